This design comes from an exercise in tuning for small area and a short achievable clock period on the open sky130 flow, not from production work.
At most, simulation tests tie the RTL to the original design; equivalence was not proved.
The runs stand in the order in which they began. Some may have run side by side, so a run need not build on the results above it, and the first need not be the original design.
Not every run is shown, and edits may drop behaviour that the tests do not exercise.
The RTL of run 2 was laid out without a check of its function.
No activity file was given, so power comes from the tool's default toggle rates. The flow treats the clock pin as an ideal source, which a real chip does not have.

==> design.v <==
module PC (
    input rst,
    input clk,
    input En,
    input [31:0] PCNext,
    output reg [31:0] PC
);
  always @(posedge clk) begin
    if (rst) begin
      PC <= 32'b0;
    end else if (En == 1'b1) begin
      PC <= PCNext;
    end else begin
      PC <= PC;
    end
  end
endmodule
module cla_4_bit (
    input [3:0] A,
    input [3:0] B,
    input Cin,
    output [3:0] S,
    output Cout
);
  wire G[3:0], P[3:0];
  wire C[3:0];
  assign G[0] = A[0] & B[0];
  assign G[1] = A[1] & B[1];
  assign G[2] = A[2] & B[2];
  assign G[3] = A[3] & B[3];
  assign P[0] = A[0] | B[0];
  assign P[1] = A[1] | B[1];
  assign P[2] = A[2] | B[2];
  assign P[3] = A[3] | B[3];
  assign C[0] = Cin;
  assign C[1] = G[0] | (P[0] & Cin);
  assign C[2] = G[1] | (P[1] & (G[0] | (P[0] & Cin)));
  assign C[3] = G[2] | (P[2] & (G[1] | (P[1] & (G[0] | (P[0] & Cin)))));
  assign Cout = G[3] | (P[3] & (G[2] | (P[2] & (G[1] | (P[1] & (G[0] | (P[0] & Cin)))))));
  assign S[0] = A[0] ^ B[0] ^ C[0];
  assign S[1] = A[1] ^ B[1] ^ C[1];
  assign S[2] = A[2] ^ B[2] ^ C[2];
  assign S[3] = A[3] ^ B[3] ^ C[3];
endmodule
module cla_32_bit (
    input [31:0] A,
    input [31:0] B,
    input Cin,
    output [31:0] S,
    output Cout
);
  wire [3:0] S_in[0:7];
  wire [3:0] Co  [0:7];
  cla_4_bit F0 (
      .A(A[3:0]),
      .B(B[3:0]),
      .Cin(Cin),
      .S(S_in[0]),
      .Cout(Co[0])
  );
  cla_4_bit F1 (
      .A(A[7:4]),
      .B(B[7:4]),
      .Cin(Co[0]),
      .S(S_in[1]),
      .Cout(Co[1])
  );
  cla_4_bit F2 (
      .A(A[11:8]),
      .B(B[11:8]),
      .Cin(Co[1]),
      .S(S_in[2]),
      .Cout(Co[2])
  );
  cla_4_bit F3 (
      .A(A[15:12]),
      .B(B[15:12]),
      .Cin(Co[2]),
      .S(S_in[3]),
      .Cout(Co[3])
  );
  cla_4_bit F4 (
      .A(A[19:16]),
      .B(B[19:16]),
      .Cin(Co[3]),
      .S(S_in[4]),
      .Cout(Co[4])
  );
  cla_4_bit F5 (
      .A(A[23:20]),
      .B(B[23:20]),
      .Cin(Co[4]),
      .S(S_in[5]),
      .Cout(Co[5])
  );
  cla_4_bit F6 (
      .A(A[27:24]),
      .B(B[27:24]),
      .Cin(Co[5]),
      .S(S_in[6]),
      .Cout(Co[6])
  );
  cla_4_bit F7 (
      .A(A[31:28]),
      .B(B[31:28]),
      .Cin(Co[6]),
      .S(S_in[7]),
      .Cout(Co[7])
  );
  assign Cout = Co[7];
  assign S = {S_in[7], S_in[6], S_in[5], S_in[4], S_in[3], S_in[2], S_in[1], S_in[0]};
endmodule
module alu (
    input [31:0] A,
    input [31:0] B,
    input [2:0] ALUControl,
    output [31:0] Result,
    output Zero
);
  wire [31:0] a_and_b;
  wire [31:0] a_or_b;
  wire [31:0] not_b;
  wire [31:0] sum;
  reg [31:0] mux_1, mux_2;
  wire Cout;
  assign a_and_b = A & B;
  assign a_or_b  = A | B;
  assign not_b   = ~B;
  assign mux_1   = (ALUControl[2] == 0) ? B : not_b;
  cla_32_bit ADDER (
      .A(A),
      .B(mux_1),
      .Cin(ALUControl[2]),
      .Cout(Cout),
      .S(sum)
  );
  assign mux_2 = (ALUControl[1:0] == 2'b00) ? a_and_b : 
             (ALUControl[1:0] == 2'b01) ? a_or_b : 
             (ALUControl[1:0] == 2'b10) ? sum : 
             (ALUControl[1:0] == 2'b11) ? {31'b0, sum[31]} : {32'b0};
  assign Result = mux_2;
  assign Zero = &(~Result);
endmodule
module alu_decoder (
    input  [5:0] Funct,
    input  [1:0] ALUOp,
    output [2:0] ALUControl
);
  assign ALUControl = (ALUOp == 2'b00) ? 3'b010: 
                    (ALUOp[0] == 1'b1) ? 3'b110:
                    ((ALUOp[1] == 1'b1) & (Funct == 6'b100000)) ? 3'b010:
                    ((ALUOp[1] == 1'b1) & (Funct == 6'b100010)) ? 3'b110:
                    ((ALUOp[1] == 1'b1) & (Funct == 6'b100100)) ? 3'b000:
                    ((ALUOp[1] == 1'b1) & (Funct == 6'b100101)) ? 3'b001:
                    ((ALUOp[1] == 1'b1) & (Funct == 6'b101010)) ? 3'b111: 3'b000;
endmodule
module main_decoder (
    input [5:0] Opcode,
    output MemtoReg,
    output MemWrite,
    output Branch,
    ALUSrc,
    RegDst,
    RegWrite,
    output [1:0] ALUOp
);
  assign RegWrite = ((Opcode == 6'b000000) || (Opcode == 6'b100011)) ? 1'b1 : 1'b0;
  assign MemWrite = (Opcode == 6'b101011) ? 1'b1 : 1'b0;
  assign ALUSrc = ((Opcode == 6'b101011) || (Opcode == 6'b100011)) ? 1'b1 : 1'b0;
  assign Branch = (Opcode == 6'b000100) ? 1'b1 : 1'b0;
  assign RegDst = (Opcode == 6'b000000) ? 1'b1 : 1'b0;
  assign MemtoReg = (Opcode == 6'b100011) ? 1'b1 : 1'b0;
  assign ALUOp = (Opcode == 6'b000000) ? 2'b10 : (Opcode == 6'b000100) ? 2'b01 : 2'b00;
endmodule
module control_unit (
    input [5:0] Opcode,
    input [5:0] Funct,
    output MemtoReg,
    MemWrite,
    Branch,
    ALUSrc,
    RegDst,
    RegWrite,
    output [2:0] ALUControl
);
  wire [1:0] ALUOp;
  main_decoder MAIN_DECODER (
      .Opcode(Opcode),
      .MemtoReg(MemtoReg),
      .MemWrite(MemWrite),
      .Branch(Branch),
      .ALUSrc(ALUSrc),
      .RegDst(RegDst),
      .RegWrite(RegWrite),
      .ALUOp(ALUOp)
  );
  alu_decoder ALU_DECODER (
      .Funct(Funct),
      .ALUOp(ALUOp),
      .ALUControl(ALUControl)
  );
endmodule
module sign_extend (
    input  [15:0] sign_in,
    output [31:0] SignImm
);
  assign SignImm = {{16{sign_in[15]}}, sign_in};
endmodule
module register_file (
    input clk,
    input rst,
    input [4:0] A1,
    A2,
    A3,
    input [31:0] WD3,
    output [31:0] RD1,
    RD2,
    input WE3
);
  reg [31:0] Registers[31:0];
  assign RD1 = (rst == 1'b1) ? 32'b0 : Registers[A1];
  assign RD2 = (rst == 1'b1) ? 32'b0 : Registers[A2];
  integer i;
  always @(posedge clk) begin
    if (rst) begin
      for (i = 0; i < 32; i = i + 1) begin
        Registers[i] = 32'd0;
      end
    end else if (WE3) begin
      Registers[A3] <= WD3;
    end
  end
endmodule
module fetch_cycle (
    input clk,
    input rst,
    input PCSrcM,
    input StallD,
    input StallF,
    input [31:0] PCBranchM,
    input [31:0] InstrF,
    output [31:0] PCF,
    output reg [31:0] InstructionD,
    output reg [31:0] PCPlus4D
);
  wire [31:0] PCF_Next;
  wire [31:0] PCPlus4F;
  PC PCIns (
      .En(~StallF),
      .rst(rst),
      .clk(clk),
      .PCNext(PCF_Next),
      .PC(PCF)
  );
  assign PCF_Next = (PCSrcM == 1) ? PCBranchM : PCPlus4F;
  assign PCPlus4F = (PCF + 32'd4);
  always @(posedge clk) begin
    if (rst) begin
      InstructionD <= 0;
      PCPlus4D <= 0;
    end else begin
      if (StallD == 1'b1) begin
        PCPlus4D <= PCPlus4D;
        InstructionD <= InstructionD;
      end else begin
        PCPlus4D <= PCPlus4F;
        InstructionD <= InstrF;
      end
    end
  end
endmodule
module decode_cycle (
    input clk,
    input rst,
    input RegWriteW,
    input [31:0] ResultW,
    input [31:0] PCPlus4D,
    input [4:0] WriteRegW,
    input [31:0] InstructionD,
    input FlushE,
    output reg [31:0] PCPlus4E,
    output reg [31:0] SignImmE,
    output reg [31:0] RD1E,
    output reg [31:0] RD2E,
    output reg [4:0] RtE,
    RdE,
    RsE,
    output reg RegWriteE,
    MemtoRegE,
    MemWriteE,
    BranchE,
    ALUSrcE,
    RegDstE,
    output reg [2:0] ALUControlE,
    output [4:0] RsD,
    RtD
);
  wire [31:0] RD1D, RD2D;
  wire [31:0] SignImmD;
  wire RegWriteD, MemtoRegD, MemWriteD, BranchD, ALUSrcD, RegDstD;
  wire [2:0] ALUControlD;
  register_file RF (
      .clk(clk),
      .rst(rst),
      .A1 (InstructionD[25:21]),
      .A2 (InstructionD[20:16]),
      .A3 (WriteRegW),
      .WD3(ResultW),
      .RD1(RD1D),
      .RD2(RD2D),
      .WE3(RegWriteW)
  );
  sign_extend SignExtend (
      .sign_in(InstructionD[15:0]),
      .SignImm(SignImmD)
  );
  control_unit CU (
      .Opcode(InstructionD[31:26]),
      .Funct(InstructionD[5:0]),
      .MemtoReg(MemtoRegD),
      .MemWrite(MemWriteD),
      .Branch(BranchD),
      .ALUSrc(ALUSrcD),
      .RegDst(RegDstD),
      .RegWrite(RegWriteD),
      .ALUControl(ALUControlD)
  );
  assign RsD = InstructionD[25:21];
  assign RtD = InstructionD[20:16];
  always @(posedge clk) begin
    if (rst) begin
      RtE <= 0;
      RdE <= 0;
      RsE <= 0;
      SignImmE <= 0;
      RD1E <= 0;
      RD2E <= 0;
      PCPlus4E <= 0;
      RegWriteE <= 0;
      MemtoRegE <= 0;
      MemWriteE <= 0;
      BranchE <= 0;
      ALUSrcE <= 0;
      RegDstE <= 0;
      ALUControlE <= 0;
    end else begin
      if (FlushE == 1'b1) begin
        RtE <= 0;
        RdE <= 0;
        RsE <= 0;
        SignImmE <= 0;
        RD1E <= 0;
        RD2E <= 0;
        PCPlus4E <= 0;
        RegWriteE <= 0;
        MemtoRegE <= 0;
        MemWriteE <= 0;
        BranchE <= 0;
        ALUSrcE <= 0;
        RegDstE <= 0;
        ALUControlE <= 0;
      end else begin
        RtE <= InstructionD[20:16];
        RdE <= InstructionD[15:11];
        RsE <= InstructionD[25:21];
        SignImmE <= SignImmD;
        PCPlus4E <= PCPlus4D;
        RD1E <= RD1D;
        RD2E <= RD2D;
        RegWriteE <= RegWriteD;
        MemtoRegE <= MemtoRegD;
        MemWriteE <= MemWriteD;
        BranchE <= BranchD;
        ALUSrcE <= ALUSrcD;
        RegDstE <= RegDstD;
        ALUControlE <= ALUControlD;
      end
    end
  end
endmodule
module hazard_unit (
    input [4:0] WriteRegM,
    WriteRegW,
    input RegWriteM,
    RegWriteW,
    input MemtoRegE,
    input [4:0] RsD,
    RtD,
    RsE,
    RtE,
    output [1:0] ForwardAE,
    ForwardBE,
    output StallF,
    StallD,
    FlushE
);
  assign ForwardAE = ((RsE) != 0 && (RsE == WriteRegM) && RegWriteM)  ? 2'b10  : 
                        ((RsE) !=0 && (RsE == WriteRegW) && RegWriteW) ? 2'b01 :  2'b00;
  assign ForwardBE = ((RtE) != 0 && (RtE == WriteRegM) && RegWriteM)  ? 2'b10  : 
                        ((RtE) !=0 && (RtE == WriteRegW) && RegWriteW) ? 2'b01 :  2'b00;
  wire lwstall;
  assign lwstall = (((RsD == RtE) || (RtD == RtE)) && MemtoRegE) ? 1'b1 : 1'b0;
  assign StallF  = lwstall;
  assign StallD  = lwstall;
  assign FlushE  = lwstall;
endmodule
module execute_cycle (
    input clk,
    input rst,
    input RegWriteE,
    MemtoRegE,
    MemWriteE,
    BranchE,
    ALUSrcE,
    RegDstE,
    input [31:0] ALUInFromM,
    input [31:0] ResultW,
    input [2:0] ALUControlE,
    input [31:0] RD1E,
    RD2E,
    input [1:0] ForwardAE,
    ForwardBE,
    input [4:0] RtE,
    RdE,
    input [31:0] SignImmE,
    input [31:0] PCPlus4E,
    output reg ZeroM,
    output reg [31:0] ALUOutM,
    output reg [31:0] WriteDataM,
    output reg [4:0] WriteRegM,
    output reg [31:0] PCBranchM,
    output reg RegWriteM,
    output reg MemtoRegM,
    output reg MemWriteM,
    output reg BranchM
);
  wire [31:0] _SrcBE, SrcBE, SrcAE;
  wire [31:0] WriteDataE;
  wire [4:0] WriteRegE;
  wire [31:0] PCBranchE;
  wire [31:0] ALUResultE;
  wire ZeroE;
  assign SrcAE = (ForwardAE == 2'b00) ? RD1E : (ForwardAE == 2'b01) ? ResultW : ALUInFromM;
  assign _SrcBE = (ForwardBE == 2'b00) ? RD2E : (ForwardBE == 2'b01) ? ResultW : ALUInFromM;
  assign SrcBE = (ALUSrcE == 1) ? SignImmE : _SrcBE;
  assign WriteDataE = RD2E;
  assign WriteRegE = (RegDstE == 1) ? RdE : RtE;
  assign PCBranchE = (PCPlus4E + (SignImmE << 2));
  alu ALU (
      .A(SrcAE),
      .B(SrcBE),
      .ALUControl(ALUControlE),
      .Result(ALUResultE),
      .Zero(ZeroE)
  );
  always @(posedge clk) begin
    if (rst) begin
      ZeroM <= 0;
      ALUOutM <= 0;
      WriteDataM <= 0;
      WriteRegM <= 0;
      PCBranchM <= 0;
      RegWriteM <= 0;
      MemtoRegM <= 0;
      MemWriteM <= 0;
      BranchM <= 0;
    end else begin
      ZeroM <= ZeroE;
      ALUOutM <= ALUResultE;
      WriteDataM <= WriteDataE;
      WriteRegM <= WriteRegE;
      PCBranchM <= PCBranchE;
      RegWriteM <= RegWriteE;
      MemtoRegM <= MemtoRegE;
      MemWriteM <= MemWriteE;
      BranchM <= BranchE;
    end
  end
endmodule
module memory_cycle (
    input clk,
    input rst,
    input RegWriteM,
    input MemtoRegM,
    input MemWriteM,
    input BranchM,
    input ZeroM,
    input [31:0] ALUOutM,
    input [31:0] WriteDataM,
    input [4:0] WriteRegM,
    input [31:0] ReadDataM,
    output reg RegWriteW,
    output reg MemtoRegW,
    output reg [31:0] ALUOutW,
    output reg [31:0] ReadDataW,
    output reg [4:0] WriteRegW,
    output PCSrcM,
    output [31:0] _ALUOutM
);
  assign PCSrcM = BranchM & ZeroM;
  assign _ALUOutM = ALUOutM;
  always @(posedge clk) begin
    if (rst) begin
      RegWriteW <= 0;
      MemtoRegW <= 0;
      ALUOutW   <= 0;
      ReadDataW <= 0;
      WriteRegW <= 0;
    end else begin
      RegWriteW <= RegWriteM;
      MemtoRegW <= MemtoRegM;
      ALUOutW   <= ALUOutM;
      ReadDataW <= ReadDataM;
      WriteRegW <= WriteRegM;
    end
  end
endmodule
module writeback_cycle (
    input clk,
    rst,
    input MemtoRegW,
    input [31:0] ALUOutW,
    input [31:0] ReadDataW,
    output [31:0] ResultW
);
  assign ResultW = (MemtoRegW == 1) ? ReadDataW : ALUOutW;
endmodule
module pipelined_mips (
    input clk,
    input rst,
    output [31:0] imem_addr,
    input [31:0] imem_rdata,
    output [31:0] dmem_addr,
    output [31:0] dmem_wdata,
    output dmem_we,
    output dmem_re,
    input [31:0] dmem_rdata
);
  wire [31:0] PCBranchM, InstructionD, PCPlus4D;
  wire RegWriteW;
  wire [31:0] ResultW, PCPlus4E, SignImmE, RD2E, RD1E;
  wire [4:0] RtE, RdE, RsE, RsD, RtD;
  wire RegWriteE, MemtoRegE, BranchE, ALUSrcE, RegDstE, MemWriteE;
  wire [2:0] ALUControlE;
  wire ZeroM, RegWriteM, MemtoRegM, MemWriteM, BranchM;
  wire [31:0] ALUOutM, WriteDataM;
  wire [4:0] WriteRegM;
  wire [1:0] ForwardAE, ForwardBE;
  wire [31:0] ALUInFromM;
  wire MemtoRegW, PCSrcM;
  wire [31:0] ALUOutW, ReadDataW;
  wire [4:0] WriteRegW;
  wire StallF, StallD, FlushE;
  wire [31:0] PCF;
  assign imem_addr  = PCF;
  assign dmem_addr  = ALUOutM;
  assign dmem_wdata = WriteDataM;
  assign dmem_we    = MemWriteM;
  assign dmem_re    = MemtoRegM;
  fetch_cycle FetchCycle (
      .clk(clk),
      .rst(rst),
      .StallD(StallD),
      .StallF(StallF),
      .PCSrcM(PCSrcM),
      .PCBranchM(PCBranchM),
      .InstrF(imem_rdata),
      .PCF(PCF),
      .InstructionD(InstructionD),
      .PCPlus4D(PCPlus4D)
  );
  decode_cycle DecodeCycle (
      .clk(clk),
      .rst(rst),
      .RegWriteW(RegWriteW),
      .FlushE(FlushE),
      .ResultW(ResultW),
      .PCPlus4D(PCPlus4D),
      .WriteRegW(WriteRegW),
      .InstructionD(InstructionD),
      .PCPlus4E(PCPlus4E),
      .SignImmE(SignImmE),
      .RD1E(RD1E),
      .RD2E(RD2E),
      .RtE(RtE),
      .RdE(RdE),
      .RsE(RsE),
      .RegWriteE(RegWriteE),
      .MemtoRegE(MemtoRegE),
      .MemWriteE(MemWriteE),
      .BranchE(BranchE),
      .ALUSrcE(ALUSrcE),
      .RegDstE(RegDstE),
      .ALUControlE(ALUControlE),
      .RsD(RsD),
      .RtD(RtD)
  );
  hazard_unit HazardUnit (
      .WriteRegM(WriteRegM),
      .WriteRegW(WriteRegW),
      .RegWriteM(RegWriteM),
      .RegWriteW(RegWriteW),
      .MemtoRegE(MemtoRegE),
      .RsE(RsE),
      .RtE(RtE),
      .RsD(RsD),
      .RtD(RtD),
      .ForwardAE(ForwardAE),
      .ForwardBE(ForwardBE),
      .StallF(StallF),
      .StallD(StallD),
      .FlushE(FlushE)
  );
  execute_cycle ExecuteCycle (
      .clk(clk),
      .rst(rst),
      .PCPlus4E(PCPlus4E),
      .SignImmE(SignImmE),
      .ALUInFromM(ALUInFromM),
      .ResultW(ResultW),
      .ForwardAE(ForwardAE),
      .ForwardBE(ForwardBE),
      .RD1E(RD1E),
      .RD2E(RD2E),
      .RtE(RtE),
      .RdE(RdE),
      .RegWriteE(RegWriteE),
      .MemtoRegE(MemtoRegE),
      .MemWriteE(MemWriteE),
      .BranchE(BranchE),
      .ALUSrcE(ALUSrcE),
      .RegDstE(RegDstE),
      .ALUControlE(ALUControlE),
      .ZeroM(ZeroM),
      .ALUOutM(ALUOutM),
      .WriteDataM(WriteDataM),
      .WriteRegM(WriteRegM),
      .PCBranchM(PCBranchM),
      .RegWriteM(RegWriteM),
      .MemtoRegM(MemtoRegM),
      .MemWriteM(MemWriteM),
      .BranchM(BranchM)
  );
  memory_cycle MemoryCycle (
      .clk(clk),
      .rst(rst),
      .RegWriteM(RegWriteM),
      .MemtoRegM(MemtoRegM),
      .MemWriteM(MemWriteM),
      .BranchM(BranchM),
      .ZeroM(ZeroM),
      .ALUOutM(ALUOutM),
      .WriteDataM(WriteDataM),
      .WriteRegM(WriteRegM),
      .ReadDataM(dmem_rdata),
      .RegWriteW(RegWriteW),
      .MemtoRegW(MemtoRegW),
      .ALUOutW(ALUOutW),
      .ReadDataW(ReadDataW),
      .WriteRegW(WriteRegW),
      .PCSrcM(PCSrcM),
      ._ALUOutM(ALUInFromM)
  );
  writeback_cycle WriteBackCycle (
      .clk(clk),
      .rst(rst),
      .MemtoRegW(MemtoRegW),
      .ALUOutW(ALUOutW),
      .ReadDataW(ReadDataW),
      .ResultW(ResultW)
  );
endmodule
==> run.sh <==
#!/bin/bash
# synth_recipe.tcl (not shown) runs the flow's synth.tcl, then flattens the netlist and writes it again
# the make line also repeats each setting of config.mk as NAME=value (left out here)
make -C /OpenROAD-flow-scripts/flow DESIGN_CONFIG=/design/flow/config.mk WORK_HOME=/design/flow/orfs CLKGATE_MAP_FILE= SYNTH_SCRIPT=/design/flow/synth_recipe.tcl finish
==> config.mk <==
export PLATFORM = sky130hd
export DESIGN_NAME = pipelined_mips
export DESIGN_NICKNAME = pipelined_mips
export VERILOG_FILES = /design/flow/design.v
export SDC_FILE = /design/flow/constraint.sdc
export NUM_CORES = 4
export LEC_CHECK = 0
export CAP_MARGIN = 20
export CORE_MARGIN = 2
export CORE_UTILIZATION = 40
export PLACE_DENSITY = 0.6
export SLEW_MARGIN = 20
==> constraint.sdc <==
create_clock -name core_clock -period 17.0 [get_ports {clk}]
set_input_delay 3.4000 -clock core_clock [delete_from_list [all_inputs] [get_ports {clk}]]
set_output_delay 3.4000 -clock core_clock [all_outputs]
set_load 0.01 [all_outputs]
==> results.sh, run 1 <==
export IMPL_cp_required_ns=17.71
export IMPL_placement_io_buffers=163
export IMPL_period_minus_slack_ns=16.52
export IMPL_ys_warn_count=10
export IMPL_fin_cells=7649
export IMPL_die_width_um=421
export IMPL_ir_drop_v=0.0000917
export IMPL_outcome="complete, no violations"
export IMPL_worst_hold_path_type="reg2reg"
export IMPL_clk_path_buf_depth=3
export IMPL_maxSlewViolCount=0
export IMPL_first_pass_iters=8
export IMPL_grt_total_usage_pct=26.7
export IMPL_switching_share_pct=24.4
export IMPL_worst_setup_path_type="reg2reg"
export IMPL_mostFrequentLayoutCells="1305 x nor2_1, 1024 x edfxtp_1, 640 x mux4_2"
export IMPL_switching_power_uw=2030
export IMPL_wirelength_um=236000
export IMPL_antenna_found_initial=4
export IMPL_largest_reg_flops=1024
export IMPL_pin_count=164
export IMPL_final_common_cell="nor2_1"
export IMPL_postCtsHoldBufs=0
export IMPL_max_clock_freq_mhz=60.5
export IMPL_synth_main_ff_cell="edfxtp_1"
export IMPL_drv_cap=0
export IMPL_finalClockSkew_ns=0.0377
export IMPL_drc=0
export IMPL_core_area_mm2=0.172
export IMPL_cp_end_kind="register"
export IMPL_grt_max_degree=183
export IMPL_cts_root_buf="clkbuf_16"
export IMPL_crit_arrival_ns=17.23
export IMPL_setup_tns_ns=0
export IMPL_cp_top_family="adder cells"
export IMPL_finalCritPeriodShare_pct=97.2
export IMPL_drive_gt1_share_pct=22.5
export IMPL_internal_power_uw=6270
export IMPL_grt_pass1_wl_um=337000
export IMPL_hold_viol=0
export IMPL_path_clk_slew_ns=0.06
export IMPL_areaGrowthSynthToFinish_pct=14.1
export IMPL_start_util_pct=40.4
export IMPL_htreeDepth=4
export IMPL_netlist_area_mm2=0.0695
export IMPL_grt_overflow_total=0
export IMPL_slowest_stage="or4_4"
export IMPL_clkPwrFrac_pct=42.3
export IMPL_p_leak_uw=0.0265
export IMPL_post_place_cells=7365
export IMPL_ys_ff_latch=1428
export IMPL_rsz0062_at_grt="no"
export IMPL_p_comb_share_pct=10.1
export IMPL_via_per_inst=6.08
export IMPL_drtIter0Drc=5895
export IMPL_setup_viol=0
export IMPL_clk_latency_ns=0.81
export IMPL_start_kind="register"
export IMPL_syn_inst=5230
export IMPL_final_util_pct=46.1
export IMPL_routedWlPerCell_um=30.8
export IMPL_grt_pass1_vias=46600
export IMPL_cts_tree="done"
export IMPL_cts_inserted_buffers=155
export IMPL_crit_buf_inv=4
export IMPL_synth_edff_count=1024
export IMPL_power_frac_seq_pct=47.6
export IMPL_synthArstFlopShare_pct=0
export IMPL_syn_avg_cell_area_um2=13.3
export IMPL_relSlewSlack_pct=21.4
export IMPL_p_per_area_mw_per_mm2=105
export IMPL_antenna_left=0
export IMPL_slowest_delay_ns=0.58
export IMPL_nets=5341
export IMPL_dpl_hpwl_um=140000
export IMPL_largest_register="DecodeCycle.RF.Registers"
export IMPL_holdWs_ns=0.435
export IMPL_crit_top_cell="fa_1"
export IMPL_tightestPinTransition_ns=1.18
export IMPL_yosysUniqueCellTypes=77
export IMPL_dieArea_mm2=0.177
export IMPL_cts_sink_count=1428
export IMPL_gp_congestion=0.881
export IMPL_die_h_um=421
export IMPL_critical_path_max_fanout=3
export IMPL_vias=46500
export IMPL_seq_area_frac_synth_pct=55.9
export IMPL_rows=152
[worst paths after layout]
path / slack, ns / end / cells past startpoint / start
hold / removal: 0.44 / ExecuteCycle.PCBranchM[0] / 1 / DecodeCycle.PCPlus4E[0]
setup reg to reg: 0.48 / ExecuteCycle.ZeroM / 46 / DecodeCycle.RtE[2]
setup / recovery: 0.48 / ExecuteCycle.ZeroM / 46 / DecodeCycle.RtE[2]
hold reg to reg: 0.44 / ExecuteCycle.PCBranchM[0] / 1 / DecodeCycle.PCPlus4E[0]
[Yosys cell counts (all sizes together) (16+ instances only)]
cell type	n	share of area, %
nor3b	22	0.24
nand3	47	0.34
edfxtp	1024	44
o21ai	108	0.81
buf	101	0.75
nand2	207	1.1
mux2i	104	1.5
clkbuf	411	2.2
fa	31	0.89
o31ai	45	0.50
xnor2	58	0.73
ha	30	0.54
mux4	640	21
a21oi	134	0.97
dfxtp	404	12
nor2b	114	1.0
xor2	53	0.67
nor2	1306	7.1
a211oi	45	0.49
a31oi	16	0.14
and3	91	0.82
inv	44	0.24
nor3	25	0.18
maj3	21	0.31
[area by class of cell]
cell class / count / area, um2
multi-input cells: 3246 / 29100
inverters: 44 / 166
well taps: 2310 / 2890
fillers: 15100 / 92800
diodes: 1 / 2.50
clock buffers: 211 / 4520
flip-flops and latches: 1428 / 38900
clock inverters: 70 / 753
repair buffers: 339 / 3000
[stage by stage]
| stage | total power, uW | setup slack [ns] | instance area [um2] |
|---|---|---|---|
| 2_1_floorplan | 4490 | 0.562 | 69500 |
| 3_3_place_gp | 4840 | 0.128 | 73900 |
| 3_5_place_dp | 4850 | 0.0317 | 73900 |
| 4_1_cts | 8330 | 0.0197 | 79200 |
| 5_1_grt | 8520 | 0.00458 | 79300 |
| 6_report | 8310 | 0.479 | 79300 |
[layer usage]
metal / routed length (um) / GRT usage (%) / vias to the layer above / part of all wire [%]
met2: 112000 / 43.1 / 2839 / 48
met3: 25000 / 6.31 / 602 / 11
met5: 41 / 0 / - / 0.017
li1: - / - / 19400 / -
met1: 85600 / 33.7 / 23700 / 36
met4: 12800 / 13.4 / 6 / 5.4
[repair_timing]
item,in CTS,in global routing
setup endpoints to repair,0,3
setup buffers,0,1
resized for setup,0,9
[logic make-up after synthesis]
| logic type | share of synthesized area [%] |
|---|---|
| AND/OR/NAND/NOR | 11.5 |
| flip-flops | 55.9 |
| multiplexers | 22.2 |
| buffers and inverters | 3.20 |
| AO/OA/AOI/OAI | 3.96 |
| XOR/XNOR | 1.43 |
| adder cells (fa/ha/maj) | 1.75 |
[power groups by stage]
stage	clock [uW]	combinational [uW]	sequential, uW
floorplan	0	524	3970
global placement	0	821	4020
detailed placement	0	823	4030
CTS	3550	825	3950
global route	3680	874	3970
finish	3510	837	3950
==> run 2: changes to the inputs <==
==> design.v (replaced) <==
module register_file (
    input clk,
    input clr,
    input [4:0] A1,
    input [4:0] A2,
    input [4:0] A3,
    input [31:0] WD3,
    input WE3,
    output [31:0] RD1,
    output [31:0] RD2
);
  wire [31:0] wdata = clr ? 32'd0 : WD3;
  reg [31:0] R[0:31];
  genvar i;
  generate
    for (i = 0; i < 32; i = i + 1) begin : g_reg
      wire wen = clr | (WE3 & (A3 == i));
      always @(posedge clk) if (wen) R[i] <= wdata;
    end
  endgenerate
  reg [31:0] rd1, rd2;
  integer k;
  always @(*) begin
    rd1 = 32'd0;
    rd2 = 32'd0;
    for (k = 0; k < 32; k = k + 1) begin
      rd1 = rd1 | (R[k] & {32{A1 == k}});
      rd2 = rd2 | (R[k] & {32{A2 == k}});
    end
  end
  assign RD1 = rd1;
  assign RD2 = rd2;
endmodule
module pipelined_mips (
    input clk,
    input rst,
    output [31:0] imem_addr,
    input [31:0] imem_rdata,
    output [31:0] dmem_addr,
    output [31:0] dmem_wdata,
    output dmem_we,
    output dmem_re,
    input [31:0] dmem_rdata
);
  reg  [31:2] pcF;
  wire [31:2] pcPlus4F = pcF + 30'd1;
  wire        stall;
  reg         pcSrcM;
  reg  [31:0] wdataM;   
  always @(posedge clk) begin
    if (rst) pcF <= 30'd0;
    else if (!stall) pcF <= pcSrcM ? wdataM[31:2] : pcPlus4F;
  end
  assign imem_addr = {pcF, 2'b00};
  wire [5:0] opF = imem_rdata[31:26];
  wire isRF = (opF == 6'b000000);
  wire isLwF = (opF == 6'b100011);
  wire isSwF = (opF == 6'b101011);
  wire isBeqF = (opF == 6'b000100);
  reg isRD, isLwD, isSwD, isBeqD;
  reg [4:0] rsD, rtD;
  reg [15:0] immD;
  reg [31:2] pcPlus4D;
  always @(posedge clk) begin
    if (rst) begin
      isRD   <= 1'b0;
      isLwD  <= 1'b0;
      isSwD  <= 1'b0;
      isBeqD <= 1'b0;
    end else if (!stall) begin
      isRD   <= isRF;
      isLwD  <= isLwF;
      isSwD  <= isSwF;
      isBeqD <= isBeqF;
    end
    if (!stall) begin
      rsD      <= imem_rdata[25:21];
      rtD      <= imem_rdata[20:16];
      immD     <= imem_rdata[15:0];
      pcPlus4D <= pcPlus4F;
    end
  end
  wire [4:0] rdD = immD[15:11];
  wire [5:0] functD = immD[5:0];
  wire [31:0] rd1D, rd2D;
  reg  [31:0] resultW;
  reg  [ 4:0] writeRegW;
  reg         regWriteW;
  reg rstQ;
  always @(posedge clk) rstQ <= rst;
  register_file RF (
      .clk(clk),
      .clr(rstQ),
      .A1 (rsD),
      .A2 (rtD),
      .A3 (writeRegW),
      .WD3(resultW),
      .WE3(regWriteW),
      .RD1(rd1D),
      .RD2(rd2D)
  );
  reg [2:0] aluCtlD;
  always @(*) begin
    if (!isRD) aluCtlD = 3'b010;
    else
      case (functD)
        6'b100000: aluCtlD = 3'b010;
        6'b100010: aluCtlD = 3'b110;
        6'b100101: aluCtlD = 3'b001;
        6'b101010: aluCtlD = 3'b111;
        default:   aluCtlD = 3'b000;
      endcase
  end
  wire [4:0] writeRegD = isRD ? rdD : rtD;
  reg regWriteE, memToRegE, memWriteE, branchE;
  reg [4:0] writeRegE;
  reg regWriteM;
  reg [4:0] writeRegM;
  wire rsHitE = (rsD == writeRegE);
  wire rtHitE = (rtD == writeRegE);
  assign stall = memToRegE & (rsHitE | rtHitE);
  wire rsNZ = |rsD;
  wire rtNZ = |rtD;
  wire fwdAMD = rsNZ & rsHitE & regWriteE;
  wire fwdBMD = rtNZ & rtHitE & regWriteE;
  wire fwdAWD = rsNZ & (rsD == writeRegM) & regWriteM;
  wire fwdBWD = rtNZ & (rtD == writeRegM) & regWriteM;
  reg [31:0] rd1E, rd2E;
  reg [15:0] immE;
  reg [31:2] pcPlus4E;
  reg aluSrcE;
  reg [2:0] aluCtlE;
  reg fwdAME, fwdAWE, fwdBME, fwdBWE;
  always @(posedge clk) begin
    if (rst | stall) begin
      regWriteE <= 1'b0;
      memToRegE <= 1'b0;
      memWriteE <= 1'b0;
      branchE   <= 1'b0;
    end else begin
      regWriteE <= isRD | isLwD;
      memToRegE <= isLwD;
      memWriteE <= isSwD;
      branchE   <= isBeqD;
    end
    writeRegE <= writeRegD;
    rd1E      <= rd1D;
    rd2E      <= rd2D;
    immE      <= immD;
    pcPlus4E  <= pcPlus4D;
    aluSrcE   <= isLwD | isSwD;
    aluCtlE   <= aluCtlD;
    fwdAME    <= fwdAMD;
    fwdAWE    <= fwdAWD;
    fwdBME    <= fwdBMD;
    fwdBWE    <= fwdBWD;
  end
  reg [31:0] aluOutM;
  wire [31:0] srcA = fwdAME ? aluOutM : fwdAWE ? resultW : rd1E;
  wire [31:0] regB = fwdBME ? aluOutM : fwdBWE ? resultW : rd2E;
  wire [31:0] immExtE = {{16{immE[15]}}, immE};
  wire [31:0] srcB = aluSrcE ? immExtE : regB;
  wire [31:0] bIn = aluCtlE[2] ? ~srcB : srcB;
  wire [31:0] sum = srcA + bIn + {31'd0, aluCtlE[2]};
  reg  [31:0] aluRes;
  always @(*) begin
    case (aluCtlE[1:0])
      2'b00: aluRes = srcA & srcB;
      2'b01: aluRes = srcA | srcB;
      2'b10: aluRes = sum;
      default: aluRes = {31'd0, sum[31]};
    endcase
  end
  wire eqE = (srcA == regB);
  wire [31:2] targetE = pcPlus4E + {{14{immE[15]}}, immE};
  reg memToRegM, memWriteM;
  always @(posedge clk) begin
    if (rst) begin
      regWriteM <= 1'b0;
      memToRegM <= 1'b0;
      memWriteM <= 1'b0;
      pcSrcM    <= 1'b0;
    end else begin
      regWriteM <= regWriteE;
      memToRegM <= memToRegE;
      memWriteM <= memWriteE;
      pcSrcM    <= branchE & eqE;
    end
    writeRegM <= writeRegE;
    aluOutM   <= aluRes;
    wdataM    <= branchE ? {targetE, 2'b00} : rd2E;
  end
  assign dmem_addr  = aluOutM;
  assign dmem_wdata = wdataM;
  assign dmem_we    = memWriteM;
  assign dmem_re    = memToRegM;
  always @(posedge clk) begin
    if (rst) regWriteW <= 1'b0;
    else regWriteW <= regWriteM;
    writeRegW <= writeRegM;
    resultW   <= memToRegM ? dmem_rdata : aluOutM;
  end
endmodule
==> run 2 against run 1 <==
Synthesized area fell by 16%. Still clean on timing, DRC and antenna. Register-to-register slack improved by 12 ns. Final cell count fell by 15%. Power grew 14%. Highest routed layer unchanged.
==> results.sh, run 2 <==
export IMPL_outcome="complete, no violations"
export IMPL_placement_io_buffers=161
export IMPL_nets=4624
export IMPL_crit_arrival_ns=2.48
export IMPL_yosys_area_top_type="edfxtp_1"
export IMPL_worst_hold_path_type="reg2reg"
export IMPL_period_minus_slack_ns=5.88
export IMPL_wirelength_um=268000
export IMPL_place_area_mm2=0.0628
export IMPL_drive_gt1_share_pct=11.9
export IMPL_mostFrequentLayoutCells="1080 x edfxtp_1, 648 x a22oi_1, 264 x dfxtp_1"
export IMPL_first_pass_iters=11
export IMPL_antenna_found_initial=14
export IMPL_ys_warn_count=3
export IMPL_hold_viol=0
export IMPL_setup_viol=0
export IMPL_synth_most_common_cell="edfxtp_1"
export IMPL_cts_sink_count=1353
export IMPL_start_util_pct=40.4
export IMPL_worst_setup_path_type="reg2out"
export IMPL_cp_top_family="flip-flops"
export IMPL_postCtsHoldBufs=0
export IMPL_grt_pass1_wl_um=357000
export IMPL_grt_max_degree=69
export IMPL_die_width_um=386
export IMPL_largest_reg_flops=1024
export IMPL_via_per_inst=7.26
export IMPL_pin_count=164
export IMPL_tightestPinTransition_ns=1.28
export IMPL_antenna_left=0
export IMPL_drtIter0Drc=9951
export IMPL_syn_avg_cell_area_um2=13.3
export IMPL_final_area_mm2=0.0675
export IMPL_drv_cap=0
export IMPL_critical_path_max_fanout=34
export IMPL_grt_total_usage_pct=34.8
export IMPL_p_per_area_mw_per_mm2=140
export IMPL_finalCritPeriodShare_pct=34.6
export IMPL_synth_top_cell_area_share_pct=55.7
export IMPL_seq_area_frac_synth_pct=65.1
export IMPL_final_common_cell="edfxtp_1"
export IMPL_postCtsSetupRepairBufs=0
export IMPL_setup_tns_ns=0
export IMPL_cts_tree="done"
export IMPL_yosysUniqueCellTypes=80
export IMPL_synth_edff_count=1080
export IMPL_die_h_um=386
export IMPL_synth_area_top_cells="edfxtp_1 56%, dfxtp_1 9.4%, a22oi_1 8.4%, a221oi_1 2.9%, a22o_1 2.9%"
export IMPL_maxSlewViolCount=0
export IMPL_areaGrowthSynthToFinish_pct=16.0
export IMPL_synthArstFlopShare_pct=0
export IMPL_path_clk_slew_ns=0.06
export IMPL_gp_congestion=0.939
export IMPL_grt_overflow_total=0
export IMPL_clk_latency_ns=0.82
export IMPL_netlist_area_mm2=0.0582
export IMPL_relSlewSlack_pct=14.7
export IMPL_ys_ff_latch=1353
export IMPL_dieArea_mm2=0.149
export IMPL_syn_inst=4365
export IMPL_crit_chain="clkdlybuf4s50_1"
export IMPL_start_kind="register"
export IMPL_vias=47500
export IMPL_reg2reg_slack_ns=12.22
export IMPL_ctsResizeCount=0
export IMPL_ys_top_cells_by_count="1080 x edfxtp_1, 648 x a22oi_1, 273 x dfxtp_1"
export IMPL_finalClockSkew_ns=0.0422
export IMPL_ir_drop_v=0.000118
export IMPL_slowest_delay_ns=0.99
export IMPL_cts_root_buf="clkbuf_16"
export IMPL_cp_end_kind="output pin"
export IMPL_largest_register="RF.R"
export IMPL_dpl_hpwl_um=140000
export IMPL_routedWlPerCell_um=40.9
export IMPL_fillers=12600
export IMPL_cp_required_ns=13.60
export IMPL_rsz0062_at_grt="no"
export IMPL_rows=139
export IMPL_core_area_mm2=0.144
export IMPL_cts_inserted_buffers=141
export IMPL_slowest_stage="dfxtp_2"
export IMPL_grt_pass1_vias=44100
export IMPL_crit_buf_inv=1
export IMPL_p_leak_uw=0.0234
export IMPL_drc=0
export IMPL_synth_main_ff_cell="edfxtp_1"
export IMPL_htreeDepth=4
export IMPL_max_clock_freq_mhz=170
export IMPL_clk_path_buf_depth=3
run 2: cell types whose count changed after synthesis, sizes merged, moves of 107 or more:
| cell | change |
|---|---|
| a22o | +191 |
| clkbuf | -180 |
| nand2 | -112 |
| nand4 | +107 |
| nand3 | +127 |
| a221oi | +188 |
| mux4 | -640 |
| nor2 | -1069 |
| dfxtp | -131 |
| a22oi | +636 |
run 2: path summary, 6_finish.rpt:
path | from | to | depth (start not counted)
hold / removal | pcPlus4D[12] | pcPlus4E[12] | 0
setup reg to reg | fwdBWE | aluOutM[28] | 17
setup / recovery | memToRegM | dmem_re | 1
hold reg to reg | pcPlus4D[12] | pcPlus4E[12] | 0
run 2: cell families (layout without fill, tap and decap cells):
kind of cell    after synthesis  count (layout)  share of synthesized area, %
other cells                   1              28                       0.00644
simple gates                850             850                          7.50
mux                         134             134                          2.42
xor+xnor                    161             161                          2.42
flops                      1353            1353                          65.1
fa+ha+maj                    92              92                          1.87
compound gates             1420            1420                          18.3
buf+inv                     354             598                          2.35
run 2: area by class of cell:
class / instances / area [um2] / share of cell area [%]
flip-flops and latches: 1353 / 37900 / 56.1
clock buffers: 182 / 3740 / 5.54
inverters: 56 / 210 / 0.311
clock inverters: 75 / 838 / 1.24
diodes: 26 / 65.1 / 0.0963
multi-input cells: 2659 / 19800 / 29.4
repair buffers: 285 / 2560 / 3.79
well taps: 1903 / 2380 / 3.53
run 2: per-stage QoR:
stage	setup slack (ns)	instances	utilization (%)	hold slack (ns)	total power, uW
6_report	11.12	6539	46.9	0.334	9470
3_3_place_gp	11.92	6253	43.6	0.324	6270
4_1_cts	11.06	6510	46.8	0.331	9350
3_5_place_dp	11.90	6253	43.6	0.328	6290
5_1_grt	11.01	6528	46.9	0.345	9680
2_1_floorplan	12.44	4366	-	0.323	5450
run 2: routing by layer:
| layer | up-vias | GRT usage [%] | wire length, um |
|---|---|---|---|
| li1 | 18000 | - | - |
| met5 | - | 1.98 | 301 |
| met3 | 1621 | 16.2 | 46200 |
| met1 | 22900 | 41.6 | 88300 |
| met4 | 12 | 24.4 | 25600 |
| met2 | 4988 | 49.3 | 107000 |
run 2: where the power goes:
part	switching [uW]	total (uW)	internal (uW)	leakage [uW]
logic	881	1380	502	0.00779
registers	571	4960	4390	0.0134
clock network	1390	3120	1730	0.00223
total	2840	9470	6630	0.0234
==> run 3: changes to the inputs <==
--- a/design.v
+++ b/design.v
@@ -11,24 +11,83 @@
 );
   wire [31:0] wdata = clr ? 32'd0 : WD3;
-  reg [31:0] R[0:31];
-  genvar i;
+  wire [31:0] q[0:31];
+  genvar i, j;
   generate
     for (i = 0; i < 32; i = i + 1) begin : g_reg
+      reg [31:0] r;
       wire wen = clr | (WE3 & (A3 == i));
-      always @(posedge clk) if (wen) R[i] <= wdata;
+      always @(posedge clk) if (wen) r <= wdata;
+      assign q[i] = r;
     end
   endgenerate
-  reg [31:0] rd1, rd2;
-  integer k;
-  always @(*) begin
-    rd1 = 32'd0;
-    rd2 = 32'd0;
-    for (k = 0; k < 32; k = k + 1) begin
-      rd1 = rd1 | (R[k] & {32{A1 == k}});
-      rd2 = rd2 | (R[k] & {32{A2 == k}});
-    end
-  end
-  assign RD1 = rd1;
-  assign RD2 = rd2;
+  wire [31:0] sel1, sel2;
+  generate
+    for (i = 0; i < 32; i = i + 1) begin : g_dec
+      assign sel1[i] = (A1 == i);
+      assign sel2[i] = (A2 == i);
+    end
+    for (j = 0; j < 32; j = j + 1) begin : g_bit
+      wire [31:0] col;
+      for (i = 0; i < 32; i = i + 1) begin : g_col
+        assign col[i] = q[i][j];
+      end
+      rf_read_bit P1 (.sel(sel1), .d(col), .y(RD1[j]));
+      rf_read_bit P2 (.sel(sel2), .d(col), .y(RD2[j]));
+    end
+  endgenerate
+endmodule
+module rf_read_bit (
+    input [31:0] sel,
+    input [31:0] d,
+    output y
+);
+  wire [10:0] n;
+  genvar k;
+  generate
+    for (k = 0; k < 10; k = k + 1) begin : g_aoi
+      rf_aoi222 G (
+          .a1(sel[3*k]), .a2(d[3*k]),
+          .b1(sel[3*k+1]), .b2(d[3*k+1]),
+          .c1(sel[3*k+2]), .c2(d[3*k+2]),
+          .y(n[k])
+      );
+    end
+  endgenerate
+  rf_aoi22 G10 (.a1(sel[30]), .a2(d[30]), .b1(sel[31]), .b2(d[31]), .y(n[10]));
+  wire [2:0] m;
+  rf_nand4 N0 (.a(n[0]), .b(n[1]), .c(n[2]), .d(n[3]), .y(m[0]));
+  rf_nand4 N1 (.a(n[4]), .b(n[5]), .c(n[6]), .d(n[7]), .y(m[1]));
+  rf_nand3 N2 (.a(n[8]), .b(n[9]), .c(n[10]), .y(m[2]));
+  rf_or3 O (.a(m[0]), .b(m[1]), .c(m[2]), .y(y));
+endmodule
+module rf_aoi222 (
+    input a1, a2, b1, b2, c1, c2,
+    output y
+);
+  assign y = ~((a1 & a2) | (b1 & b2) | (c1 & c2));
+endmodule
+module rf_aoi22 (
+    input a1, a2, b1, b2,
+    output y
+);
+  assign y = ~((a1 & a2) | (b1 & b2));
+endmodule
+module rf_nand4 (
+    input a, b, c, d,
+    output y
+);
+  assign y = ~(a & b & c & d);
+endmodule
+module rf_nand3 (
+    input a, b, c,
+    output y
+);
+  assign y = ~(a & b & c);
+endmodule
+module rf_or3 (
+    input a, b, c,
+    output y
+);
+  assign y = a | b | c;
 endmodule
 module pipelined_mips (
@@ -122,14 +181,27 @@
   wire rsNZ = |rsD;
   wire rtNZ = |rtD;
+  wire aluSrcD = isLwD | isSwD;
   wire fwdAMD = rsNZ & rsHitE & regWriteE;
   wire fwdBMD = rtNZ & rtHitE & regWriteE;
   wire fwdAWD = rsNZ & (rsD == writeRegM) & regWriteM;
   wire fwdBWD = rtNZ & (rtD == writeRegM) & regWriteM;
+  wire [2:0] selAD = fwdAMD ? 3'b001 : fwdAWD ? 3'b010 : 3'b100;
+  wire [3:0] selBD = aluSrcD ? 4'b1000 : fwdBMD ? 4'b0001 : fwdBWD ? 4'b0010 : 4'b0100;
+  reg [3:0] resSelD;
+  always @(*) begin
+    case (aluCtlD[1:0])
+      2'b00: resSelD = 4'b0001;
+      2'b01: resSelD = 4'b0010;
+      2'b10: resSelD = 4'b0100;
+      default: resSelD = 4'b1000;
+    endcase
+  end
   reg [31:0] rd1E, rd2E;
   reg [15:0] immE;
   reg [31:2] pcPlus4E;
-  reg aluSrcE;
-  reg [2:0] aluCtlE;
-  reg fwdAME, fwdAWE, fwdBME, fwdBWE;
+  reg subE;
+  reg [3:0] resSelE;
+  reg [2:0] selAE;
+  reg [3:0] selBE;
   always @(posedge clk) begin
     if (rst | stall) begin
@@ -149,30 +221,25 @@
     immE      <= immD;
     pcPlus4E  <= pcPlus4D;
-    aluSrcE   <= isLwD | isSwD;
-    aluCtlE   <= aluCtlD;
-    fwdAME    <= fwdAMD;
-    fwdAWE    <= fwdAWD;
-    fwdBME    <= fwdBMD;
-    fwdBWE    <= fwdBWD;
+    subE      <= aluCtlD[2];
+    resSelE   <= resSelD;
+    selAE     <= selAD;
+    selBE     <= selBD;
   end
   reg [31:0] aluOutM;
-  wire [31:0] srcA = fwdAME ? aluOutM : fwdAWE ? resultW : rd1E;
-  wire [31:0] regB = fwdBME ? aluOutM : fwdBWE ? resultW : rd2E;
   wire [31:0] immExtE = {{16{immE[15]}}, immE};
-  wire [31:0] srcB = aluSrcE ? immExtE : regB;
-  wire [31:0] bIn = aluCtlE[2] ? ~srcB : srcB;
-  wire [31:0] sum = srcA + bIn + {31'd0, aluCtlE[2]};
-  reg  [31:0] aluRes;
-  always @(*) begin
-    case (aluCtlE[1:0])
-      2'b00: aluRes = srcA & srcB;
-      2'b01: aluRes = srcA | srcB;
-      2'b10: aluRes = sum;
-      default: aluRes = {31'd0, sum[31]};
-    endcase
-  end
-  wire eqE = (srcA == regB);
+  wire [31:0] srcA = ({32{selAE[0]}} & aluOutM) | ({32{selAE[1]}} & resultW) |
+                     ({32{selAE[2]}} & rd1E);
+  wire [31:0] srcB = ({32{selBE[0]}} & aluOutM) | ({32{selBE[1]}} & resultW) |
+                     ({32{selBE[2]}} & rd2E) | ({32{selBE[3]}} & immExtE);
+  wire [31:0] bIn = subE ? ~srcB : srcB;
+  wire [31:0] sum = srcA + bIn + {31'd0, subE};
+  wire [31:0] aluRes = ({32{resSelE[0]}} & (srcA & srcB)) |
+                       ({32{resSelE[1]}} & (srcA | srcB)) |
+                       ({32{resSelE[2]}} & sum) |
+                       {31'd0, resSelE[3] & sum[31]};
+  wire eqE = (srcA == srcB);
   wire [31:2] targetE = pcPlus4E + {{14{immE[15]}}, immE};
   reg memToRegM, memWriteM;
+  reg ldM;   
   always @(posedge clk) begin
     if (rst) begin
@@ -187,4 +254,5 @@
       pcSrcM    <= branchE & eqE;
     end
+    ldM       <= memToRegE;
     writeRegM <= writeRegE;
     aluOutM   <= aluRes;
@@ -199,5 +267,5 @@
     else regWriteW <= regWriteM;
     writeRegW <= writeRegM;
-    resultW   <= memToRegM ? dmem_rdata : aluOutM;
-  end
-endmodule
+    resultW   <= ldM ? dmem_rdata : aluOutM;
+  end
+endmodule
==> flow/run.sh (new file) <==
#!/bin/bash
# Layout flow: the standard flow (standard.sh, unchanged synthesis), with
# two changes to how the layout is made:
#  - every input and output port still gets a buffer, but a buf_2 instead of
#    the delay-cell buffer that buffer_ports picks by default;
#  - timing repair over-fixes setup: it works on every path whose slack is
#    under SETUP_SLACK_MARGIN, so the achieved period shrinks. The clock
#    period and the constraints are the design's, unchanged.
# The make output goes to flow_make.log here; ORFS keeps each step's own log
# under orfs/logs/.
set -euo pipefail
bash standard.sh \
  "BUFFER_PORTS_ARGS=-buffer_cell sky130_fd_sc_hd__buf_2" \
  SETUP_SLACK_MARGIN=12.8 \
  finish > flow_make.log 2>&1
==> standard.sh (new file) <==
#!/bin/bash
# synth_recipe.tcl (not shown) runs the flow's synth.tcl, then flattens the netlist and writes it again
# the make line also repeats each setting of config.mk as NAME=value (left out here)
make -C /OpenROAD-flow-scripts/flow DESIGN_CONFIG=/design/flow/config.mk WORK_HOME=/design/flow/orfs CLKGATE_MAP_FILE= SYNTH_SCRIPT=/design/flow/synth_recipe.tcl "${@:-finish}"
--- a/config.mk
+++ b/config.mk
@@ -8,5 +8,8 @@
 export CAP_MARGIN = 20
 export CORE_MARGIN = 2
-export CORE_UTILIZATION = 40
-export PLACE_DENSITY = 0.6
+export CORE_UTILIZATION = 60
+export CTS_CLUSTER_DIAMETER = 100
+export CTS_CLUSTER_SIZE = 30
+export PLACE_DENSITY = 0.75
 export SLEW_MARGIN = 20
+export SYNTH_HIERARCHICAL = 1
removed: run.sh
==> run 3 against run 2 <==
Hold slack better by 0.011 ns. Sequential share of layout area is 4.5 points higher. Non-clock buffer count is 90 higher. Largest cell class unchanged. Flip-flop and latch count is 5 higher. Critical path type unchanged. Still clean. Clock skew hardly changed. Clock power is 48% lower. Via count is 11% lower. Synthesized cell count is 14% lower. Die area is 35% lower. Design area is 6.7% lower. First-iteration DRC count is 3.3% higher. Count of clock-buffer cells in the layout is 100 lower.
==> results.sh, run 3 <==
export IMPL_largest_register="RF.g.r"
export IMPL_finalCritPeriodShare_pct=27.2
export IMPL_seq_area_mm2=0.0382
export IMPL_gp_congestion=1.01
export IMPL_seq_area_frac_synth_pct=67.4
export IMPL_rr_worst_depth=6
export IMPL_cts_tree="done"
export IMPL_crit_arrival_ns=1.23
export IMPL_grt_overflow_total=0
export IMPL_slowest_delay_ns=0.38
export IMPL_p_leak_uw=0.0226
export IMPL_via_per_inst=7.81
export IMPL_syn_avg_cell_area_um2=15.0
export IMPL_synth_main_ff_cell="edfxtp_1"
export IMPL_period_minus_slack_ns=4.63
export IMPL_setup_viol=0
export IMPL_dieArea_mm2=0.0965
export IMPL_mostFrequentLayoutCells="1080 x edfxtp_1, 672 x a222oi_1, 209 x buf_4"
export IMPL_post_place_cells=5224
export IMPL_placement_io_buffers=161
export IMPL_nets=4294
export IMPL_crit_chain="buf_6"
export IMPL_areaGrowthSynthToFinish_pct=11.7
export IMPL_ys_top_cells_by_count="1080 x edfxtp_1, 672 x a222oi_1, 278 x dfxtp_1"
export IMPL_synth_most_common_cell="edfxtp_1"
export IMPL_relSlewSlack_pct=17.5
export IMPL_critical_path_max_fanout=2
export IMPL_synth_edff_count=1080
export IMPL_worst_hold_path_type="reg2reg"
export IMPL_die_width_um=311
export IMPL_min_path_cells=0
export IMPL_fillers=6317
export IMPL_multi_input_area_mm2=0.0182
export IMPL_htreeDepth=2
export IMPL_vias=42200
export IMPL_drive_gt1_share_pct=19.3
export IMPL_ys_ff_latch=1358
export IMPL_synthArstFlopShare_pct=0
export IMPL_cp_required_ns=13.60
export IMPL_clk_path_buf_depth=3
export IMPL_final_util_pct=67.6
export IMPL_clk_latency_ns=0.73
export IMPL_wirelength_um=196000
export IMPL_cp_top_family="flip-flops"
export IMPL_grt_pass1_wl_um=275000
export IMPL_grt_total_usage_pct=39.3
export IMPL_p_comb_share_pct=19.4
export IMPL_synth_top_cell_area_share_pct=57.5
export IMPL_drv_cap=0
export IMPL_switching_share_pct=30.4
export IMPL_finalClockSkew_ns=0.0418
export IMPL_power_frac_seq_pct=60.6
export IMPL_grt_max_degree=65
export IMPL_fin_cells=5400
export IMPL_outcome="complete, no violations"
export IMPL_switching_power_uw=2440
export IMPL_die_h_um=311
export IMPL_start_util_pct=60.5
export IMPL_drtIter0Drc=10300
export IMPL_first_pass_iters=12
export IMPL_syn_inst=3763
export IMPL_rows=112
export IMPL_path_depth=1
export IMPL_netlist_area_mm2=0.0564
export IMPL_clkPwrFrac_pct=20.1
export IMPL_antenna_found_initial=34
export IMPL_drc=0
export IMPL_postCtsHoldBufs=0
export IMPL_routedWlPerCell_um=36.2
export IMPL_core_area_mm2=0.0932
export IMPL_ys_warn_count=8
export IMPL_cts_sink_count=1358
export IMPL_slowest_stage="dfxtp_4"
export IMPL_p_per_area_mw_per_mm2=128
export IMPL_ir_drop_v=0.0000844
export IMPL_cts_root_buf="clkbuf_16"
export IMPL_start_kind="register"
export IMPL_max_clock_freq_mhz=216
export IMPL_setup_tns_ns=0
export IMPL_largest_reg_flops=1024
export IMPL_final_common_cell="edfxtp_1"
export IMPL_hold_viol=0
export IMPL_yosysUniqueCellTypes=78
export IMPL_p_total_uw=8030
export IMPL_maxSlewViolCount=0
export IMPL_crit_buf_inv=1
export IMPL_yosys_area_top_type="edfxtp_1"
export IMPL_cp_end_kind="output pin"
export IMPL_internal_power_uw=5590
export IMPL_worst_setup_path_type="reg2out"
export IMPL_path_clk_slew_ns=0.12
export IMPL_antenna_left=0
export IMPL_pin_count=164
export IMPL_dp_slack_ns=12.27
export IMPL_synth_area_top_cells="edfxtp_1 58%, a222oi_1 12%, dfxtp_1 9.9%, ha_1 2.8%, nand4_1 1.5%"
export IMPL_fin_ws_ns=12.37
export IMPL_rsz0062_at_grt="yes"
export IMPL_grt_pass1_vias=39500
export IMPL_cts_inserted_buffers=52
export IMPL_dpl_hpwl_um=120000
export IMPL_tightestPinTransition_ns=1.24
==> run 3: layout make-up <==
cell class / count / share of cell area (%)
Inverter: 88 / 0.526
Antenna cell: 10 / 0.0397
Tap cell: 1254 / 2.49
Sequential cell: 1358 / 60.7
Multi-Input combinational cell: 2227 / 29.0
Timing Repair Buffer: 375 / 4.89
Clock inverter: 6 / 0.127
Clock buffer: 82 / 2.31
==> run 3: per-layer routing <==
layer,GRT usage [%],vias to the layer above,wire length (um)
met1,50.8,20500,64400
met4,24.5,24,14800
met5,0,-,180
met3,12.3,622,31800
li1,-,17200,-
met2,57.9,3912,84400
==> run 3: kinds of logic after synthesis <==
| family | count (synthesis) | share of synthesized area, % |
|---|---|---|
| adder cells (fa/ha/maj) | 126 | 2.82 |
| XOR/XNOR | 124 | 1.93 |
| flip-flops | 1358 | 67.4 |
| buffers and inverters | 179 | 1.21 |
| other | 1 | 0.00665 |
| multiplexers | 68 | 1.33 |
| AND/OR/NAND/NOR | 800 | 7.50 |
| AO/OA/AOI/OAI | 1107 | 17.8 |
==> run 3: worst paths after layout <==
kind                from       endpoint  slack, ns
max reg2reg       rtD[1]       rd2E[25]      13.02
max          aluOutM[29]  dmem_addr[29]      12.37
min              immD[9]        immE[9]       0.34
min reg2reg      immD[9]        immE[9]       0.34
==> run 3: modules after synthesis, one instance, submodules excluded, a selection <==
| module | cells | flops+latches | times used |
|---|---|---|---|
| rf_nand3 | 1 | 0 | 64 |
| rf_or3 | 1 | 0 | 64 |
| pipelined_mips | 1597 | 334 | 1 |
| rf_aoi22 | 1 | 0 | 64 |
| rf_aoi222 | 1 | 0 | 640 |
| rf_nand4 | 1 | 0 | 128 |
| register_file | 1206 | 1024 | 1 |
==> run 3: repair_timing <==
action | in CTS | in global routing
pin swaps | 0 | 1
hold endpoints to repair | 0 | 0
setup buffers | 63 | 12
resized for setup | 226 | 10
endpoints found under the setup margin | 100 | 147
==> run 3: power by group through the flow <==
stage	Combinational, uW	Sequential [uW]	Clock, uW
floorplan	729	4730	0
global placement	1300	4850	0
detailed placement	1320	4890	0
CTS	1480	4830	1610
global route	1620	4900	1710
finish	1560	4860	1610
==> run 3: through the flow <==
step                      hold WS [ns]  area (um2)
after global routing             0.357       63000
after global placement           0.323       59900
after CTS                        0.351       62800
final                            0.344       63000
after detailed placement         0.329       60000
after floorplan                  0.323       56400
==> run 4: changes to the inputs <==
--- a/design.v
+++ b/design.v
@@ -1,2 +1,33 @@
+module bk_add #(
+    parameter N = 32
+) (
+    input [N-1:0] A,
+    input [N-1:0] B,
+    input CI,
+    output [N-1:0] S
+);
+  wire [N-1:0] p = A ^ B;
+  wire [N-1:0] g0 = A & B;
+  reg [N-1:0] G, P;
+  integer l, i;
+  always @(*) begin
+    G = g0;
+    P = p;
+    G[0] = g0[0] | (p[0] & CI);
+    for (l = 0; (1 << l) < N; l = l + 1)
+      for (i = 0; i < N; i = i + 1)
+        if (((i + 1) % (2 << l)) == 0) begin
+          G[i] = G[i] | (P[i] & G[i-(1<<l)]);
+          P[i] = P[i] & P[i-(1<<l)];
+        end
+    for (l = 5; l >= 0; l = l - 1)
+      for (i = 0; i < N; i = i + 1)
+        if ((2 << l) <= i && ((i + 1) % (2 << l)) == (1 << l) && (1 << l) < N) begin
+          G[i] = G[i] | (P[i] & G[i-(1<<l)]);
+          P[i] = P[i] & P[i-(1<<l)];
+        end
+  end
+  assign S = p ^ {G[N-2:0], CI};
+endmodule
 module register_file (
     input clk,
@@ -233,5 +264,6 @@
                      ({32{selBE[2]}} & rd2E) | ({32{selBE[3]}} & immExtE);
   wire [31:0] bIn = subE ? ~srcB : srcB;
-  wire [31:0] sum = srcA + bIn + {31'd0, subE};
+  wire [31:0] sum;
+  bk_add #(.N(32)) ALU_ADD (.A(srcA), .B(bIn), .CI(subE), .S(sum));
   wire [31:0] aluRes = ({32{resSelE[0]}} & (srcA & srcB)) |
                        ({32{resSelE[1]}} & (srcA | srcB)) |
@@ -239,5 +271,6 @@
                        {31'd0, resSelE[3] & sum[31]};
   wire eqE = (srcA == srcB);
-  wire [31:2] targetE = pcPlus4E + {{14{immE[15]}}, immE};
+  wire [31:2] targetE;
+  bk_add #(.N(30)) BR_ADD (.A(pcPlus4E), .B({{14{immE[15]}}, immE}), .CI(1'b0), .S(targetE));
   reg memToRegM, memWriteM;
   reg ldM;   
==> flow/run.sh (replaced) <==
#!/bin/bash
# Layout flow: the standard flow (standard.sh, unchanged synthesis), with
# three changes to how the layout is made:
#  - every input and output port still gets a buffer, but a buf_2 instead of
#    the delay-cell buffer that buffer_ports picks by default;
#  - timing repair over-fixes setup: it works on every path whose slack is
#    under SETUP_SLACK_MARGIN, so the achieved period shrinks. The clock
#    period and the constraints are the design's, unchanged;
#  - clock tree synthesis clusters up to 30 sinks per leaf buffer and adds
#    no dummy loads.
# The make output goes to flow_make.log here; ORFS keeps each step's own log
# under orfs/logs/.
set -euo pipefail
bash standard.sh \
  "BUFFER_PORTS_ARGS=-buffer_cell sky130_fd_sc_hd__buf_2" \
  SETUP_SLACK_MARGIN=12.4 \
  "CTS_ARGS=-sink_clustering_enable -repair_clock_nets -sink_clustering_size 30 -sink_clustering_max_diameter 100 -dont_use_dummy_load" \
  finish > flow_make.log 2>&1
==> run 4 against run 3 <==
Flip-flop and latch count is the same. Synthesized cell count fell by 4.1%. Power decreased by 3.6%. Register-to-register slack lost 0.55 ns. First-iteration DRC count increased by 5.6%. Wire length increased by 0.75%. Maximum frequency is 0.90% higher. Die area decreased by 0.41%. Critical endpoint is now dmem_wdata[14]. Largest cell class unchanged. Largest power group unchanged.
==> results.sh, run 4 <==
export IMPL_outcome="complete, no violations"
export IMPL_final_common_cell="edfxtp_1"
export IMPL_ys_warn_count=10
export IMPL_cts_inserted_buffers=52
export IMPL_synth_area_top_cells="edfxtp_1 58%, a222oi_1 12%, dfxtp_1 9.9%, ha_1 2.7%, nand4_1 1.6%"
export IMPL_grt_pass1_vias=38600
export IMPL_wirelength_um=197000
export IMPL_place_area_mm2=0.0597
export IMPL_nets=4125
export IMPL_grt_total_usage_pct=40.1
export IMPL_yosys_area_top_type="edfxtp_1"
export IMPL_synth_top_cell_area_share_pct=57.7
export IMPL_drtIter0Drc=10900
export IMPL_htreeDepth=2
export IMPL_grt_max_degree=49
export IMPL_cp_required_ns=13.60
export IMPL_dp_slack_ns=11.78
export IMPL_holdWs_ns=0.347
export IMPL_crit_chain="buf_2"
export IMPL_p_total_uw=7750
export IMPL_routedWlPerCell_um=38.1
export IMPL_clk_path_buf_depth=3
export IMPL_worst_hold_path_type="reg2reg"
export IMPL_antenna_found_initial=41
export IMPL_synthArstFlopShare_pct=0
export IMPL_start_kind="register"
export IMPL_worst_setup_path_type="reg2out"
export IMPL_via_per_inst=7.93
export IMPL_syn_avg_cell_area_um2=15.6
export IMPL_first_pass_iters=14
export IMPL_vias=41100
export IMPL_final_area_mm2=0.0618
export IMPL_synth_edff_count=1080
export IMPL_met3_length_um=36000
export IMPL_rows=112
export IMPL_die_h_um=310
export IMPL_path_clk_slew_ns=0.11
export IMPL_ys_top_cells_by_count="1080 x edfxtp_1, 672 x a222oi_1, 278 x dfxtp_1"
export IMPL_drive_gt1_share_pct=19.8
export IMPL_setup_viol=0
export IMPL_wl_met2_um=83600
export IMPL_ir_drop_v=0.0000811
export IMPL_mostFrequentLayoutCells="1080 x edfxtp_1, 672 x a222oi_1, 188 x dfxtp_1"
export IMPL_finalClockSkew_ns=0.0886
export IMPL_maxSlewViolCount=0
export IMPL_netlist_area_mm2=0.0562
export IMPL_grt_pass1_wl_um=273000
export IMPL_die_width_um=310
export IMPL_syn_inst=3609
export IMPL_ys_ff_latch=1358
export IMPL_r2r_start="selBE[3]"
export IMPL_cts_root_buf="clkbuf_16"
export IMPL_finalCritPeriodShare_pct=27.0
export IMPL_seq_area_frac_synth_pct=67.7
export IMPL_relSlewSlack_pct=16.8
export IMPL_cts_tree="done"
export IMPL_p_leak_uw=0.0223
export IMPL_slowest_stage="dfxtp_2"
export IMPL_period_minus_slack_ns=4.59
export IMPL_critical_path_max_fanout=2
export IMPL_largest_register="RF.g.r"
export IMPL_crit_buf_inv=1
export IMPL_max_clock_freq_mhz=218
export IMPL_top_layer_used="met5"
export IMPL_antenna_left=0
export IMPL_setup_tns_ns=0
export IMPL_p_per_area_mw_per_mm2=125
export IMPL_crit_arrival_ns=1.19
export IMPL_tightestPinTransition_ns=1.24
export IMPL_dpl_hpwl_um=121000
export IMPL_pin_count=164
export IMPL_cts_sink_count=1358
export IMPL_dieArea_mm2=0.0961
export IMPL_gp_congestion=0.967
export IMPL_synth_most_common_cell="edfxtp_1"
export IMPL_worstHoldStart="pcPlus4D[13]"
export IMPL_clk_latency_ns=0.71
export IMPL_yosysUniqueCellTypes=92
export IMPL_start_util_pct=60.4
export IMPL_placement_io_buffers=161
export IMPL_cp_top_family="flip-flops"
export IMPL_cp_end_kind="output pin"
export IMPL_hold_viol=0
export IMPL_rsz0062_at_grt="no"
export IMPL_synth_main_ff_cell="edfxtp_1"
export IMPL_grt_overflow_total=0
export IMPL_drc=0
export IMPL_startpoint="wdataM[14]"
export IMPL_drv_cap=0
export IMPL_areaGrowthSynthToFinish_pct=10.0
export IMPL_fin_ws_ns=12.41
export IMPL_wl_met1_um=62000
export IMPL_slowest_delay_ns=0.38
export IMPL_core_area_mm2=0.0930
export IMPL_largest_reg_flops=1024
run 4: kinds of logic after synthesis:
family | synth area share [%]
other | 0.00668
and+or+nand+nor | 6.68
muxes | 1.47
DFF | 67.7
AOI/OAI and AO/OA | 17.1
buffers and inverters | 1.49
adders and majority gates | 3.83
xor gates and xnor gates | 1.71
run 4: modules after synthesis, one instance, submodules excluded, excerpt:
module | area, um2 | cells
register_file | 31800 | 1206
rf_aoi22 | 12.5 | 1
rf_nand4 | 6.26 | 1
pipelined_mips | 13000 | 1152
rf_aoi222 | 10.0 | 1
rf_nand3 | 5.00 | 1
rf_or3 | 6.26 | 1
run 4: power by group:
| group | internal (uW) | leakage [uW] | switching, uW |
|---|---|---|---|
| clock network | 551 | 0.000641 | 958 |
| registers | 4410 | 0.0134 | 439 |
| logic | 460 | 0.00823 | 929 |
| total | 5420 | 0.0223 | 2320 |
run 4: area by class of cell:
type	instances	area, um2
Antenna cell	20	50.0
Clock buffer	52	1300
Fill cell	6525	31200
Inverter	134	504
Multi-Input combinational cell	2037	18000
Sequential cell	1358	38200
Tap cell	1254	1570
Timing Repair Buffer	324	2190
run 4: per-layer routing:
layer	GRT usage, %	vias up
met5	0	-
met4	24.8	42
met3	18.0	816
met2	58.2	3905
met1	49.1	19900
li1	-	16400
run 4: metrics by stage:
stage / util (%) / instances
after floorplan: - / 3611
after global placement: 64.2 / 5059
after detailed placement: 64.2 / 5059
after CTS: 66.1 / 5144
after global routing: 66.4 / 5164
final: 66.4 / 5179
run 4: timing repair:
| action | 4_1_cts | 5_1_grt |
|---|---|---|
| setup endpoints to repair | 87 | 34 |
| hold buffers | 0 | 0 |
| pin swaps | 0 | 0 |
| gates resized for setup | 136 | 21 |
| buffers inserted | 33 | 10 |
| cloned | 0 | 0 |
run 4: worst paths after layout:
kind / endpoint / slack [ns] / cells past startpoint
worst max-delay path: dmem_wdata[14] / 12.41 / 1
worst max register to register: aluOutM[31] / 12.47 / 17
worst min register to register: pcPlus4E[13] / 0.35 / 0
worst min-delay path: pcPlus4E[13] / 0.35 / 0
==> run 5: changes to the inputs <==
--- a/design.v
+++ b/design.v
@@ -73,5 +73,5 @@
     output y
 );
-  wire [10:0] n;
+  wire [9:0] n;
   genvar k;
   generate
@@ -85,10 +85,11 @@
     end
   endgenerate
-  rf_aoi22 G10 (.a1(sel[30]), .a2(d[30]), .b1(sel[31]), .b2(d[31]), .y(n[10]));
   wire [2:0] m;
+  wire o;
   rf_nand4 N0 (.a(n[0]), .b(n[1]), .c(n[2]), .d(n[3]), .y(m[0]));
   rf_nand4 N1 (.a(n[4]), .b(n[5]), .c(n[6]), .d(n[7]), .y(m[1]));
-  rf_nand3 N2 (.a(n[8]), .b(n[9]), .c(n[10]), .y(m[2]));
-  rf_or3 O (.a(m[0]), .b(m[1]), .c(m[2]), .y(y));
+  rf_nand2 N2 (.a(n[8]), .b(n[9]), .y(m[2]));
+  rf_or3 O (.a(m[0]), .b(m[1]), .c(m[2]), .y(o));
+  rf_ao221 L (.a1(sel[30]), .a2(d[30]), .b1(sel[31]), .b2(d[31]), .c(o), .y(y));
 endmodule
 module rf_aoi222 (
@@ -98,9 +99,9 @@
   assign y = ~((a1 & a2) | (b1 & b2) | (c1 & c2));
 endmodule
-module rf_aoi22 (
-    input a1, a2, b1, b2,
+module rf_ao221 (
+    input a1, a2, b1, b2, c,
     output y
 );
-  assign y = ~((a1 & a2) | (b1 & b2));
+  assign y = (a1 & a2) | (b1 & b2) | c;
 endmodule
 module rf_nand4 (
@@ -110,9 +111,9 @@
   assign y = ~(a & b & c & d);
 endmodule
-module rf_nand3 (
-    input a, b, c,
+module rf_nand2 (
+    input a, b,
     output y
 );
-  assign y = ~(a & b & c);
+  assign y = ~(a & b);
 endmodule
 module rf_or3 (
==> run.sh (new file) <==
#!/bin/bash
# synth_recipe.tcl (not shown) runs the flow's synth.tcl, then flattens the netlist and writes it again
# the make line also repeats each setting of config.mk as NAME=value (left out here)
make -C /OpenROAD-flow-scripts/flow DESIGN_CONFIG=/design/flow/config.mk WORK_HOME=/design/flow/orfs CLKGATE_MAP_FILE= SYNTH_SCRIPT=/design/flow/synth_recipe.tcl finish
removed: flow/run.sh
removed: standard.sh
==> run 5 against run 4 <==
Still clean on timing, DRC and antenna. Final cell count down 0.70%. First-iteration DRC count down 9.6%. Global-route usage down 0.24 points. Die area down 0.42%. Flip-flop and latch count unchanged. Critical endpoint is now imem_addr[4]. Largest cell class unchanged. Largest power group unchanged.
==> results.sh, run 5 <==
export IMPL_netlist_area_mm2=0.0559
export IMPL_cts_tree="done"
export IMPL_fin_ws_ns=11.72
export IMPL_maxSlewViolCount=0
export IMPL_p_per_area_mw_per_mm2=126
export IMPL_crit_chain="clkdlybuf4s50_1"
export IMPL_worst_hold_path_type="reg2reg"
export IMPL_synth_compound_area_share_pct=16.9
export IMPL_grt_overflow_total=0
export IMPL_seq_area_frac_synth_pct=67.9
export IMPL_die_width_um=309
export IMPL_period_minus_slack_ns=5.28
export IMPL_final_util_pct=67.1
export IMPL_postCtsSetupRepairBufs=0
export IMPL_clk_path_buf_depth=3
export IMPL_internal_power_uw=5490
export IMPL_drc=0
export IMPL_power_frac_seq_pct=61.5
export IMPL_synth_edff_count=1080
export IMPL_vias=41100
export IMPL_ys_warn_count=10
export IMPL_multi_input_area_mm2=0.0177
export IMPL_switching_power_uw=2320
export IMPL_dieArea_mm2=0.0957
export IMPL_placement_io_buffers=161
export IMPL_cp_end_kind="output pin"
export IMPL_pin_count=164
export IMPL_antenna_left=0
export IMPL_rsz0062_at_grt="no"
export IMPL_postCtsHoldBufs=0
export IMPL_first_pass_iters=15
export IMPL_ir_drop_v=0.0000869
export IMPL_gp_congestion=0.967
export IMPL_synth_top_cell_area_share_pct=58.0
export IMPL_hold_viol=0
export IMPL_drv_cap=0
export IMPL_crit_buf_inv=1
export IMPL_areaGrowthSynthToFinish_pct=10.5
export IMPL_syn_avg_cell_area_um2=15.5
export IMPL_rows=111
export IMPL_crit_arrival_ns=1.88
export IMPL_nets=4090
export IMPL_yosys_area_share_adder_pct=3.84
export IMPL_synth_area_top_cells="edfxtp_1 58%, a222oi_1 12%, dfxtp_1 10%, ha_1 2.7%, nand4_1 1.6%"
export IMPL_mostFrequentLayoutCells="1080 x edfxtp_1, 672 x a222oi_1, 275 x dfxtp_1"
export IMPL_routedWlPerCell_um=37.7
export IMPL_cts_sink_count=1358
export IMPL_synthArstFlopShare_pct=0
export IMPL_finalCritPeriodShare_pct=31.1
export IMPL_drive_gt1_share_pct=11.0
export IMPL_synth_main_ff_cell="edfxtp_1"
export IMPL_path_clk_slew_ns=0.11
export IMPL_p_leak_uw=0.0222
export IMPL_synth_simple_area_share_pct=6.57
export IMPL_largest_reg_flops=1024
export IMPL_synth_top_family_by_area="compound AO/OA/AOI/OAI gates"
export IMPL_ys_ff_latch=1358
export IMPL_yosys_area_top_type="edfxtp_1"
export IMPL_start_util_pct=60.7
export IMPL_max_clock_freq_mhz=189
export IMPL_dp_slack_ns=11.30
export IMPL_antenna_found_initial=10
export IMPL_clk_latency_ns=0.73
export IMPL_cts_root_buf="clkbuf_16"
export IMPL_syn_inst=3609
export IMPL_synthMuxAreaShare_pct=1.47
export IMPL_relSlewSlack_pct=22.7
export IMPL_finalClockSkew_ns=0.0373
export IMPL_grt_total_usage_pct=39.8
export IMPL_seq_area_mm2=0.0380
export IMPL_ctsResizeCount=0
export IMPL_drtIter0Drc=9819
export IMPL_die_h_um=309
export IMPL_grt_pass1_wl_um=271000
export IMPL_setup_viol=0
export IMPL_p_comb_share_pct=18.2
export IMPL_clkPwrFrac_pct=20.2
export IMPL_switching_share_pct=29.7
export IMPL_worst_setup_path_type="reg2out"
export IMPL_synth_xor_area_share_pct=1.72
export IMPL_setup_tns_ns=0
export IMPL_core_area_mm2=0.0921
export IMPL_slowest_stage="clkdlybuf4s50_1"
export IMPL_dpl_hpwl_um=115000
export IMPL_cp_required_ns=13.60
export IMPL_synth_most_common_cell="edfxtp_1"
export IMPL_grt_pass1_vias=39700
export IMPL_wirelength_um=194000
export IMPL_via_per_inst=7.99
export IMPL_tightestPinTransition_ns=1.16
export IMPL_outcome="complete, no violations"
export IMPL_slowest_delay_ns=0.61
export IMPL_yosysUniqueCellTypes=91
export IMPL_cts_inserted_buffers=52
export IMPL_ys_top_cells_by_count="1080 x edfxtp_1, 672 x a222oi_1, 278 x dfxtp_1"
export IMPL_critical_path_max_fanout=8
export IMPL_final_common_cell="edfxtp_1"
export IMPL_largest_register="RF.g.r"
export IMPL_cp_top_family="buffers and inverters"
export IMPL_htreeDepth=2
export IMPL_fillers=6381
export IMPL_grt_max_degree=66
export IMPL_holdWs_ns=0.349
export IMPL_start_kind="register"
-- run 5: Yosys stat by module (local to each module, per instance), excerpt --
module	area, um2	flops+latches	cells inside
rf_aoi222	10.0	0	1
pipelined_mips	13000	334	1152
register_file	31800	1024	1206
rf_or3	6.26	0	1
rf_ao221	10.0	0	1
rf_nand4	6.26	0	1
rf_nand2	3.75	0	1
-- run 5: routing by layer --
layer	global-route usage [%]	wire length (um)	vias up
li1	-	-	16400
met1	48.1	60900	20000
met2	60.1	84300	3929
met3	14.8	32400	824
met4	26.3	16200	12
met5	1.97	303	-
-- run 5: power by group through the flow --
stage	sequential [uW]	clock (uW)	combinational [uW]
2_1_floorplan	4730	0	696
3_3_place_gp	4820	0	1330
3_5_place_dp	4860	0	1360
4_1_cts	4790	1570	1370
5_1_grt	4860	1680	1490
6_report	4810	1580	1430
-- run 5: logic make-up after synthesis --
family                   count (synthesis)
AO/OA/AOI/OAI                         1025
XOR/XNOR                               109
adder cells (fa/ha/maj)                152
buffers and inverters                  216
flip-flops                            1358
multiplexers                            74
other                                    1
AND/OR/NAND/NOR                        674
-- run 5: final timing paths --
path | slack, ns | startpoint | end | cells past startpoint
worst min register to register | 0.35 | pcPlus4D[17] | pcPlus4E[17] | 0
worst min-delay path | 0.35 | pcPlus4D[17] | pcPlus4E[17] | 0
worst max-delay path | 11.72 | pcF[4] | imem_addr[4] | 1
worst max register to register | 12.34 | selBE[3] | aluOutM[0] | 13
-- run 5: final cells by class --
type                            count  share of cell area (%)
Sequential cell                  1358                    61.5
Multi-Input combinational cell   2037                    28.6
Timing Repair Buffer              289                    4.16
Tap cell                         1243                    2.52
Clock buffer                       67                    2.21
Inverter                          134                   0.814
Clock inverter                      9                   0.170
Antenna cell                        6                  0.0243
-- run 5: stage by stage --
step,cells,cell area (um2),total power (uW)
5_1_grt,5138,61800,8030
4_1_cts,5137,61800,7720
3_3_place_gp,5061,60300,6150
6_report,5143,61800,7810
3_5_place_dp,5061,60300,6230
2_1_floorplan,3611,55900,5420
==> run 6: changes to the inputs <==
--- a/design.v
+++ b/design.v
@@ -5,8 +5,12 @@
     input [N-1:0] B,
     input CI,
-    output [N-1:0] S
+    output [N-1:0] S,
+    output [N-1:0] PX,
+    output [N-1:0] GX
 );
   wire [N-1:0] p = A ^ B;
   wire [N-1:0] g0 = A & B;
+  assign PX = p;
+  assign GX = g0;
   reg [N-1:0] G, P;
   integer l, i;
@@ -191,16 +195,22 @@
       .RD2(rd2D)
   );
-  reg [2:0] aluCtlD;
+  reg [4:0] aluFnD;   
   always @(*) begin
-    if (!isRD) aluCtlD = 3'b010;
-    else
+    if (isRD)
       case (functD)
-        6'b100000: aluCtlD = 3'b010;
-        6'b100010: aluCtlD = 3'b110;
-        6'b100101: aluCtlD = 3'b001;
-        6'b101010: aluCtlD = 3'b111;
-        default:   aluCtlD = 3'b000;
+        6'b100000: aluFnD = 5'b00010;
+        6'b100010: aluFnD = 5'b10010;
+        6'b100101: aluFnD = 5'b01100;
+        6'b101010: aluFnD = 5'b10001;
+        default:   aluFnD = 5'b01000;
       endcase
+    else if (isBeqD) aluFnD = 5'b10010;
+    else aluFnD = 5'b00010;
   end
+  wire subD = aluFnD[4];
+  wire selGD = aluFnD[3];
+  wire selPD = aluFnD[2];
+  wire selSD = aluFnD[1];
+  wire selLtD = aluFnD[0];
   wire [4:0] writeRegD = isRD ? rdD : rtD;
   reg regWriteE, memToRegE, memWriteE, branchE;
@@ -220,18 +230,8 @@
   wire [2:0] selAD = fwdAMD ? 3'b001 : fwdAWD ? 3'b010 : 3'b100;
   wire [3:0] selBD = aluSrcD ? 4'b1000 : fwdBMD ? 4'b0001 : fwdBWD ? 4'b0010 : 4'b0100;
-  reg [3:0] resSelD;
-  always @(*) begin
-    case (aluCtlD[1:0])
-      2'b00: resSelD = 4'b0001;
-      2'b01: resSelD = 4'b0010;
-      2'b10: resSelD = 4'b0100;
-      default: resSelD = 4'b1000;
-    endcase
-  end
   reg [31:0] rd1E, rd2E;
   reg [15:0] immE;
   reg [31:2] pcPlus4E;
-  reg subE;
-  reg [3:0] resSelE;
+  reg subE, selGE, selPE, selSE, selLtE;
   reg [2:0] selAE;
   reg [3:0] selBE;
@@ -253,6 +253,9 @@
     immE      <= immD;
     pcPlus4E  <= pcPlus4D;
-    subE      <= aluCtlD[2];
-    resSelE   <= resSelD;
+    subE      <= subD;
+    selGE     <= selGD;
+    selPE     <= selPD;
+    selSE     <= selSD;
+    selLtE    <= selLtD;
     selAE     <= selAD;
     selBE     <= selBD;
@@ -265,13 +268,11 @@
                      ({32{selBE[2]}} & rd2E) | ({32{selBE[3]}} & immExtE);
   wire [31:0] bIn = subE ? ~srcB : srcB;
-  wire [31:0] sum;
-  bk_add #(.N(32)) ALU_ADD (.A(srcA), .B(bIn), .CI(subE), .S(sum));
-  wire [31:0] aluRes = ({32{resSelE[0]}} & (srcA & srcB)) |
-                       ({32{resSelE[1]}} & (srcA | srcB)) |
-                       ({32{resSelE[2]}} & sum) |
-                       {31'd0, resSelE[3] & sum[31]};
-  wire eqE = (srcA == srcB);
+  wire [31:0] sum, pE, gE;
+  bk_add #(.N(32)) ALU_ADD (.A(srcA), .B(bIn), .CI(subE), .S(sum), .PX(pE), .GX(gE));
+  wire [31:0] aluRes = ({32{selGE}} & gE) | ({32{selPE}} & pE) | ({32{selSE}} & sum) |
+                       {31'd0, selLtE & sum[31]};
+  wire eqE = &pE;
   wire [31:2] targetE;
-  bk_add #(.N(30)) BR_ADD (.A(pcPlus4E), .B({{14{immE[15]}}, immE}), .CI(1'b0), .S(targetE));
+  bk_add #(.N(30)) BR_ADD (.A(pcPlus4E), .B({{14{immE[15]}}, immE}), .CI(1'b0), .S(targetE), .PX(), .GX());
   reg memToRegM, memWriteM;
   reg ldM;   
==> flow/run.sh (new file) <==
#!/bin/bash
# Layout flow: the standard flow (standard.sh, unchanged synthesis), with
# three changes to how the layout is made:
#  - every input and output port still gets a buffer, but a buf_2 instead of
#    the delay-cell buffer that buffer_ports picks by default;
#  - timing repair over-fixes setup: it works on every path whose slack is
#    under SETUP_SLACK_MARGIN, so the achieved period shrinks. The clock
#    period and the constraints are the design's, unchanged;
#  - clock tree synthesis clusters up to 30 sinks per leaf buffer and adds
#    no dummy loads.
# The make output goes to flow_make.log here; ORFS keeps each step's own log
# under orfs/logs/.
set -euo pipefail
bash standard.sh \
  "BUFFER_PORTS_ARGS=-buffer_cell sky130_fd_sc_hd__buf_2" \
  SETUP_SLACK_MARGIN=12.4 \
  "CTS_ARGS=-sink_clustering_enable -repair_clock_nets -sink_clustering_size 30 -sink_clustering_max_diameter 100 -dont_use_dummy_load" \
  finish > flow_make.log 2>&1
==> standard.sh (new file) <==
#!/bin/bash
# synth_recipe.tcl (not shown) runs the flow's synth.tcl, then flattens the netlist and writes it again
# the make line also repeats each setting of config.mk as NAME=value (left out here)
make -C /OpenROAD-flow-scripts/flow DESIGN_CONFIG=/design/flow/config.mk WORK_HOME=/design/flow/orfs CLKGATE_MAP_FILE= SYNTH_SCRIPT=/design/flow/synth_recipe.tcl "${@:-finish}"
removed: run.sh
==> run 6 against run 5 <==
Still clean on timing, DRC and antenna. Non-clock buffer count grew 50. Synthesized cell count decreased by 2.3%. Sequential share of layout area rose by 1.7 points. First-iteration DRC count is 3.7% higher. Clock power fell by 4%. Flip-flop and latch count stayed put. Largest cell class unchanged. Highest routed layer unchanged.
==> results.sh, run 6 <==
export IMPL_outcome="complete, no violations"
export IMPL_rsz0062_at_grt="no"
export IMPL_drc=0
export IMPL_grt_total_usage_pct=38.2
export IMPL_p_leak_uw=0.0217
export IMPL_multi_input_area_mm2=0.0168
export IMPL_cts_sink_count=1358
export IMPL_max_clock_freq_mhz=218
export IMPL_r2r_end="aluOutM[31]"
export IMPL_die_width_um=307
export IMPL_grt_max_degree=66
export IMPL_start_util_pct=60.3
export IMPL_crit_arrival_ns=1.18
export IMPL_core_area_mm2=0.0914
export IMPL_p_per_area_mw_per_mm2=126
export IMPL_clk_path_buf_depth=3
export IMPL_cp_end_kind="output pin"
export IMPL_grt_pass1_wl_um=260000
export IMPL_gp_congestion=1.02
export IMPL_antenna_left=0
export IMPL_start_kind="register"
export IMPL_finalClockSkew_ns=0.0795
export IMPL_cp_top_family="flip-flops"
export IMPL_cts_tree="done"
export IMPL_holdWs_ns=0.350
export IMPL_relSlewSlack_pct=22.3
export IMPL_placement_io_buffers=161
export IMPL_crit_buf_inv=1
export IMPL_largest_register="RF.g.r"
export IMPL_startpoint="aluOutM[9]"
export IMPL_ir_drop_v=0.0000903
export IMPL_seq_area_mm2=0.0382
export IMPL_reg2reg_slack_ns=12.65
export IMPL_pin_count=164
export IMPL_final_common_cell="edfxtp_1"
export IMPL_cp_required_ns=13.60
export IMPL_r2r_start="selBE[2]"
export IMPL_finalCritPeriodShare_pct=27.0
export IMPL_routedWlPerCell_um=36.8
export IMPL_netlist_area_mm2=0.0551
export IMPL_maxSlewViolCount=0
export IMPL_crit_end="dmem_addr[9]"
export IMPL_wirelength_um=185000
export IMPL_grt_overflow_total=0
export IMPL_slowest_stage="dfxtp_2"
export IMPL_slowest_delay_ns=0.40
export IMPL_largest_reg_flops=1024
export IMPL_worst_hold_path_type="reg2reg"
export IMPL_rows=111
export IMPL_worst_setup_path_type="reg2out"
export IMPL_grt_pass1_vias=38600
export IMPL_htreeDepth=2
export IMPL_period_minus_slack_ns=4.58
export IMPL_tightestPinTransition_ns=1.17
export IMPL_path_clk_slew_ns=0.11
export IMPL_path_depth=1
export IMPL_postCtsHoldBufs=0
export IMPL_setup_viol=0
export IMPL_clk_latency_ns=0.71
export IMPL_drive_gt1_share_pct=18.1
export IMPL_cts_inserted_buffers=52
export IMPL_fillers=6279
export IMPL_syn_avg_cell_area_um2=15.6
export IMPL_first_pass_iters=11
export IMPL_setup_tns_ns=0
export IMPL_ys_warn_count=10
export IMPL_dpl_hpwl_um=110000
export IMPL_drv_cap=0
export IMPL_nets=3991
export IMPL_syn_inst=3525
export IMPL_critical_path_max_fanout=4
export IMPL_vias=40300
export IMPL_cts_root_buf="clkbuf_16"
export IMPL_drtIter0Drc=10200
export IMPL_crit_chain="buf_2"
export IMPL_rr_worst_depth=18
export IMPL_antenna_found_initial=14
export IMPL_via_per_inst=8.02
export IMPL_mostFrequentLayoutCells="1080 x edfxtp_1, 703 x a222oi_1, 202 x dfxtp_1"
export IMPL_hold_viol=0
export IMPL_dieArea_mm2=0.0942
export IMPL_areaGrowthSynthToFinish_pct=9.73
export IMPL_die_h_um=307
-- run 6: metal layers --
metal  vias to the layer above  GRT usage, %  wire length (um)
met1                     19300          47.0             58500
met5                         -         0.155                91
met2                      3951          57.1             79700
met3                       797          13.4             31000
li1                      16200             -                 -
met4                        14          25.6             15500
-- run 6: layout make-up --
type	instances	area share [%]
inverters	129	0.803
diodes	3	0.0124
well taps	1186	2.46
clock buffers	52	2.15
multi-input cells	1952	27.7
repair buffers	339	3.63
flip-flops and latches	1358	63.2
-- run 6: worst min path at each step --
| stage | from | endpoint | slack (ns) | depth (start not counted) |
|---|---|---|---|---|
| 2_1_floorplan | immD[10] | immE[10] | 0.32 | 0 |
| 3_3_place_gp | pcPlus4D[10] | pcPlus4E[10] | 0.32 | 0 |
| 3_5_place_dp | pcPlus4D[26] | pcPlus4E[26] | 0.33 | 0 |
| 4_1_cts | pcPlus4D[10] | pcPlus4E[10] | 0.35 | 0 |
| 5_1_grt | pcPlus4D[11] | pcPlus4E[11] | 0.36 | 0 |
| 6_report | pcPlus4D[10] | pcPlus4E[10] | 0.35 | 0 |
-- run 6: timing repair --
action | 4_1_cts | 5_1_grt
resized for setup | 118 | 12
setup endpoints to repair | 68 | 15
buffers inserted | 34 | 4
cloned | 0 | 0
-- run 6: metrics by stage --
step	utilization, %	power [uW]	area (um2)	instances	worst slack [ns]
floorplan	-	5400	55100	3527	12.59
global placement	64.1	5980	58600	4926	12.22
detailed placement	64.1	6050	58600	4926	12.20
CTS	66.1	7540	60400	5012	12.35
global route	66.1	7840	60400	5016	12.40
finish	66.1	7640	60400	5019	12.42
-- run 6: power breakdown --
group          switching (uW)  total (uW)  leakage, uW  internal [uW]
registers                 388        4790       0.0134           4410
logic                     870        1340      0.00767            469
clock network             958        1510     0.000641            552
==> run 7: changes to the inputs <==
==> run.sh (new file) <==
#!/bin/bash
# synth_recipe.tcl (not shown) runs the flow's synth.tcl, then flattens the netlist and writes it again
# the make line also repeats each setting of config.mk as NAME=value (left out here)
make -C /OpenROAD-flow-scripts/flow DESIGN_CONFIG=/design/flow/config.mk WORK_HOME=/design/flow/orfs CLKGATE_MAP_FILE= SYNTH_SCRIPT=/design/flow/synth_recipe.tcl finish
removed: flow/run.sh
removed: standard.sh
==> run 7 against run 6 <==
Register-to-register slack got worse by 0.15 ns. Clock power is 4% higher. First-iteration DRC count down 2.2%. Largest power group unchanged. Power grew 0.78%.
==> results.sh, run 7 <==
export IMPL_outcome="complete, no violations"
export IMPL_wirelength_um=185000
export IMPL_gp_congestion=0.951
export IMPL_dieArea_mm2=0.0942
export IMPL_first_pass_iters=14
export IMPL_cp_end_kind="output pin"
export IMPL_clk_latency_ns=0.70
export IMPL_antenna_left=0
export IMPL_syn_inst=3525
export IMPL_rsz0062_at_grt="no"
export IMPL_final_common_cell="edfxtp_1"
export IMPL_dp_slack_ns=12.23
export IMPL_tightestPinTransition_ns=1.15
export IMPL_p_leak_uw=0.0214
export IMPL_ctsResizeCount=0
export IMPL_drtIter0Drc=9954
export IMPL_crit_buf_inv=1
export IMPL_setup_viol=0
export IMPL_start_util_pct=60.3
export IMPL_r2r_start="selBE[2]"
export IMPL_setup_tns_ns=0
export IMPL_holdWs_ns=0.345
export IMPL_cp_required_ns=13.60
export IMPL_startpoint="pcF[17]"
export IMPL_drive_gt1_share_pct=11.2
export IMPL_fin_ws_ns=11.77
export IMPL_p_total_uw=7700
export IMPL_cts_tree="done"
export IMPL_p_per_area_mw_per_mm2=127
export IMPL_antenna_found_initial=22
export IMPL_via_per_inst=8.00
export IMPL_ys_warn_count=10
export IMPL_cts_root_buf="clkbuf_16"
export IMPL_htreeDepth=2
export IMPL_worst_setup_path_type="reg2out"
export IMPL_postCtsHoldBufs=0
export IMPL_cts_inserted_buffers=52
export IMPL_grt_total_usage_pct=38.4
export IMPL_cp_top_family="buffers and inverters"
export IMPL_relSlewSlack_pct=23.4
export IMPL_maxSlewViolCount=0
export IMPL_ir_drop_v=0.0000676
export IMPL_drc=0
export IMPL_core_area_mm2=0.0914
export IMPL_grt_pass1_wl_um=262000
export IMPL_die_width_um=307
export IMPL_routedWlPerCell_um=37.0
export IMPL_crit_arrival_ns=1.83
export IMPL_nets=3948
export IMPL_grt_pass1_vias=38300
export IMPL_crit_chain="clkdlybuf4s50_1"
export IMPL_drv_cap=0
export IMPL_areaGrowthSynthToFinish_pct=10.5
export IMPL_pin_count=164
export IMPL_period_minus_slack_ns=5.23
export IMPL_dpl_hpwl_um=109000
export IMPL_hold_viol=0
export IMPL_mostFrequentLayoutCells="1080 x edfxtp_1, 703 x a222oi_1, 274 x dfxtp_1"
export IMPL_max_clock_freq_mhz=191
export IMPL_largest_register="RF.g.r"
export IMPL_cts_sink_count=1358
export IMPL_netlist_area_mm2=0.0551
export IMPL_clk_path_buf_depth=3
export IMPL_worstHoldStart="immD[7]"
export IMPL_placement_io_buffers=161
export IMPL_slowest_stage="clkdlybuf4s50_1"
export IMPL_finalClockSkew_ns=0.0347
export IMPL_rows=111
export IMPL_critical_path_max_fanout=8
export IMPL_largest_reg_flops=1024
export IMPL_die_h_um=307
export IMPL_worst_hold_path_type="reg2reg"
export IMPL_finalCritPeriodShare_pct=30.8
export IMPL_fillers=6266
export IMPL_syn_avg_cell_area_um2=15.6
export IMPL_postCtsSetupRepairBufs=0
export IMPL_grt_overflow_total=0
export IMPL_start_kind="register"
export IMPL_slowest_delay_ns=0.61
export IMPL_vias=40000
export IMPL_grt_max_degree=86
export IMPL_path_clk_slew_ns=0.11
-- run 7: cell types whose count changed in the layout (fill, tap and decap cells not counted), sizes merged --
cell,previous run,this run
clkinv,1,6
clkdlybuf4s50,0,160
clkbuf,52,67
inv,128,130
bufinv,0,1
clkinvlp,0,1
buf,339,136
-- run 7: per-layer routing --
| layer | wire length [um] | part of all wire (%) | vias up | GRT usage, % |
|---|---|---|---|---|
| met1 | 59000 | 32 | 19300 | 47.0 |
| li1 | - | - | 16100 | - |
| met2 | 80800 | 44 | 3780 | 58.2 |
| met3 | 30200 | 16 | 739 | 13.6 |
| met4 | 14800 | 8.0 | 32 | 24.6 |
| met5 | 312 | 0.17 | - | 1.29 |
-- run 7: final cells by class --
| type | count | area (um2) | share of cell area, % |
|---|---|---|---|
| clock inverter | 9 | 116 | 0.191 |
| antenna | 3 | 7.51 | 0.0123 |
| tap | 1186 | 1480 | 2.44 |
| sequential | 1358 | 38000 | 62.5 |
| multi-input combinational | 1952 | 16800 | 27.6 |
| timing repair buffer | 296 | 2620 | 4.31 |
| clock buffer | 67 | 1360 | 2.23 |
| inverter | 129 | 485 | 0.798 |
-- run 7: through the flow --
step	utilization, %	instances	cell area [um2]
global route	66.6	4998	60800
finish	66.6	5000	60800
CTS	66.5	4997	60800
detailed placement	64.9	4921	59300
floorplan	-	3527	55100
global placement	64.9	4921	59300
-- run 7: power breakdown --
part           switching (uW)  internal (uW)  leakage (uW)
logic                     851            499       0.00733
registers                 388           4390        0.0134
clock network             983            591      0.000708
total                    2220           5480        0.0214
-- run 7: final timing paths --
path / end / slack [ns] / cells past startpoint
setup / recovery: imem_addr[17] / 11.77 / 1
hold / removal: immE[7] / 0.34 / 0
hold reg to reg: immE[7] / 0.34 / 0
setup reg to reg: aluOutM[31] / 12.50 / 18
==> run 8: changes to the inputs <==
==> flow/run.sh (new file) <==
#!/bin/bash
# Layout flow: the standard flow (standard.sh, unchanged synthesis), with
# three changes to how the layout is made:
#  - every input and output port still gets a buffer, but a buf_2 instead of
#    the delay-cell buffer that buffer_ports picks by default;
#  - timing repair over-fixes setup: it works on every path whose slack is
#    under SETUP_SLACK_MARGIN, so the achieved period shrinks. The clock
#    period and the constraints are the design's, unchanged;
#  - clock tree synthesis clusters up to 30 sinks per leaf buffer and adds
#    no dummy loads.
# The make output goes to flow_make.log here; ORFS keeps each step's own log
# under orfs/logs/.
set -euo pipefail
bash standard.sh \
  "BUFFER_PORTS_ARGS=-buffer_cell sky130_fd_sc_hd__buf_2" \
  SETUP_SLACK_MARGIN=12.5 \
  "CTS_ARGS=-sink_clustering_enable -repair_clock_nets -sink_clustering_size 30 -sink_clustering_max_diameter 100 -dont_use_dummy_load" \
  finish > flow_make.log 2>&1
==> standard.sh (new file) <==
#!/bin/bash
# synth_recipe.tcl (not shown) runs the flow's synth.tcl, then flattens the netlist and writes it again
# the make line also repeats each setting of config.mk as NAME=value (left out here)
make -C /OpenROAD-flow-scripts/flow DESIGN_CONFIG=/design/flow/config.mk WORK_HOME=/design/flow/orfs CLKGATE_MAP_FILE= SYNTH_SCRIPT=/design/flow/synth_recipe.tcl "${@:-finish}"
removed: run.sh
==> run 8 against run 7 <==
First-iteration DRC count increased by 0.64%. Combinational power increased by 7%. Still clean on timing, DRC and antenna. Largest power group unchanged. Die area unchanged.
==> results.sh, run 8 <==
export IMPL_outcome="complete, no violations"
export IMPL_rows=111
export IMPL_finalCritPeriodShare_pct=27.0
export IMPL_drc=0
export IMPL_worst_hold_path_type="reg2reg"
export IMPL_rr_worst_depth=20
export IMPL_mostFrequentLayoutCells="1080 x edfxtp_1, 703 x a222oi_1, 208 x buf_4"
export IMPL_crit_buf_inv=1
export IMPL_grt_overflow_total=0
export IMPL_grt_max_degree=66
export IMPL_die_h_um=307
export IMPL_crit_chain="buf_6"
export IMPL_drv_cap=0
export IMPL_relSlewSlack_pct=22.0
export IMPL_period_minus_slack_ns=4.58
export IMPL_cts_tree="done"
export IMPL_switching_share_pct=28.9
export IMPL_antenna_found_initial=14
export IMPL_grt_pass1_wl_um=263000
export IMPL_fillers=6145
export IMPL_worst_setup_path_type="reg2out"
export IMPL_min_path_cells=0
export IMPL_htreeDepth=2
export IMPL_critical_path_max_fanout=4
export IMPL_multi_input_area_mm2=0.0168
export IMPL_dpl_hpwl_um=110000
export IMPL_clkPwrFrac_pct=19.4
export IMPL_post_place_cells=4926
export IMPL_grt_pass1_vias=39000
export IMPL_areaGrowthSynthToFinish_pct=11.2
export IMPL_cts_root_buf="clkbuf_16"
export IMPL_switching_power_uw=2250
export IMPL_clk_latency_ns=0.71
export IMPL_drtIter0Drc=10000
export IMPL_final_common_cell="edfxtp_1"
export IMPL_ys_warn_count=10
export IMPL_path_depth=1
export IMPL_place_area_mm2=0.0586
export IMPL_setup_tns_ns=0
export IMPL_syn_inst=3525
export IMPL_wirelength_um=186000
export IMPL_crit_arrival_ns=1.18
export IMPL_cp_top_family="flip-flops"
export IMPL_max_clock_freq_mhz=218
export IMPL_p_comb_share_pct=18.7
export IMPL_nets=4022
export IMPL_largest_reg_flops=1024
export IMPL_netlist_area_mm2=0.0551
export IMPL_cp_end_kind="output pin"
export IMPL_final_util_pct=67.0
export IMPL_fin_cells=5049
export IMPL_p_total_uw=7760
export IMPL_cp_required_ns=13.60
export IMPL_maxSlewViolCount=0
export IMPL_power_frac_seq_pct=61.9
export IMPL_ir_drop_v=0.0000899
export IMPL_start_kind="register"
export IMPL_start_util_pct=60.3
export IMPL_cts_inserted_buffers=52
export IMPL_cts_sink_count=1358
export IMPL_p_per_area_mw_per_mm2=127
export IMPL_seq_area_mm2=0.0382
export IMPL_routedWlPerCell_um=36.9
export IMPL_setup_viol=0
export IMPL_postCtsHoldBufs=0
export IMPL_internal_power_uw=5520
export IMPL_vias=40300
export IMPL_rsz0062_at_grt="yes"
export IMPL_slowest_stage="dfxtp_4"
export IMPL_slowest_delay_ns=0.39
export IMPL_placement_io_buffers=161
export IMPL_path_clk_slew_ns=0.12
export IMPL_core_area_mm2=0.0914
export IMPL_grt_total_usage_pct=38.6
export IMPL_via_per_inst=7.98
export IMPL_p_leak_uw=0.0220
export IMPL_pin_count=164
export IMPL_antenna_left=0
export IMPL_gp_congestion=1.02
export IMPL_syn_avg_cell_area_um2=15.6
export IMPL_largest_register="RF.g.r"
export IMPL_dieArea_mm2=0.0942
export IMPL_hold_viol=0
export IMPL_drive_gt1_share_pct=19.3
export IMPL_die_width_um=307
export IMPL_finalClockSkew_ns=0.0786
export IMPL_tightestPinTransition_ns=1.17
export IMPL_final_area_mm2=0.0613
export IMPL_first_pass_iters=17
export IMPL_clk_path_buf_depth=3
-- run 8: layout make-up --
cell class / instances / share of cell area [%]
multi-input cells: 1952 / 27.4
well taps: 1186 / 2.42
repair buffers: 370 / 4.85
diodes: 2 / 0.00817
flip-flops and latches: 1358 / 62.4
inverters: 129 / 0.793
clock buffers: 52 / 2.12
-- run 8: worst paths after layout --
kind           startpoint            end  slack, ns
max           aluOutM[23]  dmem_addr[23]      12.42
min          pcPlus4D[10]   pcPlus4E[10]       0.35
max reg2reg      selBE[2]    aluOutM[25]      12.72
min reg2reg  pcPlus4D[10]   pcPlus4E[10]       0.35
-- run 8: power by group through the flow --
stage	Combinational [uW]	Sequential, uW	Clock (uW)
6_report	1450	4800	1510
5_1_grt	1520	4850	1600
4_1_cts	1380	4780	1490
3_5_place_dp	1210	4840	0
3_3_place_gp	1190	4790	0
2_1_floorplan	673	4720	0
-- run 8: metrics by stage --
step | hold slack [ns] | worst slack [ns]
2_1_floorplan | 0.323 | 12.59
3_3_place_gp | 0.324 | 12.22
3_5_place_dp | 0.328 | 12.20
4_1_cts | 0.351 | 12.40
5_1_grt | 0.361 | 12.40
6_report | 0.350 | 12.42
-- run 8: repair_timing --
action                     in CTS  in global routing
setup endpoints to repair      96                 97
setup buffers                  63                  6
pin swaps                       0                  4
resized for setup             246                  3
-- run 8: metal layers --
metal | part of all wire [%] | up-vias | track usage [%]
met5 | 0.11 | - | 0.155
met4 | 8.4 | 22 | 25.9
met3 | 17 | 782 | 13.6
met2 | 43 | 3907 | 57.8
met1 | 32 | 19400 | 47.5
li1 | - | 16200 | -

port drivers added, routing unchanged:
The results above use ideal ports. As a check the final layouts listed here were re-extracted and re-timed, cells and wires unchanged.
Step 1 sets driving cells, clkbuf_16 on the clock port and buf_2 on the other inputs (assumed; they add their load-dependent delay and slew).
Step 2 also shifts input and output timing later by t, the mid clock arrival at the registers, as if the neighbouring blocks saw the same clock.
Three values: no drivers, after step 1, after step 2; two values: the first two.
run | t (ns) | slack for setup (ns) | hold WS [ns] | clock arrival spread, ns
run 1 | 0.875 | 0.479 / 0.479 / 0.479 | 0.435 / 0.435 / 0.435 | 0.038 / 0.039
run 2 | 0.873 | 11.122 / 11.047 / 11.920 | 0.334 / 0.334 / 0.334 | 0.045 / 0.045
run 3 | 0.781 | 12.369 / 12.300 / 12.251 | 0.344 / 0.344 / 0.344 | 0.046 / 0.046
run 4 | 0.725 | 12.411 / 12.341 / 11.823 | 0.347 / 0.347 / 0.347 | 0.113 / 0.113
run 5 | 0.778 | 11.715 / 11.644 / 11.241 | 0.349 / 0.349 / 0.349 | 0.040 / 0.040
run 6 | 0.744 | 12.415 / 12.337 / 12.202 | 0.350 / 0.350 / 0.350 | 0.083 / 0.083
run 7 | 0.764 | 11.768 / 11.687 / 12.203 | 0.345 / 0.345 / 0.345 | 0.040 / 0.039
run 8 | 0.748 | 12.417 / 12.337 / 12.199 | 0.350 / 0.350 / 0.350 | 0.081 / 0.081
After both steps setup and hold are still met in every run listed. The setup slack of run 4, which loses most, moves by -0.070 ns with the drivers and by -0.588 ns with both steps.
